What follows belongs to an exercise in optimizing a design on an open flow for small area; a production flow would make more cautious choices.
Only simulation tests tie the RTL to the original design; equivalence was not proved.
Order is by start time. A run may have started before the one above it ended, and the first run may already hold edits.
Some runs may be left out. An edit can pass the tests and still lose a function that they never use.
The clock port is modelled as an ideal driver; clocking choices that lean on that would not hold on a real chip.
Power is estimated from default activity; no workload was simulated.

`flow/design.v`:
```
`timescale 1ns / 1ps
module top(
  input clk,
  input clr,
  input start,
  input day,
  input Wait,
  input display_d,    
  input display_w,    
  output reg[3:0]an,
  output reg[6:0]seg7,
  output reg over_3_day ,  
  output reg over_10_day,
  output reg over_10_night,
  output reg dp
    );
	reg clk_1hz;
	reg [15:0]distance;  
	reg [15:0]fee;       
	reg [15:0]wait_time;
	reg [3:0]fee_z;      
   reg [31:0]count1;
   reg [31:0]count2;
   reg [3:0]Num;
   reg clk_1khz;    
   reg [1:0]cnt;
	reg[3:0] m_one,m_ten,m_hun,m_tho;  
	reg[15:0]comb1;
	reg[3:0]comb1_a,comb1_b,comb1_c,comb1_d;
	reg[3:0] d_one,d_ten,d_hun,d_tho;   
	reg[15:0] comb2;
	reg[3:0]comb2_a,comb2_b,comb2_c,comb2_d;
   parameter S_price1=14,S_price2=17;
   parameter DIV_1HZ='d24;    
   parameter DIV_1KHZ='d3;    
   wire tick_1hz  = (count1==DIV_1HZ)  && !clk_1hz;
   wire tick_1khz = (count2==DIV_1KHZ) && !clk_1khz;
always@(posedge clk or posedge clr)
  begin
	if(clr)
	  begin
	   clk_1hz<=0;
	   count1<=0;
	  end
	else if(count1==DIV_1HZ)
	  begin
	   clk_1hz<=~clk_1hz;
	   count1<=0;
		end
	else count1<=count1+1;
	end
always@(posedge clk or posedge clr)
  begin
   if(clr)
	 distance<=0;
	else if(tick_1hz)
	 begin
	 if(!start)
	  distance<=0;
	 else if(!Wait)
	   begin
		 if(distance[3:0]=='d9&&distance[7:4]=='d9&&distance[11:8]=='d9)
		  begin
		   distance[3:0]<=0;
			distance[7:4]<=0;
			distance[11:8]<=0;
			distance[15:12]<=distance[15:12]+1;
			end
		else if(distance[3:0]=='d9&&distance[7:4]=='d9)
        begin
         distance[3:0]<=0;
         distance[7:4]<=0;
         distance[11:8]<=distance[11:8]+1;
         end
		else if(distance[3:0]=='d9)
        begin
         distance[3:0]<=0;
         distance[7:4]<=distance[7:4]+1;
         end
		else distance[3:0]<=distance[3:0]+1;
	  end
	 end
  	 end
  always@(posedge clk or posedge clr)
    begin
	  if(clr)
	    wait_time<=0;
	  else if(tick_1hz)
	   begin
	   if(!start)
         wait_time<=0;
       else if(Wait)
         wait_time<=wait_time+1;
	   end
   end
	always@(posedge clk or posedge clr)
  begin
   if  (clr)
	  begin
	  fee<=0;
	  over_3_day<=0;
	  over_10_day<=0;
	  over_10_night<=0;
	  end
	else if(!start) fee<=0;
	else
	 begin
	  if(day)
	   begin
		 if((distance[3:0]+10*distance[7:4]+100*distance[11:8]+1000*distance[15:12])<=3)
		  begin
		  fee<=S_price1+wait_time[15:1];
		  over_3_day<=0;
		  over_10_day<=0;
		  over_10_night<=0;
		  end
		 else if((distance[3:0]+10*distance[7:4]+100*distance[11:8]+1000*distance[15:12])<=10)
        begin
		  fee<=S_price1+3*((distance[3:0]+10*distance[7:4]+100*distance[11:8]+1000*distance[15:12])-3)+wait_time[15:1];
		  over_3_day<=1;
		  over_10_day<=0;
		  over_10_night<=0;
		  end
       else if((distance[3:0]+10*distance[7:4]+100*distance[11:8]+1000*distance[15:12])>10)
        begin
		  fee<=S_price1+4*((distance[3:0]+10*distance[7:4]+100*distance[11:8]+1000*distance[15:12])-10)+21+wait_time[15:1];		  over_10_day<=1;
		  over_3_day<=0;
		  over_10_night<=0;
		  end
       end
     if(!day)
      begin
       if((distance[3:0]+10*distance[7:4]+100*distance[11:8]+1000*distance[15:12])<=10)
        begin
		  fee<=S_price2+4*(distance[3:0]+10*distance[7:4]+100*distance[11:8]+1000*distance[15:12])+wait_time[15:1];
		  over_3_day<=0;
		  over_10_day<=0;
		  over_10_night<=0;
		  end
		else if((distance[3:0]+10*distance[7:4]+100*distance[11:8]+1000*distance[15:12])>10)
		  begin
        fee<=S_price2+5*((distance[3:0]+10*distance[7:4]+100*distance[11:8]+1000*distance[15:12])-10)+40+wait_time[15:1];
		  over_10_night<=1;
		  over_3_day<=0;
		  over_10_day<=0;
		  end
       end
      end
     end
  always@(posedge clk or posedge clr)
   begin
	 if(clr)
	   fee_z<=4'b0000;
	 else if(wait_time[0]==1)
	   fee_z<=4'b0101;
	 else fee_z<=4'b0000;
   end
always@(posedge clk or posedge clr)
   begin
	if(clr)
	 begin
	  comb1<='d0;
	  comb1_a<='b0000;
	  comb1_b<='b0000;
	  comb1_c<='b0000;
	  comb1_d<='b0000;
	  m_one<='b0000;
	  m_ten<='b0000;
	  m_hun<='b0000;
	  m_tho<='b0000;
	 end
	else if(comb1<fee)
     begin
	 if (comb1_a=='d9&&comb1_b=='d9&&comb1_c=='d9)
		begin
	      comb1_a<='b0000;
	      comb1_b<='b0000;
          comb1_c<='b0000;
          comb1_d<=comb1_d+1;
          comb1<=comb1+1;
        end
     else if(comb1_a=='d9&&comb1_b=='d9)
        begin
          comb1_a<='b0000;
          comb1_b<='b0000;
          comb1_c<=comb1_c+1;
          comb1<=comb1+1;
        end
     else if(comb1_a=='d9)
        begin
	      comb1_a<='b0000;
	      comb1_b<=comb1_b+1;
	      comb1<=comb1+1;
	    end
	 else
	  begin
		comb1_a<=comb1_a+1;
		comb1<=comb1+1;
      end
	 end
	else if (comb1==fee)
		begin
	      m_one<=comb1_a;
	      m_ten<=comb1_b;
	      m_hun<=comb1_c;
	      m_tho<=comb1_d;
	    end
	else if (comb1>fee)
	    begin
			comb1_a<='b0000;
			comb1_b<='b0000;
            comb1_c<='b0000;
            comb1_d<='b0000;
            comb1<='d0;
        end
 end
  always@(posedge clk or posedge clr)
   begin
	if(clr)
	 begin
	  comb2<='d0;
	  comb2_a<='b0000;
	  comb2_b<='b0000;
	  comb2_c<='b0000;
	  comb2_d<='b0000;
	  d_one<='b0000;
	  d_ten<='b0000;
	  d_hun<='b0000;
	  d_tho<='b0000;
	 end
	else if(comb2<wait_time)
     begin
	  if (comb2_a=='d9&&comb2_b=='d9&&comb2_c=='d9)
		begin
	      comb2_a<='b0000;
	      comb2_b<='b0000;
          comb2_c<='b0000;
          comb2_d<=comb2_d+1;
          comb2<=comb2+1;
        end
     else if(comb2_a=='d9&&comb2_b=='d9)
        begin
          comb2_a<='b0000;
          comb2_b<='b0000;
          comb2_c<=comb2_c+1;
          comb2<=comb2+1;
        end
     else if(comb2_a=='d9)
        begin
	      comb2_a<='b0000;
	      comb2_b<=comb2_b+1;
	      comb2<=comb2+1;
	    end
	 else
	  begin
		comb2_a<=comb2_a+1;
		comb2<=comb2+1;
      end
	 end
	else if (comb2==wait_time)
		begin
	      d_one<=comb2_a;
	      d_ten<=comb2_b;
	      d_hun<=comb2_c;
	      d_tho<=comb2_d;
	    end
	else if (comb2>wait_time)
	    begin
			comb2_a<='b0000;
			comb2_b<='b0000;
            comb2_c<='b0000;
            comb2_d<='b0000;
            comb2<='d0;
        end
 end
 always@(posedge clk or posedge clr)
    begin
		if(clr)
			begin clk_1khz<=0;count2<='d0;end
		else if(count2==DIV_1KHZ)
			begin clk_1khz<=~clk_1khz;count2<='d0;end
		else
		 begin count2<=count2+1;end
      end
always@(posedge clk or posedge clr)
   begin
	 if(clr)
	   cnt<=0;
	 else if(tick_1khz)
	   cnt<=cnt+1;
	 end
always@(*)
 begin
  if(display_d==1&&display_w==0)
   begin
	case(cnt)
	 'b00:begin Num=distance[3:0];dp=1;an='b1110;end
	 'b01:begin Num=distance[7:4];dp=1;an='b1101;end
	 'b10:begin Num=distance[11:8];dp=1;an='b1011;end
	 default:begin Num=distance[15:12];dp=1;an='b0111;end
    endcase
  end
 else if(display_d==0&&display_w==1)
   begin
	case(cnt)
	 'b00:begin Num=d_one;dp=1;an='b1110;end
	 'b01:begin Num=d_ten;dp=1;an='b1101;end
	 'b10:begin Num=d_hun;dp=1;an='b1011;end
	 default:begin Num=d_tho;dp=1;an='b0111;end
  endcase
  end
 else
    begin
    case(cnt)
      'b00:begin Num=fee_z;dp=1;an='b1110;end
	   'b01:begin Num=m_one;dp=0;an='b1101;end
	   'b10:begin Num=m_ten;dp=1;an='b1011;end
	   default:begin Num=m_hun;dp=1;an='b0111;end
    endcase
	 end
  end
always@(*)
 begin
 case(Num)
 0:seg7=7'b0000001;
 1:seg7=7'b1001111;
 2:seg7=7'b0010010;
 3:seg7=7'b0000110;
 4:seg7=7'b1001100;
 5:seg7=7'b0100100;
 6:seg7=7'b0100000;
 7:seg7=7'b0001111;
 8:seg7=7'b0000000;
 9:seg7=7'b0000100;
 default:seg7=7'b1111111;
 endcase
 end
endmodule
```
`flow/run.sh`:
```
#!/bin/bash
# synth_recipe.tcl (not shown) runs the flow's synth.tcl, then flattens the netlist and writes it again
# the make line also repeats each setting of config.mk as NAME=value (left out here)
make -C /OpenROAD-flow-scripts/flow DESIGN_CONFIG=/design/flow/config.mk WORK_HOME=/design/flow/orfs CLKGATE_MAP_FILE= SYNTH_SCRIPT=/design/flow/synth_recipe.tcl finish
```
`flow/config.mk`:
```
export PLATFORM = sky130hd
export DESIGN_NAME = top
export DESIGN_NICKNAME = top
export VERILOG_FILES = /design/flow/design.v
export SDC_FILE = /design/flow/constraint.sdc
export NUM_CORES = 4
export LEC_CHECK = 0
export CAP_MARGIN = 20
export CORE_MARGIN = 2
export CORE_UTILIZATION = 40
export SLEW_MARGIN = 20
```
`flow/constraint.sdc`:
```
create_clock -name core_clock -period 10.0 [get_ports {clk}]
set_input_delay 2.0000 -clock core_clock [delete_from_list [all_inputs] [get_ports {clk}]]
set_output_delay 2.0000 -clock core_clock [all_outputs]
set_load 0.01 [all_outputs]
```
==> results.cfg, run 1 <==
[yosys]
synth_cell_types = 74
yosysMostFrequentCell = ha_1
synth_seq_area_share_pct = 29.5
synth_seq_cells = 208
synth_fp_nets = 2279
ys_warn_count = 1
synth_top_area_share_pct = 29.5
synth-edff-count = 0
ys.flop_type = dfrtp_1
syn_avg_cell_area_um2 = 8.92
synth_area_leaders = dfrtp_1, ha_1, xnor2_1, fa_1, nand2_1
synth-async-reset-ratio_pct = 100
synth_area_leader_cell = dfrtp_1
syn_inst = 1980
synthTopCellsByCount = ha_1, dfrtp_1, nand2_1
syn_area_mm2 = 0.0177

[critical_path]
rrSetupSlack_ns = 1.98
startpoint_type = flip-flop
crit_path_max_fanout = 9
cp-end-kind = flip-flop
path_class = reg2reg
cp.required_ns = 10.41
cp_data_arrival_time_ns = 8.43

[pwr]
clkPwrFrac_pct = 18.1
powerDensity_mw_per_mm2 = 237
p_sw_w = 0.00200
p_seq_share_pct = 21.8
vdd_drop_max_mv = 0.169
switching_share_pct = 43.9
p_comb_share_pct = 60.1
power_leakage_nw = 9.18
p_int_w = 0.00255

[clock_network]
cts.sinks = 208
htreeDepth = 1
cts.reportedPaths.clkPinSlew_ns = 0.07
root_buffer = clkbuf_16
cts_buffers = 23
cts_hold_buf = 0
insertion_delay_ns = 0.55
cts_resized = 0
postCtsSetupRepairBufs = 0
cts_tree = yes
clockBufferDepth = 3

[placed_design]
dpl.hpwl_um = 32600
place_congestion = 0.866
place_inst = 2548
dpl_cell_area_mm2 = 0.0185
portBuffers = 21

[flow_run]
maxCapViolations = 0

[sta]
finClkSkew_ns = 0.0194
setup_viol = 0
rsz0062_at_grt = no
max-slew-margin-rel_pct = 42.1
tightest_slew_ns = 0.862
timing.final.hold_violations = 0
fin_crit_sh_pct = 80.2
period_minus_slack_ns = 8.02
finalSetupTns_ns = 0
clock.fmax_mhz = 125
slew_viol_final = 0

[detailed_routing]
drcViolationCount = 0
wirelength_um = 42800
wl_per_cell_um = 16.5
firstDrtPassIters = 5
drt-initial-drc-count = 954
vias_per_cell = 5.45
vias = 14100
ant_nets = 0

[finish]
nets = 2287
regArea_mm2 = 0.00520
final_cell_area_mm2 = 0.0192
num_antenna_cells = 0
final_cells = 2587
fill_cells = 4280
syn2layout_area_growth_pct = 8.92
drive_gt1_share_pct = 4.05
multi_input_comb_area_mm2 = 0.0116

[floorplanning]
rows = 76
die_h_um = 214
start_util_pct = 40.7
die_x_um = 214
dieArea_mm2 = 0.0458
io_pins = 22
core_area_mm2 = 0.0434

[global_route]
grt_busiest_layer = met2
gr-total-overflow = 0
grt_max_degree = 97
grt_pass1_vias = 13900
antenna_found_initial = 0
use_met2_pct = 30.6
gr-usage-all-layers_pct = 18.7
grt_pass1_wl_um = 71600
gr-usage-met3_pct = 2.55
use_met1_pct = 26.3

[run_status]
status = complete, no violations

[worst_hold_path]
min_path_type = reg2reg
-- through the flow --
stage,util (%),setup slack [ns],hold slack (ns),power (W)
2_1_floorplan,-,2.32,0.438,0.00309
3_3_place_gp,42.7,2.17,0.452,0.00366
3_5_place_dp,42.7,2.03,0.458,0.00370
4_1_cts,44.3,1.98,0.472,0.00456
5_1_grt,44.4,1.41,0.481,0.00502
6_report,44.4,1.98,0.469,0.00455
-- cell families (layout without fill, tap and decap cells) --
logic type / Yosys count / count (layout) / share of synthesized area [%]
muxes: 40 / 40 / 2.44
DFF: 208 / 208 / 29.5
buffers and inverters: 232 / 254 / 5.05
and+or+nand+nor: 632 / 632 / 17.3
AOI/OAI and AO/OA: 404 / 404 / 14.4
xor gates and xnor gates: 172 / 172 / 8.57
adders and majority gates: 292 / 292 / 22.7
-- layer usage --
metal  vias to the layer above  routed length [um]
met5                         -                   0
met3                        60                2040
met1                      6847               20400
met4                         0                 837
met2                       258               19500
li1                       6929                   -
-- flip-flops by register name, indices dropped and copies added (netlist names), 2 cells and up --
signal,cells
cnt,2
d_ten,4
wait_time,16
m_ten,4
comb2_c,4
comb2_a,4
m_one,4
comb2_d,4
comb1_b,4
comb2_b,4
d_tho,4
comb1_c,4
d_hun,4
distance,16
m_hun,4
comb1,16
comb1_a,4
count1,32
comb2,16
fee,16
d_one,4
count2,32
-- cell type report --
type | count | share of cell area [%]
multi-input combinational | 1540 | 60.2
sequential | 208 | 27.1
tap | 585 | 3.81
inverter | 180 | 3.55
clock buffer | 34 | 3.47
timing repair buffer | 35 | 1.64
clock inverter | 5 | 0.234
-- cells in the final DEF, fill, tap and decap left out, drive strengths merged, types with 4 or more instances in the layout --
master,n
dfrtp,208
or2,4
clkbuf,34
o22ai,13
inv,181
fa,47
nor2b,23
a21o,34
clkdlybuf4s50,21
a31oi,11
o21bai,7
xor2,48
mux2i,25
buf,14
xnor2,124
nand2,204
nor2,129
ha,245
nand2b,27
nor3,47
a21oi,87
o21a,13
and3,30
o211ai,7
nand4,28
o21ai,137
a211o,7
nor4,18
a222oi,9
or3,13
and2,12
a211oi,21
o31ai,21
mux2,14
and4,5
nand3,74
nand3b,5
-- power by group through the flow --
| stage | registers (W) | logic [W] | clock network, W |
|---|---|---|---|
| 3_5_place_dp | 0.00100 | 0.00270 | 0 |
| 3_3_place_gp | 0.00100 | 0.00266 | 0 |
| 5_1_grt | 0.00100 | 0.00313 | 0.000888 |
| 4_1_cts | 0.000989 | 0.00272 | 0.000849 |
| 2_1_floorplan | 0.000973 | 0.00211 | 0 |
| 6_report | 0.000991 | 0.00274 | 0.000824 |
-- final timing paths --
check | startpoint | to | depth (start not counted)
worst min register to register | d_ten[2]$_DFFE_PP0P_ | d_ten[2]$_DFFE_PP0P_ | 2
max in group asynchronous | clr | count1[9]$_DFF_PP0_ | 3
worst min-delay path | d_ten[2]$_DFFE_PP0P_ | d_ten[2]$_DFFE_PP0P_ | 2
worst max register to register | distance[14]$_DFFE_PP0P_ | fee[14]$_DFF_PP0_ | 26
worst max-delay path | distance[14]$_DFFE_PP0P_ | fee[14]$_DFF_PP0_ | 26
min in group asynchronous | clr | count2[19]$_DFF_PP0_ | 2
-- critical path, cell delays in order (launching register included) --
cell and delay (ns):
dfrtp_1 0.56, ha_1 0.32, fa_1 0.54, inv_1 0.07, fa_1 0.52, fa_1 0.56, inv_1 0.04, ha_1 0.28
ha_1 0.39, a21o_1 0.22, a221oi_2 0.32, xnor2_1 0.22, or4b_1 0.66, nand2b_4 0.21, nor2_1 0.13, xor2_1 0.28
fa_1 0.48, ha_1 0.30, ha_1 0.35, nand3_1 0.10, nand2_1 0.05, a41o_1 0.22, o41ai_1 0.32, xnor2_1 0.11
mux2_2 0.26, o21ai_0 0.20, o21ai_0 0.15
==> inputs of run 2 (changes only) <==
==> flow/design.v (replaced) <==
`timescale 1ns / 1ps
module top(
  input clk,
  input clr,
  input start,
  input day,
  input Wait,
  input display_d,
  input display_w,
  output reg [3:0] an,
  output reg [6:0] seg7,
  output reg over_3_day,
  output reg over_10_day,
  output reg over_10_night,
  output reg dp
);
  reg [4:0] count1;
  reg       ph1;
  wire c1_24 = count1[4] & count1[3];           
  wire tick  = c1_24 & ~ph1;                     
  wire pt1   = ph1 & (count1 == 5'd0);           
  wire pt2   = ph1 & (count1 == 5'd1);           
  always @(posedge clk or posedge clr)
    if (clr) begin count1 <= 0; ph1 <= 0; end
    else if (c1_24) begin count1 <= 0; ph1 <= ~ph1; end
    else count1 <= count1 + 1'b1;
  reg [4:0] z;
  always @(posedge clk or posedge clr)
    if (clr) z <= 5'd4;
    else z <= z + 1'b1;
  wire [1:0] cnt = z[4:3];
  reg op_s, op_w;
  always @(posedge clk or posedge clr)
    if (clr) begin op_s <= 0; op_w <= 0; end
    else if (tick) begin op_s <= start; op_w <= Wait; end
  wire op_clr  = ~op_s;
  wire op_dinc = op_s & ~op_w;
  wire op_winc = op_s & op_w;
  reg [3:0] d0, d1, d2, d3;
  always @(posedge clk or posedge clr)
    if (clr) begin d0 <= 0; d1 <= 0; d2 <= 0; d3 <= 0; end
    else if (tick) begin
      if (!start) begin d0 <= 0; d1 <= 0; d2 <= 0; d3 <= 0; end
      else if (!Wait) begin
        if (d0 == 4'd9) begin
          d0 <= 0;
          if (d1 == 4'd9) begin
            d1 <= 0;
            if (d2 == 4'd9) begin d2 <= 0; d3 <= d3 + 1'b1; end
            else d2 <= d2 + 1'b1;
          end
          else d1 <= d1 + 1'b1;
        end
        else d0 <= d0 + 1'b1;
      end
    end
  wire dhi0  = (d3 == 0) & (d2 == 0);
  wire d_le3  = dhi0 & (d1 == 0) & (d0 <= 4'd3);
  wire d_le10 = dhi0 & ((d1 == 0) | ((d1 == 4'd1) & (d0 == 0)));
  wire d_zero = dhi0 & (d1 == 0) & (d0 == 0);
  reg [6:0] wt;
  reg [3:0] w2, w1, w0;
  wire w_max = (wt == 7'd65) & (w2 == 4'd5) & (w1 == 4'd3) & (w0 == 4'd5);
  always @(posedge clk or posedge clr)
    if (clr) begin wt <= 0; w2 <= 0; w1 <= 0; w0 <= 0; end
    else if (pt2) begin
      if (op_clr | (op_winc & w_max)) begin wt <= 0; w2 <= 0; w1 <= 0; w0 <= 0; end
      else if (op_winc) begin
        if (w0 == 4'd9) begin
          w0 <= 0;
          if (w1 == 4'd9) begin
            w1 <= 0;
            if (w2 == 4'd9) begin w2 <= 0; wt <= wt + 1'b1; end
            else w2 <= w2 + 1'b1;
          end
          else w1 <= w1 + 1'b1;
        end
        else w0 <= w0 + 1'b1;
      end
    end
  wire fz = pt2 ? (op_s & (w0[0] ^ op_w)) : w0[0];
  reg [15:0] fd, fn;
  reg [15:0] dd, dn;
  always @(*) begin
    dd = 16'd0; dn = 16'd0;
    if (pt1 & op_dinc) begin
      if (d_zero) begin dd = 16'd1559; dn = 16'd51087; end
      else begin
        dd = d_le3 ? 16'd0 : d_le10 ? 16'd3 : 16'd4;
        dn = d_le10 ? 16'd4 : 16'd5;
      end
    end
    else if (pt1 & op_winc) begin
      dd = w_max ? 16'h8001 : {15'd0, w0[0]};
      dn = dd;
    end
  end
  always @(posedge clk or posedge clr)
    if (clr) begin fd <= 16'd14; fn <= 16'd17; end
    else if (pt1 & op_clr) begin fd <= 16'd14; fn <= 16'd17; end
    else begin fd <= fd + dd; fn <= fn + dn; end
  reg st_d, day_d;
  always @(posedge clk or posedge clr)
    if (clr) begin st_d <= 0; day_d <= 0; end
    else begin st_d <= start; day_d <= day; end
  wire [15:0] fee = st_d ? (day_d ? fd : fn) : 16'd0;
  always @(posedge clk or posedge clr)
    if (clr) begin over_3_day <= 0; over_10_day <= 0; over_10_night <= 0; end
    else if (start) begin
      over_3_day    <= day & ~d_le3 & d_le10;
      over_10_day   <= day & ~d_le10;
      over_10_night <= ~day & ~d_le10;
    end
  reg [15:0] c1;
  reg [3:0] ca, cb, cc;
  reg [3:0] m_one, m_ten, m_hun;
  always @(posedge clk or posedge clr)
    if (clr) begin
      c1 <= 0; ca <= 0; cb <= 0; cc <= 0;
      m_one <= 0; m_ten <= 0; m_hun <= 0;
    end
    else if (c1 < fee) begin
      c1 <= c1 + 1'b1;
      if (ca == 4'd9) begin
        ca <= 0;
        if (cb == 4'd9) begin
          cb <= 0;
          if (cc == 4'd9) cc <= 0;
          else cc <= cc + 1'b1;
        end
        else cb <= cb + 1'b1;
      end
      else ca <= ca + 1'b1;
    end
    else if (c1 == fee) begin
      m_one <= ca; m_ten <= cb; m_hun <= cc;
    end
    else begin
      c1 <= 0; ca <= 0; cb <= 0; cc <= 0;
    end
  reg [3:0] Num;
  always @(*) begin
    case (cnt)
      2'd0: an = 4'b1110;
      2'd1: an = 4'b1101;
      2'd2: an = 4'b1011;
      default: an = 4'b0111;
    endcase
    dp = 1'b1;
    if (display_d & ~display_w)
      case (cnt)
        2'd0: Num = d0;
        2'd1: Num = d1;
        2'd2: Num = d2;
        default: Num = d3;
      endcase
    else if (~display_d & display_w)
      case (cnt)
        2'd0: Num = w0;
        2'd1: Num = w1;
        2'd2: Num = w2;
        default: Num = wt[3:0];
      endcase
    else begin
      case (cnt)
        2'd0: Num = {1'b0, fz, 1'b0, fz};
        2'd1: Num = m_one;
        2'd2: Num = m_ten;
        default: Num = m_hun;
      endcase
      dp = (cnt != 2'd1);
    end
  end
  always @(*)
    case (Num)
      4'd0: seg7 = 7'b0000001;
      4'd1: seg7 = 7'b1001111;
      4'd2: seg7 = 7'b0010010;
      4'd3: seg7 = 7'b0000110;
      4'd4: seg7 = 7'b1001100;
      4'd5: seg7 = 7'b0100100;
      4'd6: seg7 = 7'b0100000;
      4'd7: seg7 = 7'b0001111;
      4'd8: seg7 = 7'b0000000;
      4'd9: seg7 = 7'b0000100;
      default: seg7 = 7'b1111111;
    endcase
endmodule
==> results.cfg, run 2 <==
[run_status]
status = complete, no violations

[yosys]
synth_fa_ha_area_share_pct = 10.0
synth_cell_types = 66
synth-simple-area-share_pct = 22.2
synth_seq_cells = 125
synthMuxAreaShare_pct = 5.92
synth_area_leader_cell = dfrtp_1
synth_seq_area_share_pct = 39.6
synth_area_leaders = dfrtp_1, ha_1, nand2_1, nor2_1, o21ai_0
ys_warn_count = 1
syn_area_mm2 = 0.00791
synth_top_area_share_pct = 37.7
ys.flop_type = dfrtp_1
syn_inst = 864
synthXorXnorAreaFrac_pct = 4.76
synth-async-reset-ratio_pct = 100
synthTopCellsByCount = nand2_1, dfrtp_1, nor2_1
syn_avg_cell_area_um2 = 9.15
synth_compound_area_share_pct = 14.2
synth_fp_nets = 933
yosysMostFrequentCell = nand2_1
synth-edff-count = 0
synth_top_family_by_area = simple AND/OR/NAND/NOR gates

[sta]
max-slew-margin-rel_pct = 38.9
period_minus_slack_ns = 6.71
finClkSkew_ns = 0.00963
timing.final.hold_violations = 0
slew_viol_final = 0
tightest_slew_ns = 0.911
finalSetupTns_ns = 0
fin_crit_sh_pct = 67.1
setup_viol = 0
hold_slack_ns = 0.446
clock.fmax_mhz = 149
rsz0062_at_grt = no

[clock_network]
cts.sinks = 125
postCtsSetupRepairBufs = 0
cts_tree = yes
cts_buffers = 17
cts_hold_buf = 0
clockBufferDepth = 2
insertion_delay_ns = 0.42
htreeDepth = 4
root_buffer = clkbuf_16
cts_resized = 0
cts.reportedPaths.clkPinSlew_ns = 0.06

[pwr]
power_leakage_nw = 4.19
p_int_w = 0.00104
p_sw_w = 0.000422
clkPwrFrac_pct = 45.6
powerDensity_mw_per_mm2 = 162
vdd_drop_max_mv = 0.116
switching_share_pct = 29.0
p_seq_share_pct = 38.8
p_comb_share_pct = 15.6

[placed_design]
dpl.hpwl_um = 12100
place_congestion = 0.833
portBuffers = 21

[global_route]
antenna_found_initial = 1
grt_pass1_vias = 5730
grt_pass1_wl_um = 28800
gr-total-overflow = 0
gr-usage-all-layers_pct = 17.5
grt_max_degree = 73

[critical_path]
cp-end-kind = output port
startpoint_type = primary input
path_class = in2out
cp.required_ns = 8.00
crit_path_max_fanout = 7
cp_data_arrival_time_ns = 4.71

[finish]
drive_gt1_share_pct = 10.0
largestRegisters = c1: 16 flops, fd: 16 flops, fn: 16 flops
final_cell_mix = nand2_1, dfrtp_1, nor2_1, ha_1, o21ai_0
final_common_cell = nand2_1
syn2layout_area_growth_pct = 13.9
fill_cells = 1831
nets = 952

[detailed_routing]
wl_per_cell_um = 14.6
vias_per_cell = 5.27
drcViolationCount = 0
firstDrtPassIters = 5
ant_nets = 0
wirelength_um = 16900
drt-initial-drc-count = 377
vias = 6122

[floorplanning]
die_h_um = 145
core_area_mm2 = 0.0195
die_x_um = 145
dieArea_mm2 = 0.0209
start_util_pct = 40.6
io_pins = 22
rows = 51

[flow_run]
maxCapViolations = 0

[worst_hold_path]
min_path_type = reg2reg
-- run 2: power by group through the flow --
stage	sequential, W	combinational (W)	clock [W]
floorplan	0.000561	0.000174	0
global placement	0.000571	0.000226	0
detailed placement	0.000573	0.000229	0
CTS	0.000564	0.000230	0.000677
global route	0.000568	0.000257	0.000703
finish	0.000565	0.000227	0.000665
-- run 2: path summary, 6_finish.rpt --
check	from	endpoint	slack, ns	cells after the start
min	z[0]$_DFF_PP0_	z[0]$_DFF_PP0_	0.45	1
max in group asynchronous	clr	fn[14]$_DFF_PP0_	6.59	3
max	display_d	seg7[6]	3.29	11
min reg2reg	z[0]$_DFF_PP0_	z[0]$_DFF_PP0_	0.45	1
min in group asynchronous	clr	over_10_day$_DFFE_PP0P_	2.03	2
max reg2reg	d3[0]$_DFFE_PP0P_	fn[15]$_DFF_PP0_	5.91	13
-- run 2: stage by stage --
stage	util, %	std cells	setup WS [ns]	power, W	instance area [um2]
finish	46.3	1162	3.29	0.00146	9010
global route	46.3	1161	3.03	0.00153	9010
CTS	46.3	1161	3.30	0.00147	9010
detailed placement	43.0	1129	3.28	0.000802	8370
floorplan	-	864	4.56	0.000735	7910
global placement	43.0	1129	3.38	0.000797	8370
-- run 2: final cells by class --
| cell class | instances | area [um2] | area share (%) |
|---|---|---|---|
| Clock inverter | 14 | 193 | 2.14 |
| Sequential cell | 125 | 3140 | 34.8 |
| Clock buffer | 18 | 439 | 4.87 |
| Inverter | 39 | 149 | 1.65 |
| Timing Repair Buffer | 25 | 240 | 2.67 |
| Antenna cell | 1 | 2.50 | 0.0278 |
| Multi-Input combinational cell | 675 | 4520 | 50.2 |
| Tap cell | 265 | 332 | 3.68 |
-- run 2: metal layers --
layer	track usage [%]	wire, um	vias to the layer above
met5	0	0	-
met4	6.39	269	0
met3	3.51	511	23
met2	25.6	7520	75
met1	25.5	8640	2946
li1	-	-	3078
-- run 2: logic make-up (layout without fill, tap and decap cells) --
family          after synthesis  in the layout
simple gates                361            361
compound gates              175            175
flops                       125            125
buf+inv                      64             96
fa+ha+maj                    62             62
xor+xnor                     43             43
mux                          34             34
other cells                   0              1
-- run 2: critical path, stage by stage --
cell,delay [ns]
clkdlybuf4s50_1,0.56
nand2b_1,0.23
o21ai_0,0.12
a21oi_1,0.14
a2bb2oi_1,0.47
inv_1,0.16
ha_1,0.23
nor2_1,0.09
o21ai_0,0.10
o21a_1,0.14
clkdlybuf4s50_1,0.47
==> inputs of run 3 (changes only) <==
--- a/flow/config.mk
+++ b/flow/config.mk
@@ -10,2 +10,5 @@
 export CORE_UTILIZATION = 40
+export CTS_BUF_LIST = sky130_fd_sc_hd__clkbuf_4
+export CTS_CLUSTER_DIAMETER = 100
+export CTS_CLUSTER_SIZE = 40
 export SLEW_MARGIN = 20
==> results.cfg, run 3 <==
[run_status]
status = complete, no violations

[finish]
syn2layout_area_growth_pct = 10.0
fill_cells = 1873
largestRegisters = c1: 16 flops, fd: 16 flops, fn: 16 flops
final_common_cell = nand2_1
nets = 952
final_cell_mix = nand2_1, dfrtp_1, nor2_1, ha_1, o21ai_0
drive_gt1_share_pct = 9.93
final_cells = 1163

[sta]
hold_slack_ns = 0.455
slew_viol_final = 0
timing.final.hold_violations = 0
finalSetupTns_ns = 0
rsz0062_at_grt = no
tightest_slew_ns = 0.919
setup_viol = 0
max-slew-margin-rel_pct = 38.3
finClkSkew_ns = 0.0154
period_minus_slack_ns = 6.73
clock.fmax_mhz = 149
fin_crit_sh_pct = 67.3

[pwr]
powerDensity_mw_per_mm2 = 138
power_leakage_nw = 4.05
p_total_w = 0.00120
vdd_drop_max_mv = 0.0837

[critical_path]
rrSetupSlack_ns = 5.87
startpoint_type = primary input
r2r_end = fn[15]$_DFF_PP0_
ff2ff_path_depth = 13
path_class = in2out
crit_path_max_fanout = 7
r2r_start = d3[0]$_DFFE_PP0P_
cp-end-kind = output port
cp_data_arrival_time_ns = 4.73
cp.required_ns = 8.00

[yosys]
ys_warn_count = 1
synth_area_leader_cell = dfrtp_1
synth-async-reset-ratio_pct = 100
synth_fp_nets = 933
synth-edff-count = 0
synth_area_leaders = dfrtp_1, ha_1, nand2_1, nor2_1, o21ai_0
synth_seq_area_share_pct = 39.6
synth_top_area_share_pct = 37.7
synth_seq_cells = 125
ys.flop_type = dfrtp_1
synth_cell_types = 66
synthTopCellsByCount = nand2_1, dfrtp_1, nor2_1
yosysMostFrequentCell = nand2_1
syn_inst = 864
syn_area_mm2 = 0.00791
syn_avg_cell_area_um2 = 9.15

[clock_network]
insertion_delay_ns = 0.57
cts_hold_buf = 0
htreeDepth = 4
clockBufferDepth = 2
cts.reportedPaths.clkPinSlew_ns = 0.12
cts.sinks = 125
cts_buffers = 17
root_buffer = clkbuf_4
postCtsSetupRepairBufs = 0
cts_resized = 0
cts_tree = yes

[detailed_routing]
drt-initial-drc-count = 393
wirelength_um = 17000
drcViolationCount = 0
firstDrtPassIters = 5
wl_per_cell_um = 14.6
vias_per_cell = 5.31
ant_nets = 0
vias = 6174

[global_route]
grt_pass1_vias = 5741
gr-total-overflow = 0
antenna_found_initial = 2
gr-usage-all-layers_pct = 17.4
grt_max_degree = 73
grt_pass1_wl_um = 28800

[placed_design]
portBuffers = 21
place_inst = 1129
place_congestion = 0.833
dpl.hpwl_um = 12100

[flow_run]
maxCapViolations = 0

[worst_hold_path]
min_from = z[0]$_DFF_PP0_
holdPathStages = 1
min_path_type = reg2reg
hold_end = z[0]$_DFF_PP0_

[floorplanning]
start_util_pct = 40.6
io_pins = 22
rows = 51
core_area_mm2 = 0.0195
die_h_um = 145
dieArea_mm2 = 0.0209
die_x_um = 145
-- run 3: cell counts after synthesis --
No cell type changed its count.
-- run 3: cell type report --
cell class / instances / area [um2] / area share, %
well taps: 265 / 332 / 3.81
flip-flops and latches: 125 / 3140 / 36.0
multi-input cells: 675 / 4520 / 51.9
clock buffers: 17 / 128 / 1.47
inverters: 39 / 149 / 1.71
clock inverters: 15 / 196 / 2.26
repair buffers: 25 / 240 / 2.76
diodes: 2 / 5.00 / 0.0575
-- run 3: logic make-up (layout without fill, tap and decap cells) --
group	count (synthesis)	after routing	share of synthesized area [%]
flops	125	125	39.6
compound gates	175	175	14.2
fa+ha+maj	62	62	10.0
simple gates	361	361	22.2
other cells	0	2	0
mux	34	34	5.92
xor+xnor	43	43	4.76
buf+inv	64	96	3.23
-- run 3: worst max path at each step --
stage	start	cells past startpoint	slack [ns]	to
detailed placement	display_d	9	3.28	seg7[5]
global route	display_d	11	2.99	seg7[6]
CTS	display_d	9	3.27	seg7[5]
global placement	display_d	9	3.38	seg7[5]
finish	display_d	11	3.27	seg7[6]
floorplan	display_d	7	4.56	seg7[5]
-- run 3: worst max-delay path, stage by stage --
cell,delay [ns]
clkdlybuf4s50_1,0.56
nand2b_1,0.23
o21ai_0,0.13
a21oi_1,0.14
a2bb2oi_1,0.47
inv_1,0.16
ha_1,0.23
nor2_1,0.09
o21ai_0,0.10
o21a_1,0.14
clkdlybuf4s50_1,0.47
-- run 3: metrics by stage --
stage               cell area [um2]  util (%)  worst slack (ns)
floorplan                      7910         -              4.56
global placement               8370      43.0              3.38
detailed placement             8370      43.0              3.28
CTS                            8700      44.7              3.27
global route                   8700      44.7              2.99
finish                         8700      44.7              3.27
-- run 3: per-layer routing --
metal,part of all wire (%),vias to the layer above,global-route usage (%)
li1,-,3084,-
met5,0,-,0
met4,1.4,0,6.03
met1,50,2984,25.6
met3,3.8,19,3.44
met2,45,87,25.7
-- run 3: power breakdown --
| part | switching (W) | internal (W) |
|---|---|---|
| registers | 0.0000332 | 0.000530 |
| clock network | 0.000212 | 0.000197 |
| logic | 0.000146 | 0.0000806 |
==> inputs of run 4 (changes only) <==
==> flow/flow/run.sh (new file) <==
#!/bin/bash
# Standard layout (standard.sh, standard synthesis), with two changes:
# port buffers use the smallest buffer cell, and clock tree synthesis inserts
# no dummy loads. Each tool's full output goes to the ORFS logs; make's own
# output goes to flow_make.log in this folder.
set -euo pipefail
CTS="-sink_clustering_enable -repair_clock_nets -dont_use_dummy_load"
CTS="$CTS -buf_list sky130_fd_sc_hd__clkbuf_4 -sink_clustering_size 40 -sink_clustering_max_diameter 100"
bash standard.sh "CTS_ARGS=$CTS" "BUFFER_PORTS_ARGS=-buffer_cell sky130_fd_sc_hd__buf_1" finish > flow_make.log 2>&1
==> flow/standard.sh (new file) <==
#!/bin/bash
# synth_recipe.tcl (not shown) runs the flow's synth.tcl, then flattens the netlist and writes it again
# the make line also repeats each setting of config.mk as NAME=value (left out here)
make -C /OpenROAD-flow-scripts/flow DESIGN_CONFIG=/design/flow/config.mk WORK_HOME=/design/flow/orfs CLKGATE_MAP_FILE= SYNTH_SCRIPT=/design/flow/synth_recipe.tcl "${@:-finish}"
--- a/flow/config.mk
+++ b/flow/config.mk
@@ -9,6 +9,3 @@
 export CORE_MARGIN = 2
-export CORE_UTILIZATION = 40
-export CTS_BUF_LIST = sky130_fd_sc_hd__clkbuf_4
-export CTS_CLUSTER_DIAMETER = 100
-export CTS_CLUSTER_SIZE = 40
+export CORE_UTILIZATION = 65
 export SLEW_MARGIN = 20
removed: flow/run.sh
==> results.cfg, run 4 <==
[global_route]
use_met1_pct = 40.6
gr-total-overflow = 0
gr-usage-all-layers_pct = 28.7
grt_busiest_layer = met2
gr-usage-met3_pct = 5.93
use_met2_pct = 44.6
grt_pass1_wl_um = 29700
grt_max_degree = 78
antenna_found_initial = 0
grt_pass1_vias = 6152

[worst_hold_path]
min_path_type = reg2reg

[critical_path]
cp-end-kind = output port
cp_data_arrival_time_ns = 4.06
cp.required_ns = 8.00
path_class = in2out
startpoint_type = primary input
crit_path_max_fanout = 7

[detailed_routing]
ant_nets = 0
drt-initial-drc-count = 523
firstDrtPassIters = 6
drcViolationCount = 0
vias_per_cell = 6.17
wirelength_um = 17400
wl_per_cell_um = 16.9
vias = 6341

[clock_network]
root_buffer = clkbuf_4
cts_buffers = 17
cts.reportedPaths.clkPinSlew_ns = 0.11
postCtsSetupRepairBufs = 0
cts_resized = 0
clockBufferDepth = 2
cts_tree = yes
cts_hold_buf = 0
htreeDepth = 4
cts.sinks = 125
insertion_delay_ns = 0.55

[yosys]
synth_area_leader_cell = dfrtp_1
synth_seq_area_share_pct = 39.6
syn_avg_cell_area_um2 = 9.15
synth_top_area_share_pct = 37.7
synth_cell_types = 66
synth-simple-area-share_pct = 22.2
synthMuxAreaShare_pct = 5.92
synth_seq_cells = 125
synthXorXnorAreaFrac_pct = 4.76
synth_area_leaders = dfrtp_1, ha_1, nand2_1, nor2_1, o21ai_0
synth-async-reset-ratio_pct = 100
synthTopCellsByCount = nand2_1, dfrtp_1, nor2_1
syn_inst = 864
ys_warn_count = 1
synth_top_family_by_area = simple AND/OR/NAND/NOR gates
ys.flop_type = dfrtp_1
synth-edff-count = 0
synth_compound_area_share_pct = 14.2
yosysMostFrequentCell = nand2_1
syn_area_mm2 = 0.00791
synth_fp_nets = 933
synth_fa_ha_area_share_pct = 10.0

[pwr]
power_leakage_nw = 3.92
powerDensity_mw_per_mm2 = 123
vdd_drop_max_mv = 0.106
p_total_w = 0.00102

[sta]
clock.fmax_mhz = 165
setup_viol = 0
tightest_slew_ns = 0.963
slew_viol_final = 0
fin_crit_sh_pct = 60.6
finClkSkew_ns = 0.0276
rsz0062_at_grt = no
period_minus_slack_ns = 6.06
max-slew-margin-rel_pct = 35.3
finalSetupTns_ns = 0
timing.final.hold_violations = 0

[finish]
final_common_cell = nand2_1
drive_gt1_share_pct = 8.63
num_antenna_cells = 0
fill_cells = 970
final_cell_area_mm2 = 0.00823
final_cells = 1028
largestRegisters = c1: 16 flops, fd: 16 flops, fn: 16 flops
nets = 952
final_cell_mix = nand2_1, dfrtp_1, nor2_1, ha_1, o21ai_0
syn2layout_area_growth_pct = 4.00
post-route-util_pct = 68.8

[flow_run]
maxCapViolations = 0

[placed_design]
place_congestion = 0.912
dpl.hpwl_um = 12700
portBuffers = 21
place_inst = 1011
dpl_cell_area_mm2 = 0.00810

[floorplanning]
die_x_um = 114
die_h_um = 114
core_area_mm2 = 0.0120
io_pins = 22
start_util_pct = 66.1
rows = 40
dieArea_mm2 = 0.0131

[run_status]
status = complete, no violations
-- run 4: worst paths after layout --
check                                        from           endpoint  slack [ns]  cells after the start
min in group asynchronous                     clr  cb[0]$_DFFE_PP0P_        1.51                      2
worst min register to register     z[0]$_DFF_PP0_     z[0]$_DFF_PP0_        0.46                      1
max in group asynchronous                     clr  w1[1]$_DFFE_PP0P_        7.09                      3
worst max-delay path                    display_d            seg7[6]        3.94                     11
worst min-delay path               z[0]$_DFF_PP0_     z[0]$_DFF_PP0_        0.46                      1
worst max register to register  d3[0]$_DFFE_PP0P_   fn[15]$_DFF_PP0_        5.76                     13
-- run 4: through the flow --
stage | hold WS, ns | setup WS, ns
floorplan | 0.422 | 4.56
global placement | 0.436 | 4.21
detailed placement | 0.440 | 4.00
CTS | 0.456 | 4.00
global route | 0.487 | 3.65
finish | 0.457 | 3.94
-- run 4: cell families after synthesis --
group / after synthesis
buffers and inverters: 64
XOR/XNOR: 43
flip-flops: 125
AO/OA/AOI/OAI: 175
multiplexers: 34
adder cells (fa/ha/maj): 62
AND/OR/NAND/NOR: 361
-- run 4: power breakdown --
| part | total [W] | leakage (nW) | internal [W] | switching [W] |
|---|---|---|---|---|
| registers | 0.000562 | 1.66 | 0.000530 | 0.0000322 |
| logic | 0.000216 | 2.18 | 0.0000699 | 0.000146 |
| clock network | 0.000237 | 0.0782 | 0.0000773 | 0.000160 |
-- run 4: worst max-delay path, cell delays in order --
cell and delay (ns):
buf_1 0.20, nand2b_1 0.23, o21ai_0 0.10, a21oi_1 0.13, a2bb2oi_1 0.49, inv_1 0.16
ha_1 0.26, nor2_1 0.10, o21ai_0 0.12, o21a_1 0.16, buf_1 0.13
-- run 4: final cells by class --
| type | instances | area (um2) | area share, % |
|---|---|---|---|
| sequential | 125 | 3140 | 38.1 |
| inverter | 39 | 149 | 1.81 |
| clock buffer | 17 | 128 | 1.55 |
| tap | 147 | 184 | 2.24 |
| timing repair buffer | 25 | 109 | 1.32 |
| multi-input combinational | 675 | 4520 | 55.0 |
-- run 4: layer usage --
| layer | up-vias | routed length, um | part of all wire [%] |
|---|---|---|---|
| li1 | 3065 | - | - |
| met2 | 133 | 8130 | 47 |
| met4 | 0 | 346 | 2.0 |
| met3 | 35 | 774 | 4.5 |
| met1 | 3108 | 8140 | 47 |
| met5 | - | 0 | 0 |
==> inputs of run 5 (changes only) <==
==> flow/flow/run.sh (replaced) <==
#!/bin/bash
# Standard layout (standard.sh, standard synthesis), with these changes:
# port buffers use the smallest buffer cell, clock tree synthesis inserts no
# dummy loads, and after global routing non-critical gates are downsized
# (ORFS's power recovery). Each tool's full output goes to the ORFS logs;
# make's own output goes to flow_make.log in this folder.
set -euo pipefail
CTS="-sink_clustering_enable -repair_clock_nets -dont_use_dummy_load"
CTS="$CTS -buf_list sky130_fd_sc_hd__clkbuf_4 -sink_clustering_size 40 -sink_clustering_max_diameter 100"
bash standard.sh "CTS_ARGS=$CTS" "BUFFER_PORTS_ARGS=-buffer_cell sky130_fd_sc_hd__buf_1" \
  RECOVER_POWER=100 finish > flow_make.log 2>&1
==> results.cfg, run 5 <==
[run_status]
status = failed layout checks
violations = max-capacitance violations, max-slew violations

[pwr]
powerDensity_mw_per_mm2 = 124
vdd_drop_max_mv = 0.105
power_leakage_nw = 3.89

[critical_path]
ff2ff_path_depth = 11
startpoint_type = primary input
rrSetupSlack_ns = 3.70
crit_start = clr
critPathMaxStageDelay_ns = 2.87
endpoint = w1[2]$_DFFE_PP0P_
crit_slowest_cell = clkbuf_1
path_class = in2async
worstPathCellList = buf_1, clkinvlp_2, clkbuf_1
cp.required_ns = 9.72
cp_data_arrival_time_ns = 6.25
r2r_start = count1[3]$_DFF_PP0_
cp-end-kind = async pin
r2r_end = fn[15]$_DFF_PP0_
crit_path_max_fanout = 77

[yosys]
synth_top_area_share_pct = 37.7
ys_warn_count = 1
synth_fp_nets = 933
syn_avg_cell_area_um2 = 9.15
syn_area_mm2 = 0.00791
synth-async-reset-ratio_pct = 100
synth-simple-area-share_pct = 22.2
synth_compound_area_share_pct = 14.2
synth_top_family_by_area = simple AND/OR/NAND/NOR gates
synth_cell_types = 66
synthTopCellsByCount = nand2_1, dfrtp_1, nor2_1
synth_seq_area_share_pct = 39.6
yosysMostFrequentCell = nand2_1
synthMuxAreaShare_pct = 5.92
ys.flop_type = dfrtp_1
synth_seq_cells = 125
synth_fa_ha_area_share_pct = 10.0
synth-edff-count = 0
synth_area_leader_cell = dfrtp_1
synth_area_leaders = dfrtp_1, ha_1, nand2_1, nor2_1, o21ai_0
synthXorXnorAreaFrac_pct = 4.76
syn_inst = 864

[floorplanning]
rows = 40
start_util_pct = 66.1
io_pins = 22
core_area_mm2 = 0.0120
die_h_um = 114
dieArea_mm2 = 0.0131
die_x_um = 114

[global_route]
grt_pass1_wl_um = 29700
gr-usage-all-layers_pct = 28.7
antenna_found_initial = 0
grt_pass1_vias = 6152
grt_max_degree = 78
gr-total-overflow = 0

[detailed_routing]
wl_per_cell_um = 17.0
vias_per_cell = 6.17
vias = 6339
drt-initial-drc-count = 514
drcViolationCount = 0
firstDrtPassIters = 5
ant_nets = 0
wirelength_um = 17400

[finish]
final_common_cell = nand2_1
largestRegisters = c1: 16 flops, fd: 16 flops, fn: 16 flops
final_cells = 1028
final_cell_mix = nand2_1, dfrtp_1, nor2_1, ha_1, o21ai_0
nets = 952
num_antenna_cells = 0
drive_gt1_share_pct = 7.72
syn2layout_area_growth_pct = 3.31

[sta]
tightest_slew_ns = 3.98
setup_viol = 0
timing.final.hold_violations = 0
finClkSkew_ns = 0.0265
slew_viol_final = 160
finalSetupTns_ns = 0
max-slew-margin-rel_pct = -165
rsz0062_at_grt = no
period_minus_slack_ns = 6.53
clock.fmax_mhz = 153
fin_crit_sh_pct = 65.3

[clock_network]
postCtsSetupRepairBufs = 0
clockBufferDepth = 2
cts_tree = yes
root_buffer = clkbuf_4
htreeDepth = 4
insertion_delay_ns = 0.56
cts_hold_buf = 0
cts_resized = 0
cts.reportedPaths.clkPinSlew_ns = 0.11
cts.sinks = 125
cts_buffers = 17

[worst_hold_path]
min_path_type = reg2reg

[placed_design]
place_congestion = 0.912
portBuffers = 21
place_inst = 1011
dpl.hpwl_um = 12700

[flow_run]
maxCapViolations = 4
run 5: cell counts after synthesis:
Identical to the previous run, type by type.
run 5: logic make-up (layout without fill, tap and decap cells):
logic type                 after synthesis  after routing
DFF                                    125            125
and+or+nand+nor                        361            361
xor gates and xnor gates                43             43
muxes                                   34             34
buffers and inverters                   64             81
AOI/OAI and AO/OA                      175            175
adders and majority gates               62             62
run 5: worst min path at each step:
stage              startpoint        endpoint  slack [ns]  depth (start not counted)
2_1_floorplan  z[0]$_DFF_PP0_  z[0]$_DFF_PP0_        0.42                          1
3_3_place_gp   z[0]$_DFF_PP0_  z[0]$_DFF_PP0_        0.44                          1
3_5_place_dp   z[0]$_DFF_PP0_  z[0]$_DFF_PP0_        0.44                          1
5_1_grt        z[0]$_DFF_PP0_  z[0]$_DFF_PP0_        0.49                          1
4_1_cts        z[0]$_DFF_PP0_  z[0]$_DFF_PP0_        0.46                          1
6_report       z[0]$_DFF_PP0_  z[0]$_DFF_PP0_        0.46                          1
run 5: area by class of cell:
cell class	instances	area, um2
Tap cell	147	184
Timing Repair Buffer	25	101
Sequential cell	125	3140
Fill cell	979	3790
Inverter	39	148
Multi-Input combinational cell	675	4470
Clock buffer	17	128
run 5: metal layers:
layer | GRT usage [%] | vias to the layer above | routed length (um)
met4 | 9.43 | 0 | 305
met1 | 40.6 | 3086 | 8150
met3 | 5.93 | 32 | 792
met5 | 0 | - | 0
li1 | - | 3060 | -
met2 | 44.6 | 161 | 8200
run 5: through the flow:
step / power, W / cell area [um2] / hold WS (ns) / setup WS, ns / util [%]
after floorplan: 0.000735 / 7910 / 0.422 / 4.56 / -
after global placement: 0.000776 / 8100 / 0.436 / 4.21 / 67.7
after detailed placement: 0.000787 / 8100 / 0.440 / 4.00 / 67.7
after CTS: 0.00102 / 8220 / 0.456 / 4.00 / 68.7
after global routing: 0.00107 / 8170 / 0.487 / 2.29 / 68.3
final: 0.00101 / 8170 / 0.458 / 3.47 / 68.3
run 5: power by group:
group / internal [W] / leakage (nW) / switching (W) / total, W
registers: 0.000530 / 1.66 / 0.0000322 / 0.000562
logic: 0.0000684 / 2.15 / 0.000144 / 0.000213
clock network: 0.0000773 / 0.0782 / 0.000159 / 0.000236
run 5: critical path, delay by kind of cell:
family,cells,cell delay [ns]
buffers and inverters,3,4.19
==> inputs of run 6 (changes only) <==
--- a/flow/design.v
+++ b/flow/design.v
@@ -16,2 +16,13 @@
 );
+  function [4:0] bcd_inc(input [3:0] a, input e);
+    reg c0;
+    begin
+      c0 = e & a[0];
+      bcd_inc = {c0 & a[3],
+                 a[3] ^ (c0 & (a[3] | (a[1] & a[2]))),
+                 a[2] ^ (c0 & a[1]),
+                 a[1] ^ (c0 & ~a[3]),
+                 a[0] ^ e};
+    end
+  endfunction
   reg [4:0] count1;
@@ -39,21 +50,15 @@
   reg [3:0] d0, d1, d2, d3;
+  wire d_clr = tick & ~start;
+  wire d_inc = tick & start & ~Wait;
+  wire [4:0] d0n = bcd_inc(d0, d_inc);
+  wire [4:0] d1n = bcd_inc(d1, d0n[4]);
+  wire [4:0] d2n = bcd_inc(d2, d1n[4]);
   always @(posedge clk or posedge clr)
     if (clr) begin d0 <= 0; d1 <= 0; d2 <= 0; d3 <= 0; end
-    else if (tick) begin
-      if (!start) begin d0 <= 0; d1 <= 0; d2 <= 0; d3 <= 0; end
-      else if (!Wait) begin
-        if (d0 == 4'd9) begin
-          d0 <= 0;
-          if (d1 == 4'd9) begin
-            d1 <= 0;
-            if (d2 == 4'd9) begin d2 <= 0; d3 <= d3 + 1'b1; end
-            else d2 <= d2 + 1'b1;
-          end
-          else d1 <= d1 + 1'b1;
-        end
-        else d0 <= d0 + 1'b1;
-      end
+    else if (d_clr) begin d0 <= 0; d1 <= 0; d2 <= 0; d3 <= 0; end
+    else begin
+      d0 <= d0n[3:0]; d1 <= d1n[3:0]; d2 <= d2n[3:0]; d3 <= d3 + d2n[4];
     end
-  wire dhi0  = (d3 == 0) & (d2 == 0);
-  wire d_le3  = dhi0 & (d1 == 0) & (d0 <= 4'd3);
+  wire dhi0   = (d3 == 0) & (d2 == 0);
+  wire d_le3  = dhi0 & (d1 == 0) & ~d0[3] & ~d0[2];
   wire d_le10 = dhi0 & ((d1 == 0) | ((d1 == 4'd1) & (d0 == 0)));
@@ -62,19 +67,13 @@
   reg [3:0] w2, w1, w0;
-  wire w_max = (wt == 7'd65) & (w2 == 4'd5) & (w1 == 4'd3) & (w0 == 4'd5);
+  wire w_max = wt[6] & wt[0] & w2[2] & w2[0] & w1[1] & w1[0] & w0[2] & w0[0];
+  wire w_clr = pt2 & (op_clr | (op_winc & w_max));
+  wire w_inc = pt2 & op_winc;
+  wire [4:0] w0n = bcd_inc(w0, w_inc);
+  wire [4:0] w1n = bcd_inc(w1, w0n[4]);
+  wire [4:0] w2n = bcd_inc(w2, w1n[4]);
   always @(posedge clk or posedge clr)
     if (clr) begin wt <= 0; w2 <= 0; w1 <= 0; w0 <= 0; end
-    else if (pt2) begin
-      if (op_clr | (op_winc & w_max)) begin wt <= 0; w2 <= 0; w1 <= 0; w0 <= 0; end
-      else if (op_winc) begin
-        if (w0 == 4'd9) begin
-          w0 <= 0;
-          if (w1 == 4'd9) begin
-            w1 <= 0;
-            if (w2 == 4'd9) begin w2 <= 0; wt <= wt + 1'b1; end
-            else w2 <= w2 + 1'b1;
-          end
-          else w1 <= w1 + 1'b1;
-        end
-        else w0 <= w0 + 1'b1;
-      end
+    else if (w_clr) begin wt <= 0; w2 <= 0; w1 <= 0; w0 <= 0; end
+    else begin
+      w0 <= w0n[3:0]; w1 <= w1n[3:0]; w2 <= w2n[3:0]; wt <= wt + w2n[4];
     end
@@ -116,26 +115,17 @@
   reg [3:0] m_one, m_ten, m_hun;
+  wire c_lt = c1 < fee;
+  wire c_eq = c1 == fee;
+  wire [4:0] can = bcd_inc(ca, c_lt);
+  wire [4:0] cbn = bcd_inc(cb, can[4]);
+  wire [4:0] ccn = bcd_inc(cc, cbn[4]);
   always @(posedge clk or posedge clr)
-    if (clr) begin
-      c1 <= 0; ca <= 0; cb <= 0; cc <= 0;
-      m_one <= 0; m_ten <= 0; m_hun <= 0;
+    if (clr) begin c1 <= 0; ca <= 0; cb <= 0; cc <= 0; end
+    else if (~c_lt & ~c_eq) begin c1 <= 0; ca <= 0; cb <= 0; cc <= 0; end
+    else begin
+      c1 <= c1 + c_lt;
+      ca <= can[3:0]; cb <= cbn[3:0]; cc <= ccn[3:0];
     end
-    else if (c1 < fee) begin
-      c1 <= c1 + 1'b1;
-      if (ca == 4'd9) begin
-        ca <= 0;
-        if (cb == 4'd9) begin
-          cb <= 0;
-          if (cc == 4'd9) cc <= 0;
-          else cc <= cc + 1'b1;
-        end
-        else cb <= cb + 1'b1;
-      end
-      else ca <= ca + 1'b1;
-    end
-    else if (c1 == fee) begin
-      m_one <= ca; m_ten <= cb; m_hun <= cc;
-    end
-    else begin
-      c1 <= 0; ca <= 0; cb <= 0; cc <= 0;
-    end
+  always @(posedge clk or posedge clr)
+    if (clr) begin m_one <= 0; m_ten <= 0; m_hun <= 0; end
+    else if (c_eq) begin m_one <= ca; m_ten <= cb; m_hun <= cc; end
   reg [3:0] Num;
==> flow/flow/run.sh (replaced) <==
#!/bin/bash
# Standard layout (standard.sh, standard synthesis), with two changes:
# port buffers use the smallest buffer cell, and clock tree synthesis inserts
# no dummy loads. Each tool's full output goes to the ORFS logs; make's own
# output goes to flow_make.log in this folder.
set -euo pipefail
CTS="-sink_clustering_enable -repair_clock_nets -dont_use_dummy_load"
CTS="$CTS -buf_list sky130_fd_sc_hd__clkbuf_4 -sink_clustering_size 40 -sink_clustering_max_diameter 100"
bash standard.sh "CTS_ARGS=$CTS" "BUFFER_PORTS_ARGS=-buffer_cell sky130_fd_sc_hd__buf_1" finish > flow_make.log 2>&1
==> results.cfg, run 6 <==
[detailed_routing]
vias = 5173
ant_nets = 0
firstDrtPassIters = 5
vias_per_cell = 5.85
drt-initial-drc-count = 445
wl_per_cell_um = 16.6
wirelength_um = 14700
drcViolationCount = 0

[clock_network]
root_buffer = clkbuf_4
cts_hold_buf = 0
postCtsSetupRepairBufs = 0
cts_buffers = 17
cts_tree = yes
clockBufferDepth = 2
cts_resized = 0
htreeDepth = 4
cts.sinks = 125
cts.reportedPaths.clkPinSlew_ns = 0.08
insertion_delay_ns = 0.52

[pwr]
power_leakage_nw = 3.72
p_sw_w = 0.000276
p_int_w = 0.000679
switching_share_pct = 28.9
vdd_drop_max_mv = 0.117
powerDensity_mw_per_mm2 = 126
p_seq_share_pct = 58.2
p_comb_share_pct = 17.4
clkPwrFrac_pct = 24.5

[critical_path]
critPathMaxStageDelay_ns = 0.75
rrSetupSlack_ns = 5.54
cp-end-kind = output port
startpoint_type = primary input
crit_slowest_cell = a311oi_2
path_class = in2out
ff2ff_path_depth = 12
cp_data_arrival_time_ns = 4.25
cp.required_ns = 8.00
worstPathCellList = buf_1, nand2b_1, and2_1, a311oi_2, mux2_2, a21oi_1, buf_1
cp_common_cell = buf_1
crit_path_max_fanout = 11

[global_route]
gr-usage-all-layers_pct = 26.7
grt_pass1_vias = 5220
grt_pass1_wl_um = 24700
gr-total-overflow = 0
grt_max_degree = 72
antenna_found_initial = 0

[flow_run]
maxCapViolations = 0

[finish]
final_common_cell = dfrtp_1
final_cell_mix = dfrtp_1, nor2_1, nand2_1, ha_1, mux2_2
num_antenna_cells = 0
nets = 811
drive_gt1_share_pct = 10.9
syn2layout_area_growth_pct = 4.59
fill_cells = 853
largestRegisters = c1: 16 flops, fd: 16 flops, fn: 16 flops

[worst_hold_path]
holdPathStages = 1
min_path_type = reg2reg

[floorplanning]
die_x_um = 110
dieArea_mm2 = 0.0120
start_util_pct = 66.8
io_pins = 22
die_h_um = 110
core_area_mm2 = 0.0109
rows = 38

[sta]
finalSetupTns_ns = 0
timing.final.hold_violations = 0
tightest_slew_ns = 1.03
slew_viol_final = 0
hold_slack_ns = 0.455
rsz0062_at_grt = no
clock.fmax_mhz = 160
fin_crit_sh_pct = 62.5
setup_viol = 0
finClkSkew_ns = 0.0280
max-slew-margin-rel_pct = 31.5
period_minus_slack_ns = 6.25

[yosys]
syn_inst = 724
syn_avg_cell_area_um2 = 10.0
synth_top_area_share_pct = 41.0
synth_cell_types = 58
synth_seq_area_share_pct = 43.1
ys.flop_type = dfrtp_1
synth_area_leader_cell = dfrtp_1
synth_area_leaders = dfrtp_1, ha_1, mux2_2, nor2_1, xor2_1
yosysMostFrequentCell = dfrtp_1
synth_seq_cells = 125
ys_warn_count = 1
syn_area_mm2 = 0.00727
synthTopCellsByCount = dfrtp_1, nor2_1, nand2_1
synth-edff-count = 0
synth_fp_nets = 789
synth-async-reset-ratio_pct = 100

[placed_design]
portBuffers = 21
dpl.hpwl_um = 10500
place_congestion = 0.843

[run_status]
status = complete, no violations
## run 6: changes by cell type after synthesis, moves of 11 or more
| cell | change |
|---|---|
| nand2_1 | -68 |
| xor2_1 | +11 |
| nand3_1 | -13 |
| mux2_2 | +15 |
| o21ai_0 | -32 |
| inv_1 | -13 |
| a21o_1 | -13 |
| nor2b_1 | +18 |
## run 6: final cells by class
type                            instances  area, um2  area share (%)
Multi-Input combinational cell        552       3970            52.1
Clock buffer                           17        128            1.68
Timing Repair Buffer                   24        101            1.33
Sequential cell                       125       3140            41.2
Inverter                               26        100            1.32
Tap cell                              140        175            2.30
## run 6: per-layer routing
layer,GRT usage [%],routed length (um),vias to the layer above,share of wire (%)
li1,-,-,2529,-
met1,34.4,6550,2516,45
met2,44.2,7250,102,49
met3,6.11,505,26,3.4
met4,10.0,356,0,2.4
met5,0,0,-,0
## run 6: power groups by stage
stage          clock, W  combinational (W)  sequential (W)
4_1_cts        0.000240           0.000168        0.000555
5_1_grt        0.000262           0.000188        0.000559
6_report       0.000233           0.000166        0.000555
3_5_place_dp          0           0.000166        0.000564
2_1_floorplan         0           0.000137        0.000554
3_3_place_gp          0           0.000159        0.000564
## run 6: worst max-delay path: cells and delay by family
kind / cells / cell delay [ns]
AOI/OAI and AO/OA: 2 / 0.96
and+or+nand+nor: 2 / 0.52
muxes: 1 / 0.42
buffers and inverters: 2 / 0.35
## run 6: logic make-up (layout without fill, tap and decap cells)
family	count (synthesis)	in the layout	share of synthesized area, %
AO/OA/AOI/OAI	100	100	8.47
XOR/XNOR	63	63	7.80
adder cells (fa/ha/maj)	58	58	10.2
buffers and inverters	47	67	2.60
flip-flops	125	125	43.1
multiplexers	51	51	8.76
AND/OR/NAND/NOR	280	280	19.1
## run 6: per-stage QoR
stage / setup WS [ns] / cells / total power (W) / instance area [um2] / utilization, %
after global placement: 3.98 / 867 / 0.000723 / 7470 / 68.6
final: 3.75 / 884 / 0.000955 / 7600 / 69.8
after detailed placement: 3.81 / 867 / 0.000730 / 7470 / 68.6
after floorplan: 4.18 / 724 / 0.000691 / 7270 / -
after CTS: 3.81 / 884 / 0.000963 / 7600 / 69.8
after global routing: 3.62 / 884 / 0.00101 / 7600 / 69.8
## run 6: worst paths after layout
path,from,endpoint
hold reg to reg,z[0]$_DFF_PP0_,z[0]$_DFF_PP0_
max in group asynchronous,clr,fn[5]$_DFF_PP0_
min in group asynchronous,clr,cc[1]$_DFF_PP0_
hold / removal,z[0]$_DFF_PP0_,z[0]$_DFF_PP0_
setup reg to reg,ph1$_DFFE_PP0P_,fn[15]$_DFF_PP0_
setup / recovery,display_d,seg7[0]
==> inputs of run 7 (changes only) <==
--- a/flow/design.v
+++ b/flow/design.v
@@ -81,15 +81,19 @@
   reg [15:0] fd, fn;
-  reg [15:0] dd, dn;
+  wire ud = pt1 & op_dinc, uw = pt1 & op_winc;
+  wire dwr = ud & d_zero;             
+  wire wwr = uw & w_max;              
+  wire [2:0] sd = dwr ? 3'd7 : ud ? (d_le3 ? 3'd0 : d_le10 ? 3'd3 : 3'd4) : {2'b0, uw & (w0[0] | w_max)};
+  wire [2:0] sn = dwr ? 3'd7 : ud ? (d_le10 ? 3'd4 : 3'd5) : {2'b0, uw & (w0[0] | w_max)};
+  wire [15:0] kd = {wwr, 4'b0, dwr, dwr, 4'b0, dwr, 1'b0, sd};
+  wire [15:0] kn = {wwr | dwr, dwr, 3'b0, dwr, dwr, dwr, dwr, 3'b0, dwr, sn};
+  reg [16:0] cd, cn;
+  reg [15:0] sdd, snn;
+  integer i;
   always @(*) begin
-    dd = 16'd0; dn = 16'd0;
-    if (pt1 & op_dinc) begin
-      if (d_zero) begin dd = 16'd1559; dn = 16'd51087; end
-      else begin
-        dd = d_le3 ? 16'd0 : d_le10 ? 16'd3 : 16'd4;
-        dn = d_le10 ? 16'd4 : 16'd5;
-      end
-    end
-    else if (pt1 & op_winc) begin
-      dd = w_max ? 16'h8001 : {15'd0, w0[0]};
-      dn = dd;
+    cd[0] = 1'b0; cn[0] = 1'b0;
+    for (i = 0; i < 16; i = i + 1) begin
+      sdd[i] = fd[i] ^ kd[i] ^ cd[i];
+      cd[i+1] = (fd[i] & kd[i]) | (cd[i] & (fd[i] ^ kd[i]));
+      snn[i] = fn[i] ^ kn[i] ^ cn[i];
+      cn[i+1] = (fn[i] & kn[i]) | (cn[i] & (fn[i] ^ kn[i]));
     end
@@ -99,3 +103,3 @@
     else if (pt1 & op_clr) begin fd <= 16'd14; fn <= 16'd17; end
-    else begin fd <= fd + dd; fn <= fn + dn; end
+    else begin fd <= sdd; fn <= snn; end
   reg st_d, day_d;
@@ -104,3 +108,3 @@
     else begin st_d <= start; day_d <= day; end
-  wire [15:0] fee = st_d ? (day_d ? fd : fn) : 16'd0;
+  wire [15:0] fsel = day_d ? fd : fn;
   always @(posedge clk or posedge clr)
@@ -115,4 +119,4 @@
   reg [3:0] m_one, m_ten, m_hun;
-  wire c_lt = c1 < fee;
-  wire c_eq = c1 == fee;
+  wire c_lt = st_d & (c1 < fsel);
+  wire c_eq = st_d ? (c1 == fsel) : (c1 == 16'd0);
   wire [4:0] can = bcd_inc(ca, c_lt);
--- a/flow/flow/run.sh
+++ b/flow/flow/run.sh
@@ -7,3 +7,3 @@
 CTS="-sink_clustering_enable -repair_clock_nets -dont_use_dummy_load"
-CTS="$CTS -buf_list sky130_fd_sc_hd__clkbuf_4 -sink_clustering_size 40 -sink_clustering_max_diameter 100"
+CTS="$CTS -buf_list sky130_fd_sc_hd__clkbuf_8 -sink_clustering_size 20 -sink_clustering_max_diameter 80"
 bash standard.sh "CTS_ARGS=$CTS" "BUFFER_PORTS_ARGS=-buffer_cell sky130_fd_sc_hd__buf_1" finish > flow_make.log 2>&1
==> results.cfg, run 7 <==
[run_status]
status = complete, no violations

[sta]
hold_slack_ns = 0.470
worst_slack_ns = 3.36
slew_viol_final = 0
fin_crit_sh_pct = 66.4
period_minus_slack_ns = 6.64
timing.final.hold_violations = 0
tightest_slew_ns = 0.911
max-slew-margin-rel_pct = 39.3
finClkSkew_ns = 0.0243
clock.fmax_mhz = 151
rsz0062_at_grt = no
setup_viol = 0
finalSetupTns_ns = 0

[finish]
fill_cells = 777
multi_input_comb_area_mm2 = 0.00369
drive_gt1_share_pct = 9.64
largestRegisters = c1: 16 flops, fd: 16 flops, fn: 16 flops
final_common_cell = dfrtp_1
syn2layout_area_growth_pct = 6.09
regArea_mm2 = 0.00314
final_cell_mix = dfrtp_1, nor2_1, ha_1, nand2_1, and2_1
nets = 754
num_antenna_cells = 0
final_cell_area_mm2 = 0.00746

[global_route]
grt_max_degree = 67
grt_pass1_vias = 4619
antenna_found_initial = 0
gr-total-overflow = 0
gr-usage-all-layers_pct = 25.6
grt_pass1_wl_um = 22800

[critical_path]
critPathTopFamily = adder cells
crit_slowest_cell = dfrtp_1
ff2ff_path_depth = 29
crit_buf_inv = 6
crit_path_max_fanout = 9
path_class = reg2reg
r2r_end = fn[15]$_DFF_PP0_
rrSetupSlack_ns = 3.36
cp-end-kind = flip-flop
r2r_start = count1[0]$_DFF_PP0_
startpoint_type = flip-flop
cp.required_ns = 10.35
cp_data_arrival_time_ns = 6.99
critPathMaxStageDelay_ns = 0.41

[yosys]
synth_area_leader_cell = dfrtp_1
synth-edff-count = 0
synth_seq_area_share_pct = 44.6
synth_fp_nets = 726
ys_warn_count = 1
yosysMostFrequentCell = dfrtp_1
synth_top_area_share_pct = 42.4
synth-async-reset-ratio_pct = 100
syn_inst = 648
syn_avg_cell_area_um2 = 10.8
ys.flop_type = dfrtp_1
synth_seq_cells = 125
syn_area_mm2 = 0.00703
synthTopCellsByCount = dfrtp_1, nor2_1, ha_1
synth_area_leaders = dfrtp_1, ha_1, nor2_1, fa_1, mux2_2
synth_cell_types = 56

[clock_network]
cts_buffers = 17
cts_resized = 0
cts_tree = yes
cts.reportedPaths.clkPinSlew_ns = 0.06
postCtsSetupRepairBufs = 0
insertion_delay_ns = 0.45
cts.sinks = 125
clockBufferDepth = 2
htreeDepth = 4
cts_hold_buf = 0
root_buffer = clkbuf_8

[pwr]
vdd_drop_max_mv = 0.0921
power_leakage_nw = 3.73
powerDensity_mw_per_mm2 = 130

[detailed_routing]
wl_per_cell_um = 16.5
wirelength_um = 13400
ant_nets = 0
drcViolationCount = 0
drt-initial-drc-count = 243
vias = 4610
vias_per_cell = 5.69
firstDrtPassIters = 5

[worst_hold_path]
holdPathStages = 1
min_path_type = reg2reg
hold_end = z[0]$_DFF_PP0_
min_from = z[0]$_DFF_PP0_

[placed_design]
dpl_cell_area_mm2 = 0.00722
post-place-ws_ns = 3.38
place_congestion = 0.821
dpl.hpwl_um = 9660
portBuffers = 21

[floorplanning]
io_pins = 22
rows = 37
start_util_pct = 67.5
core_area_mm2 = 0.0104
die_x_um = 108
dieArea_mm2 = 0.0117
die_h_um = 108

[flow_run]
maxCapViolations = 0
==> run 7: worst max-delay path by stage <==
stage	start	slack, ns	cells past startpoint	end
final	count1[0]$_DFF_PP0_	3.36	29	fn[15]$_DFF_PP0_
after global routing	count1[0]$_DFF_PP0_	2.90	29	fn[15]$_DFF_PP0_
after CTS	count1[0]$_DFF_PP0_	3.34	29	fn[15]$_DFF_PP0_
after detailed placement	count1[0]$_DFF_PP0_	3.38	29	fn[15]$_DFF_PP0_
after global placement	count1[0]$_DFF_PP0_	3.58	29	fn[15]$_DFF_PP0_
after floorplan	count1[0]$_DFF_PP0_	3.84	29	fn[15]$_DFF_PP0_
==> run 7: worst reg2reg max path, delay by kind of cell, from the launching register on <==
family / cells / cell delay [ns]
adder cells (fa/ha/maj): 16 / 4.11
AND/OR/NAND/NOR: 4 / 0.98
buffers and inverters: 6 / 0.64
flip-flops: 1 / 0.41
AO/OA/AOI/OAI: 2 / 0.28
XOR/XNOR: 1 / 0.15
==> run 7: where the power goes <==
part | internal, W | leakage, nW | switching [W] | total, W
sequential | 0.000524 | 1.68 | 0.0000178 | 0.000542
combinational | 0.0000480 | 1.93 | 0.0000681 | 0.000116
clock | 0.000149 | 0.122 | 0.000165 | 0.000314
total | 0.000721 | 3.73 | 0.000251 | 0.000972
==> run 7: stage by stage <==
step                std cells  power, W  utilization (%)
CTS                       810  0.000983             71.6
detailed placement        793  0.000667             69.3
global route              810   0.00102             71.6
global placement          793  0.000664             69.3
finish                    810  0.000972             71.6
floorplan                 648  0.000636                -
==> run 7: layout make-up <==
class,instances,share of cell area [%]
multi-input cells,477,49.5
flip-flops and latches,125,42.0
clock buffers,17,3.14
well taps,136,2.28
inverters,30,1.54
repair buffers,25,1.46
==> run 7: layer usage <==
metal	share of wire, %	wire length (um)	up-vias	global-route usage [%]
li1	-	-	2248	-
met1	47	6270	2243	35.6
met2	47	6340	99	39.8
met3	4.0	534	20	5.79
met4	1.8	236	0	9.16
met5	0	0	-	0
==> run 7: cell families (layout without fill, tap and decap cells) <==
logic type / count (synthesis) / after routing / synth area share, %
AOI/OAI and AO/OA: 64 / 64 / 6.14
xor gates and xnor gates: 48 / 48 / 5.98
adders and majority gates: 71 / 71 / 14.0
buffers and inverters: 46 / 72 / 2.85
DFF: 125 / 125 / 44.6
muxes: 46 / 46 / 8.19
and+or+nand+nor: 248 / 248 / 18.2
==> inputs of run 8 (changes only) <==
--- a/flow/flow/run.sh
+++ b/flow/flow/run.sh
@@ -7,3 +7,3 @@
 CTS="-sink_clustering_enable -repair_clock_nets -dont_use_dummy_load"
-CTS="$CTS -buf_list sky130_fd_sc_hd__clkbuf_8 -sink_clustering_size 20 -sink_clustering_max_diameter 80"
+CTS="$CTS -buf_list {sky130_fd_sc_hd__clkbuf_4 sky130_fd_sc_hd__clkbuf_8}"
 bash standard.sh "CTS_ARGS=$CTS" "BUFFER_PORTS_ARGS=-buffer_cell sky130_fd_sc_hd__buf_1" finish > flow_make.log 2>&1
==> results.cfg, run 8 <==
[critical_path]
critPathMaxStageDelay_ns = 0.41
cp.required_ns = 10.35
crit_slowest_cell = dfrtp_1
crit_buf_inv = 6
critPathTopFamily = adder cells
cp-end-kind = flip-flop
path_class = reg2reg
crit_path_max_fanout = 9
cp_data_arrival_time_ns = 6.99
startpoint_type = flip-flop

[yosys]
synth_seq_cells = 125
synth_seq_area_share_pct = 44.6
yosysMostFrequentCell = dfrtp_1
synthTopCellsByCount = dfrtp_1, nor2_1, ha_1
ys.flop_type = dfrtp_1
ys_warn_count = 1
syn_inst = 648
synth-async-reset-ratio_pct = 100
synth_fp_nets = 726
syn_area_mm2 = 0.00703
synth-edff-count = 0
synth_area_leader_cell = dfrtp_1
synth_cell_types = 56
synth_top_area_share_pct = 42.4
syn_avg_cell_area_um2 = 10.8
synth_area_leaders = dfrtp_1, ha_1, nor2_1, fa_1, mux2_2

[sta]
rsz0062_at_grt = no
max-slew-margin-rel_pct = 39.3
slew_viol_final = 0
period_minus_slack_ns = 6.64
finClkSkew_ns = 0.0243
finalSetupTns_ns = 0
timing.final.hold_violations = 0
clock.fmax_mhz = 151
setup_viol = 0
tightest_slew_ns = 0.911
fin_crit_sh_pct = 66.4

[detailed_routing]
drcViolationCount = 0
vias_per_cell = 5.69
firstDrtPassIters = 5
ant_nets = 0
drt-initial-drc-count = 243
vias = 4610
wl_per_cell_um = 16.5
wirelength_um = 13400

[floorplanning]
core_area_mm2 = 0.0104
rows = 37
die_x_um = 108
io_pins = 22
start_util_pct = 67.5
die_h_um = 108
dieArea_mm2 = 0.0117

[pwr]
p_comb_share_pct = 11.9
vdd_drop_max_mv = 0.0921
power_leakage_nw = 3.73
clkPwrFrac_pct = 32.3
switching_share_pct = 25.8
p_int_w = 0.000721
p_seq_share_pct = 55.7
powerDensity_mw_per_mm2 = 130
p_sw_w = 0.000251

[finish]
post-route-util_pct = 71.6
nets = 754
final_cell_area_mm2 = 0.00746
num_antenna_cells = 0
fill_cells = 777
drive_gt1_share_pct = 9.64
final_cell_mix = dfrtp_1, nor2_1, ha_1, nand2_1, and2_1
syn2layout_area_growth_pct = 6.09
final_common_cell = dfrtp_1
final_cells = 810
largestRegisters = c1: 16 flops, fd: 16 flops, fn: 16 flops

[clock_network]
cts_resized = 0
htreeDepth = 4
cts_tree = yes
clockBufferDepth = 2
root_buffer = clkbuf_8
insertion_delay_ns = 0.45
postCtsSetupRepairBufs = 0
cts_buffers = 17
cts.sinks = 125
cts.reportedPaths.clkPinSlew_ns = 0.06
cts_hold_buf = 0

[placed_design]
portBuffers = 21
dpl.hpwl_um = 9660
place_inst = 793
place_congestion = 0.821
dpl_cell_area_mm2 = 0.00722

[global_route]
grt_pass1_wl_um = 22800
gr-total-overflow = 0
antenna_found_initial = 0
gr-usage-all-layers_pct = 25.6
grt_pass1_vias = 4619
grt_max_degree = 67

[worst_hold_path]
min_path_type = reg2reg

[flow_run]
maxCapViolations = 0

[run_status]
status = complete, no violations
[run 8: cell families (layout without fill, tap and decap cells)]
family | after synthesis | after routing | share of synthesized area (%)
flops | 125 | 125 | 44.6
buf+inv | 46 | 72 | 2.85
fa+ha+maj | 71 | 71 | 14.0
xor+xnor | 48 | 48 | 5.98
simple gates | 248 | 248 | 18.2
mux | 46 | 46 | 8.19
compound gates | 64 | 64 | 6.14
[run 8: path summary, 6_finish.rpt]
path                       slack [ns]  cells after the start                start          endpoint
setup / recovery                 3.36                     29  count1[0]$_DFF_PP0_  fn[15]$_DFF_PP0_
hold / removal                   0.47                      1       z[0]$_DFF_PP0_    z[0]$_DFF_PP0_
setup reg to reg                 3.36                     29  count1[0]$_DFF_PP0_  fn[15]$_DFF_PP0_
hold reg to reg                  0.47                      1       z[0]$_DFF_PP0_    z[0]$_DFF_PP0_
max in group asynchronous        7.03                      3                  clr   d3[1]$_DFF_PP0_
min in group asynchronous        1.68                      2                  clr  c1[10]$_DFF_PP0_
[run 8: metrics by stage]
| step | hold WS [ns] | power [W] | setup slack (ns) |
|---|---|---|---|
| after floorplan | 0.421 | 0.000636 | 3.84 |
| after global placement | 0.442 | 0.000664 | 3.58 |
| after detailed placement | 0.460 | 0.000667 | 3.38 |
| after CTS | 0.469 | 0.000983 | 3.34 |
| after global routing | 0.476 | 0.00102 | 2.90 |
| final | 0.470 | 0.000972 | 3.36 |
[run 8: cell type report]
| type | count | area, um2 | area share [%] |
|---|---|---|---|
| inverter | 30 | 115 | 1.54 |
| clock buffer | 17 | 234 | 3.14 |
| tap | 136 | 170 | 2.28 |
| timing repair buffer | 25 | 109 | 1.46 |
| multi-input combinational | 477 | 3690 | 49.5 |
| sequential | 125 | 3140 | 42.0 |
[run 8: per-layer routing]
metal / up-vias / GRT usage [%] / part of all wire, %
met2: 99 / 39.8 / 47
met4: 0 / 9.16 / 1.8
met3: 20 / 5.79 / 4.0
li1: 2248 / - / -
met1: 2243 / 35.6 / 47
met5: - / 0 / 0
[run 8: power groups by stage]
stage          sequential, W  clock (W)  combinational, W
6_report            0.000542   0.000314          0.000116
5_1_grt             0.000544   0.000343          0.000131
4_1_cts             0.000542   0.000324          0.000118
3_5_place_dp        0.000551          0          0.000117
3_3_place_gp        0.000551          0          0.000113
2_1_floorplan       0.000543          0         0.0000931
==> inputs of run 9 (changes only) <==
==> flow/flow/run.sh (replaced) <==
#!/bin/bash
# Standard layout (standard.sh, standard synthesis), with these changes:
# port buffers use the smallest buffer cell; clock tree synthesis uses
# clkbuf_4 and no dummy loads, and afterwards (flow/post_cts.tcl) upsizes the
# clock buffers that drive 10 or more clock pins. Each tool's full output goes
# to the ORFS logs; make's own output goes to flow_make.log in this folder.
set -euo pipefail
CTS="-sink_clustering_enable -repair_clock_nets -dont_use_dummy_load"
CTS="$CTS -buf_list sky130_fd_sc_hd__clkbuf_4 -sink_clustering_size 40 -sink_clustering_max_diameter 100"
bash standard.sh "CTS_ARGS=$CTS" "BUFFER_PORTS_ARGS=-buffer_cell sky130_fd_sc_hd__buf_1" \
  "POST_CTS_TCL=$PWD/flow/post_cts.tcl" finish > flow_make.log 2>&1
==> flow/flow/post_cts.tcl (new file) <==
set block [ord::get_db_block]
set changed 0
foreach inst [$block getInsts] {
  if {[[$inst getMaster] getName] ne "sky130_fd_sc_hd__clkbuf_4"} { continue }
  foreach it [$inst getITerms] {
    if {![$it isOutputSignal]} { continue }
    set net [$it getNet]
    if {$net eq "NULL"} { continue }
    set fo [expr {[llength [$net getITerms]] - 1}]
    if {$fo >= 10} {
      puts "post_cts: [$inst getName] drives $fo pins, upsized to clkbuf_8"
      replace_cell [$inst getName] sky130_fd_sc_hd__clkbuf_8
      incr changed
    }
  }
}
if {$changed > 0} {
  detailed_placement
  check_placement -verbose
}
==> results.cfg, run 9 <==
[run_status]
status = complete, no violations

[placed_design]
dpl.hpwl_um = 9660
portBuffers = 21
dpl_cell_area_mm2 = 0.00722
place_congestion = 0.821

[yosys]
synthTopCellsByCount = dfrtp_1, nor2_1, ha_1
synth_seq_cells = 125
syn_inst = 648
synth_cell_types = 56
yosysMostFrequentCell = dfrtp_1
synth_area_leaders = dfrtp_1, ha_1, nor2_1, fa_1, mux2_2
synth_seq_area_share_pct = 44.6
synth-edff-count = 0
synth_area_leader_cell = dfrtp_1
synth_fp_nets = 726
synth-async-reset-ratio_pct = 100
syn_avg_cell_area_um2 = 10.8
syn_area_mm2 = 0.00703
ys.flop_type = dfrtp_1
synth_top_area_share_pct = 42.4
ys_warn_count = 1

[clock_network]
insertion_delay_ns = 0.42
cts.sinks = 125
cts_tree = yes
cts.reportedPaths.clkPinSlew_ns = 0.09

[pwr]
vdd_drop_max_mv = 0.108
power_leakage_nw = 3.69
powerDensity_mw_per_mm2 = 123

[critical_path]
path_class = reg2reg
cp_data_arrival_time_ns = 6.98
cp.required_ns = 10.33
critPathMaxStageDelay_ns = 0.43
cp-end-kind = flip-flop
crit_path_max_fanout = 9
startpoint_type = flip-flop
crit_slowest_cell = dfrtp_1

[sta]
max-slew-margin-rel_pct = 40.4
hold_slack_ns = 0.474
tightest_slew_ns = 0.895
fin_crit_sh_pct = 66.5
timing.final.hold_violations = 0
rsz0062_at_grt = no
finClkSkew_ns = 0.0212
finalSetupTns_ns = 0
period_minus_slack_ns = 6.65
clock.fmax_mhz = 150
setup_viol = 0
slew_viol_final = 0

[detailed_routing]
drcViolationCount = 0
vias_per_cell = 5.74
wl_met2_um = 6300
wl_met3_um = 525
drt-met1-wl_um = 6290
top_layer_used = met4
wl_per_cell_um = 16.4
drt-initial-drc-count = 244
firstDrtPassIters = 5
vias = 4646
ant_nets = 0
wirelength_um = 13300

[floorplanning]
die_x_um = 108
start_util_pct = 67.5
die_h_um = 108
core_area_mm2 = 0.0104
dieArea_mm2 = 0.0117
rows = 37
io_pins = 22

[finish]
drive_gt1_share_pct = 9.64
nets = 754
num_antenna_cells = 0
syn2layout_area_growth_pct = 4.75
final_cell_mix = dfrtp_1, nor2_1, ha_1, nand2_1, and2_1
largestRegisters = c1: 16 flops, fd: 16 flops, fn: 16 flops
final_common_cell = dfrtp_1
final_cell_area_mm2 = 0.00736

[global_route]
gr-total-overflow = 0
antenna_found_initial = 0
gr-usage-all-layers_pct = 25.4
grt_max_degree = 67
grt_pass1_wl_um = 22800
grt_pass1_vias = 4586

[worst_hold_path]
min_path_type = reg2reg

[flow_run]
maxCapViolations = 0
-- run 9: final timing paths --
kind | end | start | slack (ns) | cells past startpoint
max | fn[15]$_DFF_PP0_ | count1[0]$_DFF_PP0_ | 3.35 | 29
max reg2reg | fn[15]$_DFF_PP0_ | count1[0]$_DFF_PP0_ | 3.35 | 29
min in group asynchronous | c1[10]$_DFF_PP0_ | clr | 1.70 | 2
min | z[0]$_DFF_PP0_ | z[0]$_DFF_PP0_ | 0.47 | 1
max in group asynchronous | d3[1]$_DFF_PP0_ | clr | 7.01 | 3
min reg2reg | z[0]$_DFF_PP0_ | z[0]$_DFF_PP0_ | 0.47 | 1
-- run 9: worst max-delay path: cells and delay by family, from the launching register on --
| kind | cells | cell delay, ns |
|---|---|---|
| buf+inv | 6 | 0.64 |
| simple gates | 4 | 0.98 |
| fa+ha+maj | 16 | 4.10 |
| compound gates | 2 | 0.28 |
| xor+xnor | 1 | 0.15 |
| flops | 1 | 0.43 |
-- run 9: metal layers --
metal	up-vias	GRT usage, %
met2	92	39.4
met3	8	6.51
met5	-	0
li1	2257	-
met1	2289	35.7
met4	0	7.23
-- run 9: cell families (layout without fill, tap and decap cells) --
group,after synthesis,in the layout,synth area share [%]
xor gates and xnor gates,48,48,5.98
and+or+nand+nor,248,248,18.2
adders and majority gates,71,71,14.0
muxes,46,46,8.19
AOI/OAI and AO/OA,64,64,6.14
buffers and inverters,46,72,2.85
DFF,125,125,44.6
-- run 9: area by class of cell --
class,instances,area (um2)
well taps,136,170
fillers,794,3050
clock buffers,17,140
multi-input cells,477,3690
repair buffers,25,109
flip-flops and latches,125,3140
inverters,30,115
-- run 9: power breakdown --
group          switching [W]  internal (W)
registers          0.0000179      0.000523
logic              0.0000683     0.0000481
clock network       0.000158     0.0000875
-- run 9: per-stage QoR --
step / utilization (%) / cells / total power (W) / setup slack [ns]
final: 70.7 / 810 / 0.000902 / 3.35
after detailed placement: 69.3 / 793 / 0.000667 / 3.38
after global placement: 69.3 / 793 / 0.000664 / 3.58
after global routing: 70.7 / 810 / 0.000948 / 2.89
after floorplan: - / 648 / 0.000636 / 3.84
==> inputs of run 10 (changes only) <==
--- a/flow/config.mk
+++ b/flow/config.mk
@@ -9,3 +9,3 @@
 export CORE_MARGIN = 2
-export CORE_UTILIZATION = 65
+export CORE_UTILIZATION = 80
 export SLEW_MARGIN = 20
==> results.cfg, run 10 <==
[run_status]
status = complete, no violations

[yosys]
synth_top_area_share_pct = 42.4
synth-async-reset-ratio_pct = 100
synth_area_leader_cell = dfrtp_1
yosysMostFrequentCell = dfrtp_1
synth_area_leaders = dfrtp_1, ha_1, nor2_1, fa_1, mux2_2
synth_fp_nets = 726
synth_cell_types = 56
synth_seq_cells = 125
syn_area_mm2 = 0.00703
syn_avg_cell_area_um2 = 10.8
ys_warn_count = 1
synthTopCellsByCount = dfrtp_1, nor2_1, ha_1
synth_seq_area_share_pct = 44.6
ys.flop_type = dfrtp_1
syn_inst = 648
synth-edff-count = 0

[global_route]
gr-usage-all-layers_pct = 31.2
grt_pass1_vias = 5026
antenna_found_initial = 0
grt_pass1_wl_um = 23500
gr-total-overflow = 0
grt_max_degree = 69

[finish]
syn2layout_area_growth_pct = 4.43
final_common_cell = dfrtp_1
nets = 754
largestRegisters = c1: 16 flops, fd: 16 flops, fn: 16 flops
drive_gt1_share_pct = 9.64
num_antenna_cells = 0
multi_input_comb_area_mm2 = 0.00369
regArea_mm2 = 0.00314
fill_cells = 485
final_cell_mix = dfrtp_1, nor2_1, ha_1, nand2_1, and2_1

[critical_path]
startpoint_type = flip-flop
critPathTopFamily = adder cells
crit_buf_inv = 6
crit_path_max_fanout = 9
cp_data_arrival_time_ns = 7.06
cp.required_ns = 10.34
path_class = reg2reg
critPathMaxStageDelay_ns = 0.42
crit_slowest_cell = dfrtp_1
cp-end-kind = flip-flop

[pwr]
p_sw_w = 0.000248
vdd_drop_max_mv = 0.0856
power_leakage_nw = 3.70
switching_share_pct = 27.1
p_comb_share_pct = 12.8
p_seq_share_pct = 59.2
p_int_w = 0.000667
powerDensity_mw_per_mm2 = 125
clkPwrFrac_pct = 28.1

[sta]
timing.final.hold_violations = 0
clock.fmax_mhz = 149
rsz0062_at_grt = no
finalSetupTns_ns = 0
fin_crit_sh_pct = 67.1
period_minus_slack_ns = 6.71
worst_slack_ns = 3.29
setup_viol = 0
slew_viol_final = 0
tightest_slew_ns = 0.887
finClkSkew_ns = 0.0408
max-slew-margin-rel_pct = 40.9

[floorplanning]
die_h_um = 97.7
dieArea_mm2 = 0.00955
core_area_mm2 = 0.00864
rows = 34
die_x_um = 97.7
start_util_pct = 81.4
io_pins = 22

[placed_design]
post-place-ws_ns = 3.32
dpl.hpwl_um = 9840
portBuffers = 21
place_congestion = 0.886

[detailed_routing]
wirelength_um = 13600
firstDrtPassIters = 5
vias = 4799
drcViolationCount = 0
vias_per_cell = 6.14
drt-initial-drc-count = 276
wl_per_cell_um = 17.5
ant_nets = 0

[clock_network]
cts.sinks = 125
cts.reportedPaths.clkPinSlew_ns = 0.09
insertion_delay_ns = 0.42
cts_tree = yes

[worst_hold_path]
min_path_type = reg2reg

[flow_run]
maxCapViolations = 0
-- run 10: cell families (layout without fill, tap and decap cells) --
group	Yosys count	count (layout)	share of synthesized area, %
simple gates	248	248	18.2
xor+xnor	48	48	5.98
flops	125	125	44.6
compound gates	64	64	6.14
fa+ha+maj	71	71	14.0
buf+inv	46	72	2.85
mux	46	46	8.19
-- run 10: path summary, 6_finish.rpt --
kind                       cells past startpoint           startpoint  slack (ns)               end
max                                           29  count1[0]$_DFF_PP0_        3.29  fn[15]$_DFF_PP0_
min                                            1       z[0]$_DFF_PP0_        0.46    z[0]$_DFF_PP0_
max reg2reg                                   29  count1[0]$_DFF_PP0_        3.29  fn[15]$_DFF_PP0_
min reg2reg                                    1       z[0]$_DFF_PP0_        0.46    z[0]$_DFF_PP0_
max in group asynchronous                      3                  clr        7.02   d3[1]$_DFF_PP0_
min in group asynchronous                      2                  clr        1.68   wt[2]$_DFF_PP0_
-- run 10: area by class of cell --
type                    instances  share of cell area [%]
multi-input cells             477                    50.3
flip-flops and latches        125                    42.7
clock buffers                  17                    2.08
well taps                     108                    1.84
inverters                      30                    1.57
repair buffers                 25                    1.48
-- run 10: per-stage QoR --
stage / hold slack [ns] / instance area (um2) / power [W] / instances / util, %
3_5_place_dp: 0.454 / 7190 / 0.000666 / 765 / 83.2
2_1_floorplan: 0.421 / 7030 / 0.000636 / 648 / -
6_report: 0.465 / 7340 / 0.000915 / 782 / 85.0
3_3_place_gp: 0.435 / 7190 / 0.000662 / 765 / 83.2
5_1_grt: 0.479 / 7340 / 0.000954 / 782 / 85.0
-- run 10: power groups by stage --
| stage | Sequential [W] | Combinational (W) | Clock (W) |
|---|---|---|---|
| 6_report | 0.000541 | 0.000117 | 0.000257 |
| 5_1_grt | 0.000544 | 0.000132 | 0.000278 |
| 3_5_place_dp | 0.000550 | 0.000116 | 0 |
| 3_3_place_gp | 0.000550 | 0.000112 | 0 |
| 2_1_floorplan | 0.000543 | 0.0000931 | 0 |
-- run 10: layer usage --
| metal | track usage, % | vias to the layer above | wire (um) |
|---|---|---|---|
| li1 | - | 2264 | - |
| met1 | 38.7 | 2364 | 5640 |
| met2 | 54.4 | 135 | 7100 |
| met3 | 6.87 | 36 | 579 |
| met4 | 11.1 | 0 | 333 |
| met5 | 0 | - | 0 |

static timing again, ports no longer ideal:
Ports are ideal in the flow. The routed layouts listed here were re-timed in OpenROAD.
Step 1 sets driving cells, clkbuf_16 on the clock port and buf_2 on the other inputs (assumed; they add their load-dependent delay and slew).
Step 2 also shifts input and output timing later by t, the mid clock arrival at the registers, as if the neighbouring blocks saw the same clock.
Slacks: no drivers / after step 1 / after step 2; pairs: no drivers / after step 1.
run	t (ns)	setup WS [ns]	slew at the worst register clock pin (ns)
run 1	0.595	1.980 / 1.980 / 1.980	0.07 / 0.07
run 2	0.462	3.293 / 3.254 / 3.254	0.06 / 0.06
run 3	0.599	3.274 / 3.234 / 3.234	0.12 / 0.12
run 4	0.573	3.938 / 3.905 / 3.905	0.11 / 0.11
run 5	0.579	3.470 / 3.484 / 2.905	0.11 / 0.11
run 6	0.534	3.747 / 3.710 / 3.710	0.11 / 0.11
run 7	0.472	3.360 / 3.360 / 3.360	0.08 / 0.08
run 8	0.472	3.360 / 3.360 / 3.360	0.08 / 0.08
run 9	0.442	3.354 / 3.354 / 3.354	0.10 / 0.10
run 10	0.441	3.285 / 3.285 / 3.285	0.11 / 0.11
The setup slack of run 5, which loses most, moves by +0.014 ns with the drivers and by -0.565 ns with both steps. Setup slack includes reset recovery checks.
